This is an optimization exercise on Yosys and OpenROAD, whose aim is small area, not a production implementation. Function was checked by simulation only, so behaviour that the tests miss may differ from the original. Runs are listed by start time; runs that overlapped did not see each other's results, and the first one shown may already differ from the original design. The series may have gaps, and a smaller design here may also do less where the tests do not look. Power is estimated from default activity; no workload was simulated.

**design/flow/constraint.sdc**
```tcl
create_clock -name core_clock -period 11.0 [get_ports {clk}]
set_input_delay 2.2000 -clock core_clock [delete_from_list [all_inputs] [get_ports {clk}]]
set_output_delay 2.2000 -clock core_clock [all_outputs]
set_load 0.01 [all_outputs]
```
**design/flow/config.mk**
```make
export PLATFORM = sky130hd
export DESIGN_NAME = riscy_core
export DESIGN_NICKNAME = riscy_core
export VERILOG_FILES = /design/flow/design.v
export SDC_FILE = /design/flow/constraint.sdc
export NUM_CORES = 4
export LEC_CHECK = 0
export CAP_MARGIN = 20
export CORE_MARGIN = 2
export CORE_UTILIZATION = 40
export SLEW_MARGIN = 20
```
**design/flow/run.sh**
```bash
#!/bin/bash
# synth_recipe.tcl (not shown) runs the flow's synth.tcl, then flattens the netlist and writes it again
# the make line also repeats each setting of config.mk as NAME=value (left out here)
make -C /OpenROAD-flow-scripts/flow DESIGN_CONFIG=/design/flow/config.mk WORK_HOME=/design/flow/orfs CLKGATE_MAP_FILE= SYNTH_SCRIPT=/design/flow/synth_recipe.tcl finish
```
**design/flow/design.v**
```verilog
module control_unit
(
    input [31:0] instr_in,
    output reg valid_out,
    output reg rs1_read_out,
    output reg rs2_read_out,
    output reg [6:0] imm_out,
    output reg [6:0] alu_op_out,
    output reg [2:0] alu_sub_sra_out,
    output reg [3:0] alu_src1_out,             
    output reg [3:0] alu_src2_out,            
    output reg rd_write_out,
    output reg mem_read_out,
    output reg mem_write_out,
    output reg [3:0] mem_width_out,
    output reg mem_zero_extend_out,  
    output reg [3:0] branch_op_out
  );
 always @* begin
      valid_out = 0;
      rs1_read_out = 0;
      rs2_read_out = 0;
      imm_out = 7'b0;
      alu_op_out = 7'b0;
      alu_sub_sra_out = 3'b0;
      alu_src1_out = 4'b0;
      alu_src2_out = 4'b0;
      rd_write_out = 0;
      mem_read_out = 0;
      mem_write_out = 0;
      mem_width_out = 4'b0;
      mem_zero_extend_out = 1'b0;
      branch_op_out = 4'b0000;
 casez (instr_in)
  32'b???????_?????_?????_000_?????_0010011  : begin
                 valid_out = 0;
                 rs1_read_out = 1;
                 imm_out = 7'b0010011;
                 alu_op_out = 7'b0010011;
                 alu_sub_sra_out = 0;
                 alu_src1_out = 4'b0000;
                 alu_src2_out = 4'b0101;
                 rd_write_out = 1;
             end
  32'b???????_?????_?????_010_?????_0010011: begin
                 valid_out = 0;
                 rs1_read_out = 1;
                 imm_out = 7'b0010011;
                 alu_op_out = 7'b0010011;
                 alu_sub_sra_out = 1;
                 alu_src1_out = 4'b0000;
                 alu_src2_out = 4'b0101;
                 rd_write_out = 1;
             end
  32'b???????_?????_?????_011_?????_0010011: begin
                 valid_out = 0;
                 rs1_read_out = 1;
                 imm_out = 7'b0010011;
                 alu_op_out = 7'b0010011;
                 alu_sub_sra_out = 1;
                 alu_src1_out = 4'b0000;
                 alu_src2_out = 4'b0101;
                 rd_write_out = 1;
             end
  32'b???????_?????_?????_100_?????_0010011: begin
                 valid_out = 0;
                 rs1_read_out = 1;
                 imm_out = 7'b0010011;
                 alu_op_out = 7'b0010011;
                 alu_src1_out = 4'b0000;
                 alu_src2_out = 4'b0101;
                 rd_write_out = 1;
             end
  32'b???????_?????_?????_110_?????_0010011: begin
                 valid_out = 0;
                 rs1_read_out = 1;
                 imm_out = 7'b0010011;
                 alu_op_out = 7'b0010011;
                 alu_src1_out = 4'b0000;
                 alu_src2_out = 4'b0101;
                 rd_write_out = 1;
             end
  32'b???????_?????_?????_111_?????_0010011: begin
                 valid_out = 0;
                 rs1_read_out = 1;
                 imm_out = 7'b0010011;
                 alu_op_out = 7'b0010011;
                 alu_src1_out = 4'b0000;
                 alu_src2_out = 4'b0101;
                 rd_write_out = 1;
             end
  32'b0000000_?????_?????_001_?????_0010011: begin
                 valid_out = 0;
                 rs1_read_out = 1;
                 imm_out = 7'b0010011;
                 alu_op_out = 7'b0010011;
                 alu_src1_out = 4'b0000;
                 alu_src2_out = 4'b0101;
                 rd_write_out = 1;
             end
  32'b0000000_?????_?????_101_?????_0010011: begin
                 valid_out = 0;
                 rs1_read_out = 1;
                 imm_out = 7'b0010011;
                 alu_op_out = 7'b0010011;
                 alu_sub_sra_out = 0;
                 alu_src1_out = 4'b0000;
                 alu_src2_out = 4'b0101;
                 rd_write_out = 1;
             end
  32'b0100000_?????_?????_101_?????_0010011: begin
                 valid_out = 0;
                 rs1_read_out = 1;
                 imm_out = 7'b0010011;
                 alu_op_out = 7'b0010011;
                 alu_sub_sra_out = 1;
                 alu_src1_out = 4'b0000;
                 alu_src2_out = 4'b0101;
                 rd_write_out = 1;
             end
  32'b0000000_?????_?????_000_?????_0110011  : begin
                 valid_out = 0;
                 rs1_read_out = 1;
                 rs2_read_out = 1;
                 alu_op_out = 7'b0110011;
                 alu_sub_sra_out = 0;
                 alu_src1_out = 4'b0000;
                 alu_src2_out = 4'b0000;
                 rd_write_out = 1;
             end
  32'b0100000_?????_?????_000_?????_0110011: begin
                 valid_out = 0;
                 rs1_read_out = 1;
                 rs2_read_out = 1;
                 alu_op_out = 7'b0110011;
                 alu_sub_sra_out = 1;
                 alu_src1_out = 4'b0000;
                 alu_src2_out = 4'b0000;
                 rd_write_out = 1;
             end
  32'b0000000_?????_?????_001_?????_0110011: begin
                 valid_out = 0;
                 rs1_read_out = 1;
                 rs2_read_out = 1;
                 alu_op_out = 7'b0110011;
                 alu_src1_out = 4'b0000;
                 alu_src2_out = 4'b0000;
                 rd_write_out = 1;
             end
  32'b0000000_?????_?????_010_?????_0110011: begin
                 valid_out = 0;
                 rs1_read_out = 1;
                 rs2_read_out = 1;
                 alu_op_out = 7'b0110011;
                 alu_sub_sra_out = 1;
                 alu_src1_out = 4'b0000;
                 alu_src2_out = 4'b0000;
                 rd_write_out = 1;
             end
  32'b0000000_?????_?????_011_?????_0110011: begin
                 valid_out = 0;
                 rs1_read_out = 1;
                 rs2_read_out = 1;
                 alu_op_out = 7'b0110011;
                 alu_sub_sra_out = 1;
                 alu_src1_out = 4'b0000;
                 alu_src2_out = 4'b0000;
                 rd_write_out = 1;
             end
  32'b0000000_?????_?????_100_?????_0110011: begin
                 valid_out = 0;
                 rs1_read_out = 1;
                 rs2_read_out = 1;
                 alu_op_out =  7'b0110011;
                 alu_src1_out = 4'b0000;
                 alu_src2_out = 4'b0000;
                 rd_write_out = 1;
             end
  32'b0000000_?????_?????_101_?????_0110011: begin
                 valid_out = 0;
                 rs1_read_out = 1;
                 rs2_read_out = 1;
                 alu_op_out = 7'b0110011;
                 alu_sub_sra_out = 0;
                 alu_src1_out = 4'b0000;
                 alu_src2_out = 4'b0000;
                 rd_write_out = 1;
             end
  32'b0100000_?????_?????_101_?????_0110011: begin
                 valid_out = 0;
                 rs1_read_out = 1;
                 rs2_read_out = 1;
                 alu_op_out = 7'b0110011;
                 alu_sub_sra_out = 1;
                 alu_src1_out = 4'b0000;
                 alu_src2_out = 4'b0000;
                 rd_write_out = 1;
             end
  32'b0000000_?????_?????_110_?????_0110011: begin
                 valid_out = 0;
                 rs1_read_out = 1;
                 rs2_read_out = 1;
                 alu_op_out = 7'b0110011;
                 alu_src1_out = 4'b0000;
                 alu_src2_out = 4'b0000;
                 rd_write_out = 1;
             end
  32'b0000000_?????_?????_111_?????_0110011: begin
                 valid_out = 0;
                 rs1_read_out = 1;
                 rs2_read_out = 1;
                 alu_op_out = 7'b0110011;
                 alu_src1_out = 4'b0000;
                 alu_src2_out = 4'b0000;
                 rd_write_out = 1;
             end
   32'b???????_?????_?????_???_?????_0110111  : begin
                 valid_out = 0;
                 imm_out = 7'b0110111;
                 alu_op_out = 7'b0110111;
                 alu_sub_sra_out = 0;
                 alu_src1_out = 4'b1010;  
                 alu_src2_out = 4'b0101;  
                 rd_write_out = 1;
             end
   32'b???????_?????_?????_???_?????_0010111  : begin
                 valid_out = 0;
                 imm_out = 7'b0110111;
                 alu_op_out = 7'b0110111;
                 alu_sub_sra_out = 0;
                 alu_src1_out = 4'b0101;  
                 alu_src2_out = 4'b0101;  
                 rd_write_out = 1;
             end
    32'b???????_?????_?????_???_?????_1101111  : begin
                 valid_out = 0;
                 imm_out = 7'b1101111;
                 alu_op_out = 7'b1101111;
                 alu_sub_sra_out = 0;
                 alu_src1_out = 4'b0101;  
                 alu_src2_out = 4'b1010;  
                 branch_op_out = 4'b1111;
                 rd_write_out = 1;
             end
     32'b???????_?????_?????_000_?????_1100111  : begin
                 valid_out = 0;
                 rs1_read_out = 1;
                 imm_out = 7'b1101111;
                 alu_op_out = 7'b1101111;
                 alu_sub_sra_out = 0;
                 alu_src1_out = 4'b0101;  
                 alu_src2_out = 4'b1010;  
                 branch_op_out = 4'b1111;
                 rd_write_out = 1;
             end
      32'b???????_?????_?????_000_?????_1100011  : begin
                 valid_out = 0;
                 rs1_read_out = 1;
                 rs2_read_out = 1;
                 imm_out = 7'b1100011;
                 alu_op_out = 7'b1100011;
                 alu_sub_sra_out = 1;
                 alu_src1_out = 4'b0000;  
                 alu_src2_out = 4'b0000;  
                 branch_op_out = 4'b0101;
             end
      32'b???????_?????_?????_001_?????_1100011: begin
                 valid_out = 0;
                 rs1_read_out = 1;
                 rs2_read_out = 1;
                 imm_out = 7'b1100011;
                 alu_op_out = 7'b1100011;
                 alu_sub_sra_out = 1;
                 alu_src1_out = 4'b0000;  
                 alu_src2_out = 4'b0000;  
                 branch_op_out = 4'b1010;
             end
      32'b???????_?????_?????_100_?????_1100011: begin
                 valid_out = 0;
                 rs1_read_out = 1;
                 rs2_read_out = 1;
                 imm_out = 7'b1100011;
                 alu_op_out = 7'b1100011;
                 alu_sub_sra_out = 1;
                 alu_src1_out = 4'b0000;  
                 alu_src2_out = 4'b0000;  
                 branch_op_out = 4'b1010;
             end
      32'b???????_?????_?????_101_?????_1100011: begin
                 valid_out = 0;
                 rs1_read_out = 1;
                 rs2_read_out = 1;
                 imm_out = 7'b1100011;
                 alu_op_out = 7'b1100011;
                 alu_sub_sra_out = 1;
                 alu_src1_out = 4'b0000;  
                 alu_src2_out = 4'b0000;  
                 branch_op_out = 4'b0101;
             end
      32'b???????_?????_?????_110_?????_1100011: begin
                 valid_out = 0;
                 rs1_read_out = 1;
                 rs2_read_out = 1;
                 imm_out = 7'b1100011;
                 alu_op_out = 7'b1100011;
                 alu_sub_sra_out = 1;
                 alu_src1_out = 4'b0000;  
                 alu_src2_out = 4'b0000;  
                 branch_op_out = 4'b1010;
             end
      32'b???????_?????_?????_111_?????_1100011: begin
                 valid_out = 0;
                 rs1_read_out = 1;
                 rs2_read_out = 1;
                 imm_out = 7'b1100011;
                 alu_op_out = 7'b1100011;
                 alu_sub_sra_out = 1;
                 alu_src1_out = 4'b0000;  
                 alu_src2_out = 4'b0000;  
                 branch_op_out = 4'b0101;
             end
      32'b???????_?????_?????_000_?????_0000011  : begin
                 valid_out = 1;
                 rs1_read_out = 1;
                 imm_out = 7'b0000011;
                 alu_op_out = 7'b0000011;
                 alu_sub_sra_out = 0;
                 alu_src1_out = 4'b0000;  
                 alu_src2_out =  4'b0101;  
                 mem_read_out = 1;
                 mem_width_out = 4'b1010;
                 mem_zero_extend_out = 0;
                 rd_write_out = 1;
             end
      32'b???????_?????_?????_001_?????_0000011: begin
                 valid_out = 1;
                 rs1_read_out = 1;
                 imm_out = 7'b0000011;
                 alu_op_out = 7'b0000011;
                 alu_sub_sra_out = 0;
                 alu_src1_out = 4'b0000;  
                 alu_src2_out =  4'b0101;  
                 mem_read_out = 1;
                 mem_width_out = 4'b0101;
                 mem_zero_extend_out = 0;
                 rd_write_out = 1;
             end
      32'b???????_?????_?????_010_?????_0000011: begin
                 valid_out = 1;
                 rs1_read_out = 1;
                 imm_out = 7'b0000011;
                 alu_op_out = 7'b0000011;
                 alu_sub_sra_out = 0;
                 alu_src1_out = 4'b0000;  
                 alu_src2_out =  4'b0101;  
                 mem_read_out = 1;
                 mem_width_out = 4'b0000;
                 rd_write_out = 1;
             end
      32'b???????_?????_?????_100_?????_0000011: begin
                 valid_out = 1;
                 rs1_read_out = 1;
                 imm_out = 7'b0000011;
                 alu_op_out = 7'b0000011;
                 alu_sub_sra_out = 0;
                 alu_src1_out = 4'b0000;  
                 alu_src2_out =  4'b0101;  
                 mem_read_out = 1;
                 mem_width_out = 4'b1010;
                 mem_zero_extend_out = 1;
                 rd_write_out = 1;
             end
      32'b???????_?????_?????_101_?????_0000011: begin
                 valid_out = 1;
                 rs1_read_out = 1;
                 imm_out = 7'b0000011;
                 alu_op_out = 7'b0000011;
                 alu_sub_sra_out = 0;
                 alu_src1_out = 4'b0000;  
                 alu_src2_out =  4'b0101;  
                 mem_read_out = 1;
                 mem_width_out = 4'b0101;
                 mem_zero_extend_out = 1;
                 rd_write_out = 1;
             end
      32'b???????_?????_?????_000_?????_0100011  : begin
                 valid_out = 1;
                 rs1_read_out = 1;
                 rs2_read_out = 1;
                 imm_out = 7'b0100011;
                 alu_op_out = 7'b0100011;
                 alu_sub_sra_out = 0;
                 alu_src1_out = 4'b0000;  
                 alu_src2_out =  4'b0101;  
                 mem_write_out = 1;
                 mem_width_out = 4'b1010;
             end
      32'b???????_?????_?????_001_?????_0100011: begin
                 valid_out = 1;
                 rs1_read_out = 1;
                 rs2_read_out = 1;
                 imm_out = 7'b0100011;
                 alu_op_out = 7'b0100011;
                 alu_sub_sra_out = 0;
                 alu_src1_out = 4'b0000;  
                 alu_src2_out =  4'b0101;  
                 mem_write_out = 1;
                 mem_width_out = 4'b0101;
             end
      32'b???????_?????_?????_010_?????_0100011: begin
                 valid_out = 1;
                 rs1_read_out = 1;
                 rs2_read_out = 1;
                 imm_out = 7'b0100011;
                 alu_op_out = 7'b0100011;
                 alu_sub_sra_out = 0;
                 alu_src1_out = 4'b0000;  
                 alu_src2_out =  4'b0101;  
                 mem_write_out = 1;
                 mem_width_out = 4'b0000;
             end
      32'b???????_?????_00000_???_00000_0000000: begin
                            valid_out = 0;
                            rs1_read_out = 1;
                            imm_out = 7'b0000000;
                            alu_op_out = 7'b0010011;
                            alu_sub_sra_out = 0;
                            alu_src1_out = 4'b0000;
                            alu_src2_out = 4'b0101;
                            rd_write_out = 1;
                  end
             endcase
         end
     endmodule
module immediat (
    input [6:0] imm_in,
    input [31:0] instr_in,
    output reg [31:0] imm_value_out
);
    wire [31:0] imm_i;
    wire [31:0] imm_i_ld;
    wire [31:0] imm_u;
    wire [31:0] imm_b;
    wire [31:0] imm_j;
    wire [31:0] imm_s;
    assign imm_i = instr_in[31:20];
    assign imm_u = instr_in[31:12];
    assign imm_b = {instr_in[7], instr_in[30:25], instr_in[11:8], instr_in[31]};
    assign imm_j = instr_in[31:12];
    assign imm_s = {instr_in[31:25], instr_in[11:7]};
    always @* begin
        case (imm_in)
            7'b0010011:     imm_value_out = imm_i;
            7'b0000011:     imm_value_out = imm_i;
            7'b0110111:        imm_value_out = imm_u;
            7'b1100011:        imm_value_out = imm_b;
            7'b1101111:        imm_value_out = imm_j;
            7'b0100011:        imm_value_out = imm_s;
            7'b0000000:      imm_value_out = 32'b0;
            default:        imm_value_out = 32'b0;
        endcase
    end
endmodule
module regs(
  input req,
  input rs_read,
  input [4:0] rs1_in,
  input [4:0] rs2_in,
  input [4:0] rd_in,
  input rd_write_in,
  input [31:0] rd_value_in,
  output reg [31:0] rs1_value_out,
  output reg [31:0] rs2_value_out
);
  reg [31:0] regs [31:0];
  always @(posedge req)
  begin
      if (!rs_read) begin
          rs1_value_out <= regs[rs1_in];
          rs2_value_out <= regs[rs2_in];
      end
      if (!rd_write_in)
          regs[rd_in] <= rd_value_in;
  end
endmodule
module decode (
   input req,
   input reset,
   input rs_read,
   input [4:0] rd_in,
   input rd_write_in,
   input [31:0] rd_value_in,
   input [31:0] instr_in,
   input [31:0] pc_in_dec,
   output reg [31:0] pc_out_dec,
   output reg valid_out,
   output reg [2:0] funct3_out,         
   output reg [6:0] funct7_out,        
   output reg [6:0] alu_op_out,
   output reg alu_sub_sra_out,    
   output reg [4:0] rd_out,
   output reg rd_write_out,
   output reg [31:0] rs1_value_out,            
   output reg [31:0] rs2_value_out,           
   output reg [31:0] imm_value_out           
);
    wire [4:0] rs2;
    wire [4:0] rs1;
    wire [4:0] rd;
    logic [2:0] funct3;
    wire [6:0] funct7;
    assign rs2 = instr_in[24:20];
    assign rs1 = instr_in[19:15];
    assign rd  = instr_in[11:7];
    assign funct7 = instr_in[31:25];
    always @ ( * ) begin
      if (instr_in[6:0] == 7'b0000000) funct3 = 3'b0;
      else funct3 = instr_in[14:12];
    end
    reg [31:0] rs1_v_out;
    reg [31:0] rs2_v_out;
    regs regs (
        .req(req),
        .rs_read(rs_read),
        .rs1_in(rs1),
        .rs2_in(rs2),
        .rd_in(rd_in),
        .rd_write_in(rd_write_in),
        .rd_value_in(rd_value_in),
        .rs1_value_out(rs1_v_out),
        .rs2_value_out(rs2_v_out)
    );
    reg valid;
    wire rs1_read;
    wire rs2_read;
    reg [6:0] imm;
    reg [6:0] alu_op;
    reg [2:0] alu_sub_sra;
    reg [3:0] alu_src1;
    reg [3:0] alu_src2;
    reg rd_write;
    reg mem_read;
    reg mem_write;
    reg [3:0] mem_width;
    reg mem_zero_extend;
    reg [3:0] branch_op;
    reg branch_pc_src;
    control_unit control_unit (
        .instr_in(instr_in),
        .valid_out(valid),
        .rs1_read_out(rs1_read),
        .rs2_read_out(rs2_read),
        .imm_out(imm),
        .alu_op_out(alu_op),
        .alu_sub_sra_out(alu_sub_sra),
        .alu_src1_out(alu_src1),
        .alu_src2_out(alu_src2),
        .rd_write_out(rd_write), 
        .mem_read_out(mem_read), 
        .mem_write_out(mem_write), 
        .mem_width_out(mem_width), 
        .mem_zero_extend_out(mem_zero_extend),
        .branch_op_out(branch_op)
    );
    reg [31:0] imm_value;
    immediat immediat (
        .imm_in(imm),
        .instr_in(instr_in),
        .imm_value_out(imm_value)
    );
    always @ ( * ) begin
    rs1_value_out = rs1_v_out;
    rs2_value_out = rs2_v_out;
    end
    always_ff @(posedge req) begin
        if (reset) begin
            pc_out_dec <= 32'b0;
            valid_out <= 0;
            alu_op_out <= 7'b0;
            alu_sub_sra_out <= 1'b0;
            rd_out <= 5'b0;
            rd_write_out <= 0;
            imm_value_out <= 32'b0;
            funct3_out <= 3'b0;
            funct7_out <= 7'b0;
        end
        else if (!rs_read) begin
            pc_out_dec <= pc_in_dec;
            valid_out <= valid;
            alu_op_out <= alu_op;
            alu_sub_sra_out <= alu_sub_sra[0];
            rd_out <= rd;
            rd_write_out <= rd_write;
            imm_value_out <= imm_value;
            funct3_out <= funct3;
            funct7_out <= funct7;
        end
    end
endmodule
module alu(
  input [6:0] opcode_in,
  input [2:0] funct3,
  input [6:0] funct7,
  input [31:0] rs1_value_in,
  input [31:0] rs2_value_in,
  input [31:0] imm_value_in,
  output wire non_zero_out,
  output reg [31:0] result_out
  );
  reg [31:0] src1;
  reg [31:0] src2;
  wire src1_sign;
  wire src2_sign;
  wire [4:0] shift;
  wire [31:0] srl_sra;
  wire [32:0] add_sub;
  wire sub_or_sra;
  assign sub_or_sra = (funct7 == 7'h20 || imm_value_in[11:5] == 7'h20)? 1'b0 : 1'b1;
  wire carry;
  wire sign;
  wire ovf;
  wire lt;
  wire ltu;
  always @* begin  
        src1 = 32'b0;
        src2 = 32'b0;
        case (opcode_in)
            7'b0110011:  begin
                      src1 = rs1_value_in;
                      src2 = rs2_value_in;
                      end
            7'b0010011, 7'b0000011, 7'b0100011: begin
                                      src1 = rs1_value_in;
                                      src2 = imm_value_in;
                                      end
        endcase
  end
  assign src1_sign = src1[31];
  assign src2_sign = src2[31];
  assign shift = src2[4:0];
  assign add_sub = sub_or_sra ? src1 + src2 : src1 - src2;
  assign srl_sra = (opcode_in == 7'b0110011)? ($signed({sub_or_sra ? 1'b1 : src1_sign , src1}) >>> src2) : ($signed({sub_or_sra ? 1'b1 : src1_sign , src1}) >>> shift);
  assign carry = add_sub[32];
  assign sign  = add_sub[31];
  assign ovf   = (!src1_sign && src2_sign && sign) || (src1_sign && !src2_sign && !sign);
  assign lt  = sign != ovf;
  assign ltu = carry;
    always @* begin
      result_out = 32'b0;
      case (opcode_in)
        7'b0110011:
          case (funct3)
            3'b000: result_out = add_sub[31:0];  
            3'b100: result_out = src1 ^ src2;    
            3'b110: result_out = src1 | src2;    
            3'b111: result_out = src1 & src2;    
            3'b001: result_out = src1 << src2;   
            3'b101: result_out = srl_sra;        
            3'b010: result_out = {31'b0, lt};    
            3'b011: result_out = {31'b0, ltu};   
          endcase
        7'b0010011:
          case (funct3)
            3'b000: result_out = add_sub[31:0];  
            3'b100: result_out = src1 ^ src2;    
            3'b110: result_out = src1 | src2;    
            3'b111: result_out = src1 & src2;    
            3'b001: result_out = src1 << src2;   
            3'b101: result_out = srl_sra;        
            3'b010: result_out = {31'b0, lt};    
            3'b011: result_out = {31'b0, ltu};   
          endcase
        7'b0000011 , 7'b0100011:
              result_out = add_sub[31:0];  
      endcase
    end
    assign non_zero_out = |result_out;
endmodule
module branch_pc (
    input [6:0] opcode,
    input [31:0] pc_in,
    input funct3,
    input [31:0] rs1_value_in,
    input [31:0] rs2_value_in,
    input [31:0] imm_value_in,
    output reg [31:0] pc_out,
    output reg branch_mispredicted_out
);
    reg branch;
    always @(*) begin
      branch_mispredicted_out = 1'b0;
      pc_out = 32'b0;
      branch = 0;
      if (opcode == 7'b1100011) begin
        case(funct3)
          000: branch = (rs1_value_in == rs2_value_in) ? 1 : 0;       
          001: branch = (rs1_value_in != rs2_value_in) ? 1 : 0;       
          100: branch = (rs1_value_in < rs2_value_in) ? 1 : 0;        
          101: branch = (rs1_value_in >= rs2_value_in) ? 1 : 0;       
          110: branch = (rs1_value_in < rs2_value_in) ? 1 : 0;        
          111: branch = (rs1_value_in >= rs2_value_in) ? 1 : 0;       
          default:       branch = 0;
        endcase
      end
      if (branch == 1 || opcode == 7'b1101111 ) begin pc_out = pc_in + imm_value_in;
                                                            branch_mispredicted_out = 1;
                                                    end
      if (opcode == 7'b1100111) begin
                                        pc_out = rs1_value_in + imm_value_in;
                                        branch_mispredicted_out = 1;
                                        end
    end
endmodule
module execute(
  input req,
  input stall_in,
  input [6:0] alu_opcode_in,
  input [2:0] alu_funct3,
  input [6:0] alu_funct7,
  input [31:0] rs1_value_in,
  input [31:0] rs2_value_in,
  input [31:0] imm_value_in,
  input [31:0] pc_co_in,
  input [4:0] rd_in,
  input rd_write_in,
  output reg rd_write,
  output reg [4:0] rd_out,
  output reg alu_non_zero_out,
  output reg [31:0] result_out,
  output reg [31:0] lsu_out,
  output reg [31:0] branch_pc_out,
  output reg branch_mispredicted_out
  );
  reg [31:0] rs1_value;  
  reg [31:0] rs2_value;  
  reg alu_non_zero;
  reg [31:0] alu_result;
  alu alu(
    .opcode_in(alu_opcode_in),
    .funct3(alu_funct3),
    .funct7(alu_funct7),
    .rs1_value_in(rs1_value_in),
    .rs2_value_in(rs2_value_in),
    .imm_value_in(imm_value_in),
    .non_zero_out(alu_non_zero),
    .result_out(alu_result)
    );
    reg [31:0] branch_pc;
    branch_pc branch (
        .opcode(alu_opcode_in),
        .pc_in(pc_co_in),
        .funct3(alu_funct3),
        .rs1_value_in(rs1_value_in),
        .rs2_value_in(rs2_value_in),
        .imm_value_in(imm_value_in),
        .pc_out(branch_pc_out),
        .branch_mispredicted_out(branch_mispredicted_out)
    );
    always @ ( * ) begin
          lsu_out = alu_result;
    end
   always @(posedge req) begin
      if(!stall_in) begin
      rd_write <= !rd_write_in;
      result_out <= alu_result;
      rd_out <= rd_in;
      alu_non_zero_out <= alu_non_zero;
      end
      else rd_write <= 1'b1;
    end
endmodule
module fetch(
input req,
input reset,
input instr_rvalid_in,
input [31:0] instr_rdata_in,
input branch_mispredicted_in,  
input [31:0] pc_in,
output reg instr_req_out,
output reg [31:0] instr_addr_out,
output wire instr_read_out,
output reg [31:0] instr_out,
output reg [31:0] pc_out
);
reg [31:0] next_pc;
wire [31:0] pc;
assign pc = branch_mispredicted_in ? pc_in : next_pc;
always @ (*) begin
  instr_addr_out = pc;
end
assign instr_read_out = instr_rvalid_in;
always_ff @ (posedge req) begin
  if (instr_rvalid_in)begin
    instr_out <= instr_rdata_in;
    next_pc <= pc + 1'b1;
    pc_out <= pc;
  end
  if (reset)  begin
    next_pc <= 0;
    instr_out <= 32'h0000000f;  
    pc_out <= 32'b0;
  end
  instr_req_out <= !reset;
end
endmodule
module lsu(
  input req,
  input [6:0] opcode_in,
  input [2:0] funct3,
  input [4:0] rd_in_lsu,
  input mem_valid,
  input [31:0] data_add_in,
  input [31:0] mem_wdata_in,
  input data_rvalid,
  input [31:0] data_rdata_in,
  output reg [31:0] data_add_o,
  output reg [31:0] data_wdata_o,
  output reg [3:0] data_be_o,
  output reg data_we_o,
  output reg data_req_o,
  output reg rd_write,
  output reg [4:0] rd_out_lsu,
  output reg [31:0] mem_data_out
  );
  wire [2:0] add_req ;
  assign add_req = data_add_in % 4;
  reg [2:0] funct;
  reg [2:0] add;
  reg [4:0] rd_in_data;
  always @(posedge req) begin
    rd_in_data <= rd_in_lsu;
    if (mem_valid && opcode_in == 7'b0000011) begin
      funct <= funct3;
      add <= add_req;
    end
  end
  always @ ( * ) begin
    data_req_o = 0;
    data_we_o = 1'b0;
    data_be_o = 4'b0;
    mem_data_out = 32'b0;
    rd_write = 1'b1;
    rd_out_lsu = rd_in_data;
    data_add_o = data_add_in;
    data_wdata_o = mem_wdata_in;
    if (data_rvalid) begin
              case (funct)
                3'b000:   begin
                          case (add)
                                0:  mem_data_out = {{24{data_rdata_in[7]}},data_rdata_in[7:0]};
                                1:  mem_data_out = {{24{data_rdata_in[15]}},data_rdata_in[15:7]};
                                2:  mem_data_out = {{24{data_rdata_in[23]}},data_rdata_in[23:16]};
                                3:  mem_data_out = {{24{data_rdata_in[31]}},data_rdata_in[31:24]};
                          endcase
                          end
                3'b001:   begin
                          case (add)
                                0:  mem_data_out = {{16{data_rdata_in[15]}},data_rdata_in[15:0]};
                                2:  mem_data_out = {{16{data_rdata_in[31]}},data_rdata_in[31:16]};
                          endcase
                          end
                3'b010:   mem_data_out = data_rdata_in;
                3'b100:   begin
                          case (add)
                                0:  mem_data_out = {{24{1'b0}},data_rdata_in[7:0]};
                                1:  mem_data_out = {{24{1'b0}},data_rdata_in[15:7]};
                                2:  mem_data_out = {{24{1'b0}},data_rdata_in[23:16]};
                                3:  mem_data_out = {{24{1'b0}},data_rdata_in[31:24]};
                          endcase
                          end
                3'b101:   begin
                          case (add)
                                0:  mem_data_out = {{16{1'b0}},data_rdata_in[15:0]};
                                2:  mem_data_out = {{16{1'b0}},data_rdata_in[31:16]};
                          endcase
                          end
              endcase
              rd_write = 0;
              rd_out_lsu = rd_in_data;
    end
    if (mem_valid) begin
      data_req_o = 1;
      case (opcode_in)
        7'b0000011: begin
          data_we_o = 0;
          end
        7'b0100011:  begin
          data_we_o = 1;
          case (funct3)
            3'b000:   begin
                      case (add_req)
                            0:  data_be_o = 4'b1000;
                            1:  data_be_o = 4'b1001;
                            2:  data_be_o = 4'b1010;
                            3:  data_be_o = 4'b1100;
                      endcase
                      end
            3'b001:   begin
                      case (add_req)
                            0:  data_be_o = 4'b0010;
                            2:  data_be_o = 4'b0011;
                      endcase
                      end
            3'b010:   data_be_o = 4'b0001;
          endcase
        end
      endcase
    end
  end
endmodule
module riscy_core (
  input clk,
  input rst,
  output instr_req_o,
  output [31:0] instr_addr_o,
  input instr_rvalid_i,
  input [31:0] instr_rdata_i,
  output data_req_o,
  output data_we_o,
  output [3:0] data_be_o,
  output [31:0] data_addr_o,
  output [31:0] data_wdata_o,
  input data_rvalid_i,
  input [31:0] data_rdata_i,
  output rf_we_o,
  output [4:0] rf_waddr_o,
  output [31:0] rf_wdata_o
);
  wire [31:0] instr, pc, pc_dec, branch_pc, lsu_addr;
  wire [31:0] rs1, rs2, imm, ex_result, mem_data;
  wire [2:0] funct3;
  wire [6:0] funct7, opcode;
  wire [4:0] rd_dec, ex_rd, lsu_rd;
  wire br, rvalid, valid_dec, sub_sra, rd_write_dec, ex_rd_write, lsu_rd_write, non_zero;
  wire rd_write_n = data_rvalid_i ? lsu_rd_write : ex_rd_write;
  wire [4:0] rd_w = data_rvalid_i ? lsu_rd : ex_rd;
  wire [31:0] rd_value = data_rvalid_i ? mem_data : ex_result;
  assign rf_we_o = !rd_write_n;
  assign rf_waddr_o = rd_w;
  assign rf_wdata_o = rd_value;
  fetch fetch (
    .req(clk),
    .reset(rst),
    .instr_rvalid_in(instr_rvalid_i),
    .instr_rdata_in(instr_rdata_i),
    .branch_mispredicted_in(br),
    .pc_in(branch_pc),
    .instr_req_out(instr_req_o),
    .instr_addr_out(instr_addr_o),
    .instr_read_out(rvalid),
    .instr_out(instr),
    .pc_out(pc)
  );
  decode deco (
    .req(clk),
    .reset(rst),
    .rs_read(!rvalid),
    .rd_in(rd_w),
    .rd_write_in(rd_write_n),
    .rd_value_in(rd_value),
    .instr_in(instr),
    .pc_in_dec(pc),
    .pc_out_dec(pc_dec),
    .valid_out(valid_dec),
    .funct3_out(funct3),
    .funct7_out(funct7),
    .alu_op_out(opcode),
    .alu_sub_sra_out(sub_sra),
    .rd_out(rd_dec),
    .rd_write_out(rd_write_dec),
    .rs1_value_out(rs1),
    .rs2_value_out(rs2),
    .imm_value_out(imm)
  );
  execute exec (
    .req(clk),
    .stall_in(valid_dec),
    .alu_opcode_in(opcode),
    .alu_funct3(funct3),
    .alu_funct7(funct7),
    .rs1_value_in(rs1),
    .rs2_value_in(rs2),
    .imm_value_in(imm),
    .pc_co_in(pc_dec),
    .rd_in(rd_dec),
    .rd_write_in(rd_write_dec),
    .rd_write(ex_rd_write),
    .rd_out(ex_rd),
    .alu_non_zero_out(non_zero),
    .result_out(ex_result),
    .lsu_out(lsu_addr),
    .branch_pc_out(branch_pc),
    .branch_mispredicted_out(br)
  );
  lsu lsu (
    .req(clk),
    .opcode_in(opcode),
    .funct3(funct3),
    .rd_in_lsu(rd_dec),
    .mem_valid(valid_dec),
    .data_add_in(lsu_addr),
    .mem_wdata_in(rs2),
    .data_rvalid(data_rvalid_i),
    .data_rdata_in(data_rdata_i),
    .data_add_o(data_addr_o),
    .data_wdata_o(data_wdata_o),
    .data_be_o(data_be_o),
    .data_we_o(data_we_o),
    .data_req_o(data_req_o),
    .rd_write(lsu_rd_write),
    .rd_out_lsu(lsu_rd),
    .mem_data_out(mem_data)
  );
endmodule
```
==> results of run 1 <==
-- final timing paths --
path                                   startpoint                            end  slack, ns  cells past startpoint
setup / recovery  deco.alu_op_out[5]$_SDFFE_PP0P_                   data_be_o[1]       0.49                     22
hold / removal        deco.rd_out[4]$_SDFFE_PP0P_      lsu.rd_in_data[4]$_DFF_P_       0.37                      0
setup reg to reg  deco.alu_op_out[5]$_SDFFE_PP0P_  exec.result_out[29]$_DFFE_PN_       4.01                     20
hold reg to reg       deco.rd_out[4]$_SDFFE_PP0P_      lsu.rd_in_data[4]$_DFF_P_       0.37                      0
-- power by group through the flow --
stage          Sequential, mW  Combinational [mW]  Clock (mW)
6_report                 5.64                1.32        4.75
5_1_grt                  5.64                1.38        5.00
4_1_cts                  5.63                1.30        4.82
3_3_place_gp             5.73                1.30           0
2_1_floorplan            5.63               0.823           0
3_5_place_dp             5.74                1.30           0
-- kinds of logic after synthesis --
logic type / count (synthesis) / share of synthesized area
xor gates and xnor gates: 132 / 0.01636
adders and majority gates: 143 / 0.02547
muxes: 890 / 0.2415
buffers and inverters: 496 / 0.02670
DFF: 1308 / 0.5271
AOI/OAI and AO/OA: 989 / 0.09034
and+or+nand+nor: 1112 / 0.07249
-- per-layer routing --
metal / up-vias / share of wire
met4: 8 / 0.058
met5: - / 0.00021
met2: 2838 / 0.47
met3: 608 / 0.088
met1: 26040 / 0.39
li1: 20680 / -
-- worst max-delay path, delay by kind of cell (launching register included) --
| family | cells | cell delay, ns |
|---|---|---|
| buf+inv | 2 | 0.89 |
| compound gates | 9 | 2.99 |
| flops | 1 | 0.49 |
| fa+ha+maj | 1 | 0.41 |
| mux | 2 | 0.37 |
| simple gates | 8 | 2.36 |
-- per-stage QoR --
step / utilization / hold slack, ns / power (mW) / std cells
after floorplan: - / 0.3461 / 6.456 / 5070
after global placement: 0.4334 / 0.3629 / 7.032 / 7411
after detailed placement: 0.4334 / 0.3656 / 7.036 / 7411
after CTS: 0.4595 / 0.3729 / 11.75 / 7674
after global routing: 0.4597 / 0.3891 / 12.02 / 7676
final: 0.4598 / 0.3727 / 11.71 / 7681
-- cell usage in the layout, fill, tap and decap left out, types with 32 or more instances in the layout --
cell	count
nor3_1	58
a211oi_1	77
mux4_2	654
nand4_1	36
xnor2_1	95
nor2_1	405
mux2i_1	165
ha_1	140
clkbuf_16	144
o21ai_0	211
clkdlybuf4s50_1	205
inv_1	128
a21oi_1	270
xor2_1	36
nand3_1	71
dfxtp_1	166
a21o_1	35
nand2_1	291
o211ai_1	57
buf_4	154
and3_1	44
a31oi_1	37
clkbuf_1	36
nor2_4	33
mux2_2	71
clkinv_1	32
edfxtp_1	1130
-- state kept, by name (all words and copies together) (netlist names), 3 cells and up --
name,flops
deco.alu_op_out,6
deco.funct3_out,3
deco.funct7_out,7
deco.imm_value_out,20
deco.pc_out_dec,32
deco.rd_out,5
deco.regs.regs,1024
deco.regs.rs1_value_out,32
deco.regs.rs2_value_out,32
exec.rd_out,5
exec.result_out,32
fetch.instr_out,32
fetch.next_pc,32
fetch.pc_out,32
lsu.funct,3
lsu.rd_in_data,5
-- area by class of cell --
type                            count  area share
Tap cell                         2340     0.03608
Antenna cell                        6   0.0001850
Clock inverter                     80     0.01033
Sequential cell                  1308      0.4625
Timing Repair Buffer              366     0.04079
Clock buffer                      183     0.04658
Multi-Input combinational cell   3266      0.3975
Inverter                          132    0.006105
==> results.py, run 1 <==
metrics = {
    "status": {
        "outcome": "finished clean",
    },
    "synth": {
        "synth_edf_count": 1130,
        "synth.area.top_cells": "edfxtp_1 (48%), mux4_2 (21%), dfxtp_1 (5.0%)",
        "syn-num-nets": 5281,
        "netlist.top_cell.by_area": "edfxtp_1",
        "ys_seq_area_frac": 0.5271,
        "synth-seq-cells": 1308,
        "synth_most_common_cell": "edfxtp_1",
        "netlist.area_leader.share": 0.4770,
        "synth_cell_types": 102,
        "synth_commonest_cells": "edfxtp_1 (1130), mux4_2 (654), nor2_1 (438)",
        "synth.cell_area_mm2": 0.07113,
        "synthCells": 5070,
        "synth_ff_type": "edfxtp_1",
        "synthArstFlopShare": 0,
        "avgSynthCellArea_um2": 14.03,
        "yosys_warnings": 10,
    },
    "floorplan": {
        "ioPinCount": 209,
        "die_y_um": 425.7,
        "coreArea_mm2": 0.1765,
        "rows": 154,
        "die_w_um": 425.7,
        "start_util": 0.4030,
        "die-area_mm2": 0.1812,
    },
    "clocking": {
        "h-tree-depth": 4,
        "cts_tree": "yes",
        "cts_buffers": 142,
        "clock_sinks": 1308,
        "clkLatencyLatePin_ns": 0.82,
        "cts_hold_buffers": 0,
        "postCtsSetupRepairBufs": 0,
        "cts_buffer_depth": 3,
        "root_buffer": "clkbuf_16",
        "postCtsResizedCells": 0,
        "clk_pin_slew_worst_paths_ns": 0.06,
    },
    "run": {
        "maxCapViolCount": 0,
    },
    "route": {
        "drtIter0Drc": 6625,
        "final_antenna_net_count": 0,
        "drcViolationCount": 0,
        "vias": 50170,
        "post_drt_via_cell_ratio": 6.532,
        "wire_per_inst_um": 35.16,
        "drt_wl_total_um": 270100,
        "drt-pass1-iter-count": 6,
    },
    "sta": {
        "clock_skew_ns": 0.06051,
        "tns_ns": 0,
        "finalHoldViolCount": 0,
        "final.setup.worst_slack_ns": 0.4908,
        "setup_violations": 0,
        "final-max-slew-violation-count": 0,
        "fin_crit_ns": 10.51,
        "rsz0062_at_grt": "no",
        "relSlewSlack": 0.1928,
        "post-route-period-util": 0.9554,
        "fmax_mhz": 95.15,
        "tightest_slew_ns": 1.180,
    },
    "grt": {
        "grt_pass1_vias": 48330,
        "grtUsageMet2": 0.4663,
        "grtUsageMet1": 0.3914,
        "busiest_layer": "met2",
        "grtUsageTotal": 0.2946,
        "grt_pass1_wl_um": 376100,
        "grt_start_max_net_pins": 134,
        "antenna_found_initial": 15,
        "overflow": 0,
        "met3_usage": 0.05475,
    },
    "power_and_ir_drop": {
        "pwr-share-clk": 0.406,
        "ir_drop_mv": 0.1582,
        "power_frac_seq": 0.482,
        "p_leak_nw": 26.97,
        "p_sw_mw": 3.011,
        "pwr-share-comb": 0.112,
        "powerDensity_mw_per_mm2": 144.3,
        "switching_share": 0.2571,
        "p_int_mw": 8.699,
    },
    "layout": {
        "drive_gt1_frac": 0.2309,
        "fin_nets": 5427,
        "area_delta_synth_final_pct": 14.09,
        "final_cell_area_mm2": 0.08116,
        "n_fill_cell": 15530,
        "seq_area_mm2": 0.03753,
        "multi_input_area_mm2": 0.03226,
    },
    "placement": {
        "dp_slack_ns": 1.152,
        "hpwlAfterDp_um": 178100,
        "io_buffers": 208,
        "place.gp.congestion": 1.004,
        "place_area_mm2": 0.07649,
    },
    "critical_path": {
        "critPathMaxFanout": 17,
        "worstPathArrival_ns": 8.31,
        "end_kind": "output pin",
        "worst_path_max_delay_cell": "o311ai_2",
        "path_cells": "buf_4 > nand2_1 > o311ai_2 > and4_1 > nor2b_1 > and2_1 > nand2_1 > o21ai_0 > a22oi_1 > o22a_1 > ha_1 > and3_1 > nand2_1 > o21ai_0 > mux2i_1 > o31ai_1 > a211oi_2 > mux2i_1 > a221o_1 > and2_1 > a2111oi_2 > clkdlybuf4s50_1",
        "startpoint_type": "flip-flop",
        "cpMostUsedCell": "nand2_1",
        "critPathKind": "reg2out",
        "max_stage_delay_ns": 0.77,
        "crit_required_ns": 8.80,
    },
    "worst_hold_path": {
        "min_path_type": "reg2reg",
    },
}
==> inputs of run 2 (changes only) <==
==> design/flow/design.v (replaced) <==
module riscy_core (
  input clk,
  input rst,
  output instr_req_o,
  output [31:0] instr_addr_o,
  input instr_rvalid_i,
  input [31:0] instr_rdata_i,
  output data_req_o,
  output data_we_o,
  output [3:0] data_be_o,
  output [31:0] data_addr_o,
  output [31:0] data_wdata_o,
  input data_rvalid_i,
  input [31:0] data_rdata_i,
  output rf_we_o,
  output [4:0] rf_waddr_o,
  output [31:0] rf_wdata_o
);
  localparam [2:0] C_NONE = 3'd0, C_U = 3'd1, C_R = 3'd2, C_I = 3'd3,
                   C_B = 3'd4, C_J = 3'd5, C_L = 3'd6, C_S = 3'd7;
  wire [31:0] iw = instr_rdata_i;
  wire [6:0] op = iw[6:0];
  wire [2:0] f3 = iw[14:12];
  wire f7_0 = iw[31:25] == 7'h00;
  wire f7_20 = iw[31:25] == 7'h20;
  wire is_nop = op == 7'b0000000 && iw[19:15] == 5'd0 && iw[11:7] == 5'd0;
  reg [2:0] cls;
  always @* begin
    cls = C_NONE;
    case (op)
      7'b0010011: if ((f3 != 3'b001 && f3 != 3'b101) || f7_0 || (f3 == 3'b101 && f7_20)) cls = C_I;
      7'b0110011: if (f7_0 || (f7_20 && (f3 == 3'b000 || f3 == 3'b101))) cls = C_R;
      7'b0110111, 7'b0010111: cls = C_U;
      7'b1101111: cls = C_J;
      7'b1100111: if (f3 == 3'b000) cls = C_J;
      7'b1100011: if (f3[2:1] != 2'b01) cls = C_B;
      7'b0000011: if (f3 != 3'b011 && f3[2:1] != 2'b11) cls = C_L;
      7'b0100011: if (f3[2:1] != 2'b11 && f3 != 3'b011 && !f3[2]) cls = C_S;
      default: if (is_nop) cls = C_I;
    endcase
  end
  wire [31:7] iw_m = is_nop ? {12'b0, iw[19:15], 3'b000, iw[11:7]} : iw[31:7];
  reg [2:0] f_cls;
  reg [31:7] f_ins;
  reg [31:0] f_pc;
  reg req_q;
  wire br;
  wire [31:0] sum;
  wire [31:0] pc = br ? sum : f_pc + 32'd1;
  assign instr_addr_o = pc;
  assign instr_req_o = req_q;
  always @(posedge clk) begin
    req_q <= !rst;
    if (rst) begin
      f_cls <= C_NONE;
      f_pc <= 32'hffffffff;
    end else if (instr_rvalid_i) begin
      f_cls <= cls;
      f_pc <= pc;
    end
    if (instr_rvalid_i)
      f_ins <= iw_m;
  end
  reg [1023:0] rf;
  wire we = rf_we_o;
  wire [4:0] wa = rf_waddr_o;
  wire [31:0] wd = rf_wdata_o;
  genvar gi;
  generate
    for (gi = 0; gi < 32; gi = gi + 1) begin : g_rf
      always @(posedge clk)
        if (we && wa == gi)
          rf[gi*32 +: 32] <= wd;
    end
  endgenerate
  wire [31:0] sel1 = 32'd1 << f_ins[19:15];
  wire [31:0] sel2 = 32'd1 << f_ins[24:20];
  reg [31:0] rd1, rd2;
  integer k;
  always @* begin
    rd1 = 32'd0;
    rd2 = 32'd0;
    for (k = 0; k < 32; k = k + 1) begin
      rd1 = rd1 | ({32{sel1[k]}} & rf[k*32 +: 32]);
      rd2 = rd2 | ({32{sel2[k]}} & rf[k*32 +: 32]);
    end
  end
  reg [2:0] d_cls;
  reg [31:7] d_ins;
  reg [31:0] d_pc;
  reg [31:0] d_rs1, d_rs2;
  always @(posedge clk) begin
    if (rst)
      d_cls <= C_NONE;
    else if (instr_rvalid_i)
      d_cls <= f_cls;
    if (instr_rvalid_i) begin
      d_ins <= f_ins;
      d_pc <= f_pc;
      d_rs1 <= rd1;
      d_rs2 <= rd2;
    end
  end
  wire c_r = d_cls == C_R;
  wire c_i = d_cls == C_I;
  wire c_s = d_cls == C_S;
  wire c_b = d_cls == C_B;
  wire c_j = d_cls == C_J;
  wire c_bj = d_cls[2:1] == 2'b10;
  wire c_mem = d_cls[2:1] == 2'b11;
  wire c_alu = d_cls[2:1] == 2'b01;
  wire c_wr = c_alu || d_cls == C_U || c_j;
  wire [2:0] e_f3 = d_ins[14:12];
  wire sub = d_ins[31:25] == 7'h20 && !c_bj;
  reg [31:0] src2;
  always @* begin
    if (c_r) src2 = d_rs2;
    else if (c_s) src2 = {20'b0, d_ins[31:25], d_ins[11:7]};
    else if (c_b) src2 = {20'b0, d_ins[7], d_ins[30:25], d_ins[11:8], d_ins[31]};
    else if (c_j) src2 = {12'b0, d_ins[31:12]};
    else src2 = {20'b0, d_ins[31:20]};
  end
  wire [31:0] src1 = c_bj ? d_pc : d_rs1;
  wire [32:0] add = {1'b0, src1} + {1'b0, src2 ^ {32{sub}}} + {32'b0, sub};
  assign sum = add[31:0];
  wire ltu = add[32] ^ sub;
  wire ovf = (!src1[31] && src2[31] && sum[31]) || (src1[31] && !src2[31] && !sum[31]);
  wire lt = sum[31] != ovf;
  wire sh_left = !e_f3[2];
  wire fill = sh_left ? 1'b0 : (sub ? src1[31] : 1'b1);
  wire big = c_r && |src2[31:5];
  reg [31:0] sh_in, sh_out_l;
  integer b;
  always @* begin
    for (b = 0; b < 32; b = b + 1)
      sh_in[b] = sh_left ? src1[31-b] : src1[b];
  end
  wire [63:0] sh_ext = {{32{fill}}, sh_in} >> src2[4:0];
  wire [31:0] sh_out = big ? {32{fill}} : sh_ext[31:0];
  always @* begin
    for (b = 0; b < 32; b = b + 1)
      sh_out_l[b] = sh_out[31-b];
  end
  reg [31:0] res;
  always @* begin
    case (e_f3)
      3'b000: res = sum;
      3'b001: res = sh_out_l;
      3'b010: res = {31'b0, lt};
      3'b011: res = {31'b0, ltu};
      3'b100: res = src1 ^ src2;
      3'b101: res = sh_out;
      3'b110: res = src1 | src2;
      default: res = src1 & src2;
    endcase
    if (!c_alu) res = 32'b0;
  end
  wire eq = d_rs1 == d_rs2;
  assign br = c_j || (c_b && (eq ^ e_f3[0]));
  assign data_req_o = c_mem;
  assign data_we_o = d_cls[0];
  assign data_addr_o = sum;
  assign data_wdata_o = d_rs2;
  reg [3:0] be;
  always @* begin
    be = 4'b0000;
    case (e_f3[1:0])
      2'b00: case (sum[1:0])
               2'd0: be = 4'b1000;
               2'd1: be = 4'b1001;
               2'd2: be = 4'b1010;
               default: be = 4'b1100;
             endcase
      2'b01: if (sum[1:0] == 2'd0) be = 4'b0010;
             else if (sum[1:0] == 2'd2) be = 4'b0011;
      2'b10: be = 4'b0001;
      default: be = 4'b0000;
    endcase
  end
  assign data_be_o = be;
  reg [31:0] w_res;
  reg w_we;
  reg [4:0] w_rd;
  reg [2:0] l_f3;
  reg [1:0] l_off;
  always @(posedge clk) begin
    w_res <= res;
    w_we <= c_wr;
    w_rd <= d_ins[11:7];
    l_f3 <= e_f3;
    l_off <= sum[1:0];
  end
  wire [31:0] dr = data_rdata_i;
  reg [31:0] ld;
  always @* begin
    ld = 32'b0;
    case (l_f3)
      3'b000: case (l_off)
                2'd0: ld = {{24{dr[7]}}, dr[7:0]};
                2'd1: ld = {{23{dr[15]}}, dr[15:7]};
                2'd2: ld = {{24{dr[23]}}, dr[23:16]};
                default: ld = {{24{dr[31]}}, dr[31:24]};
              endcase
      3'b001: if (l_off == 2'd0) ld = {{16{dr[15]}}, dr[15:0]};
              else if (l_off == 2'd2) ld = {{16{dr[31]}}, dr[31:16]};
      3'b010: ld = dr;
      3'b100: case (l_off)
                2'd0: ld = {24'b0, dr[7:0]};
                2'd1: ld = {23'b0, dr[15:7]};
                2'd2: ld = {24'b0, dr[23:16]};
                default: ld = {24'b0, dr[31:24]};
              endcase
      3'b101: if (l_off == 2'd0) ld = {16'b0, dr[15:0]};
              else if (l_off == 2'd2) ld = {16'b0, dr[31:16]};
      default: ld = 32'b0;
    endcase
  end
  assign rf_we_o = data_rvalid_i || w_we;
  assign rf_waddr_o = w_rd;
  assign rf_wdata_o = data_rvalid_i ? ld : w_res;
endmodule
==> run 2 against run 1 <==
Net effect: register-to-register slack got worse by 0.18 ns; critical path depth fell by 3; non-clock buffer count rose by 40; clock-buffer cell count fell by 20; design area fell by 14%; synthesized area fell by 16%; fmax rose by 9.8%; combinational power rose by about 60%; clock power fell by 4.8%; critical endpoint is now instr_addr_o[28].
==> results.py, run 2 <==
metrics = {
    "critical_path": {
        "ff2ff_path_depth": 17,
        "r2r-start": "d_cls[2]$_SDFFE_PP0P_",
        "critPathMaxFanout": 36,
        "max_stage_delay_ns": 0.60,
        "worstPathArrival_ns": 7.37,
        "crit_required_ns": 8.80,
        "path_cells": "nand2b_2 > buf_4 > o221ai_1 > o22ai_4 > buf_4 > inv_2 > xnor2_1 > inv_1 > fa_1 > nand2b_1 > a21oi_1 > o31a_1 > o21a_1 > o21ai_0 > o21ai_0 > a21o_1 > xor2_1 > mux2_2 > clkdlybuf4s50_1",
        "critPathKind": "reg2out",
        "worst_path_max_delay_cell": "dfxtp_1",
        "end_kind": "output pin",
        "worstReg2RegEnd": "w_res[26]$_SDFF_PP0_",
        "cp_top_family": "compound AO/OA/AOI/OAI gates",
        "startpoint_type": "flip-flop",
        "path_buf_inv": 5,
        "r2r_slack_ns": 3.83,
    },
    "sta": {
        "fin_crit_ns": 9.568,
        "tightest_slew_ns": 1.370,
        "setup_violations": 0,
        "tns_ns": 0,
        "rsz0062_at_grt": "no",
        "relSlewSlack": 0.07833,
        "worst_hold_slack_ns": 0.4191,
        "clock_skew_ns": 0.03724,
        "post-route-period-util": 0.8699,
        "final-max-slew-violation-count": 0,
        "finalHoldViolCount": 0,
        "fmax_mhz": 104.5,
        "final.setup.worst_slack_ns": 1.432,
    },
    "run": {
        "maxCapViolCount": 0,
    },
    "power_and_ir_drop": {
        "ir_drop_mv": 0.1479,
        "pwr-share-clk": 0.370,
        "switching_share": 0.2965,
        "p_sw_mw": 3.621,
        "power_frac_seq": 0.457,
        "p_int_mw": 8.591,
        "powerDensity_mw_per_mm2": 176.0,
        "pwr-share-comb": 0.172,
        "p_leak_nw": 23.15,
        "power_mw": 12.21,
    },
    "placement": {
        "io_buffers": 208,
        "place.gp.congestion": 1.103,
        "dp_slack_ns": 2.430,
        "hpwlAfterDp_um": 181200,
    },
    "grt": {
        "grt_start_max_net_pins": 74,
        "overflow": 0,
        "grtUsageTotal": 0.3987,
        "met3_usage": 0.1775,
        "antenna_found_initial": 18,
        "grtUsageMet2": 0.5665,
        "grt_pass1_vias": 48260,
        "grtUsageMet1": 0.4716,
        "grt_pass1_wl_um": 412700,
        "busiest_layer": "met2",
    },
    "synth": {
        "synth.cell_area_mm2": 0.05941,
        "synth.area.top_cells": "edfxtp_1 (59%), a22oi_1 (8.3%), a221oi_1 (3.1%)",
        "ys_seq_area_frac": 0.6190,
        "synth_commonest_cells": "edfxtp_1 (1170), a22oi_1 (653), clkbuf_1 (262)",
        "synthCells": 4620,
        "netlist.area_leader.share": 0.5914,
        "netlist.top_cell.by_area": "edfxtp_1",
        "yosys_warnings": 1,
        "synth-seq-cells": 1252,
        "syn-num-nets": 4787,
        "synthArstFlopShare": 0,
        "avgSynthCellArea_um2": 12.86,
        "synth_ff_type": "edfxtp_1",
        "synth_cell_types": 87,
        "synth_edf_count": 1170,
        "synth_most_common_cell": "edfxtp_1",
    },
    "floorplan": {
        "start_util": 0.4023,
        "rows": 141,
        "coreArea_mm2": 0.1477,
        "die_y_um": 389.4,
        "die-area_mm2": 0.1516,
        "die_w_um": 389.4,
        "ioPinCount": 209,
    },
    "clocking": {
        "h-tree-depth": 4,
        "root_buffer": "clkbuf_16",
        "postCtsResizedCells": 0,
        "clkLatencyLatePin_ns": 0.81,
        "cts_hold_buffers": 0,
        "cts_buffers": 133,
        "cts_tree": "yes",
        "postCtsSetupRepairBufs": 0,
        "clock_sinks": 1252,
        "cts_buffer_depth": 3,
        "clk_pin_slew_worst_paths_ns": 0.06,
    },
    "route": {
        "drt_wl_total_um": 312600,
        "vias": 52670,
        "drt-pass1-iter-count": 12,
        "drcViolationCount": 0,
        "post_drt_via_cell_ratio": 7.641,
        "final_antenna_net_count": 0,
        "wire_per_inst_um": 45.36,
        "drtIter0Drc": 12190,
    },
    "layout": {
        "final_common_cell": "edfxtp_1",
        "final_util": 0.4700,
        "seq_area_mm2": 0.03678,
        "area_delta_synth_final_pct": 16.81,
        "largest_reg_flops": 1024,
        "fin_nets": 5004,
        "max_flop_register": "rf",
        "final_cell_mix": "edfxtp_1 (1170), a22oi_1 (653), a221oi_1 (212)",
        "drive_gt1_frac": 0.1236,
        "n_fill_cell": 12910,
        "multi_input_area_mm2": 0.02178,
    },
    "status": {
        "outcome": "finished clean",
    },
    "worst_hold_path": {
        "min_path_type": "reg2reg",
        "whs_path_depth": 0,
        "worstHoldStart": "f_ins[11]$_DFFE_PP_",
        "hold_end": "d_ins[11]$_DFFE_PP_",
    },
}
[run 2: logic make-up after synthesis]
family | Yosys count | share of synthesized area
flops | 1252 | 0.6190
simple gates | 943 | 0.08167
buf+inv | 454 | 0.03060
fa+ha+maj | 101 | 0.02131
mux | 163 | 0.03224
xor+xnor | 124 | 0.01828
compound gates | 1583 | 0.1969
[run 2: cell type report]
type | count | share of cell area
flip-flops and latches | 1252 | 0.5299
multi-input cells | 2914 | 0.3138
repair buffers | 406 | 0.05178
clock buffers | 163 | 0.05050
well taps | 1930 | 0.03480
clock inverters | 77 | 0.01134
inverters | 130 | 0.007068
diodes | 21 | 0.0007572
[run 2: power groups by stage]
stage | clock, mW | sequential [mW] | combinational [mW]
after detailed placement | 0 | 5.67 | 1.99
after global routing | 4.69 | 5.58 | 2.15
after CTS | 4.51 | 5.57 | 2.00
after floorplan | 0 | 5.56 | 0.988
after global placement | 0 | 5.67 | 1.99
final | 4.52 | 5.58 | 2.11
[run 2: worst max path at each step]
stage / start / end / slack [ns] / depth (start not counted)
floorplan: d_cls[1]$_SDFFE_PP0P_ / instr_addr_o[27] / 4.33 / 20
global placement: d_cls[2]$_SDFFE_PP0P_ / instr_addr_o[28] / 2.47 / 19
detailed placement: d_cls[2]$_SDFFE_PP0P_ / instr_addr_o[28] / 2.43 / 19
CTS: d_cls[2]$_SDFFE_PP0P_ / instr_addr_o[28] / 1.55 / 19
global route: d_cls[2]$_SDFFE_PP0P_ / instr_addr_o[26] / 0.95 / 17
finish: d_cls[2]$_SDFFE_PP0P_ / instr_addr_o[28] / 1.43 / 19
[run 2: worst reg2reg max path: cells and delay by family, from the launching register on]
| family | cells | cell delay (ns) |
|---|---|---|
| XOR/XNOR | 1 | 0.18 |
| flip-flops | 1 | 0.92 |
| adder cells (fa/ha/maj) | 2 | 0.81 |
| AO/OA/AOI/OAI | 10 | 3.63 |
| buffers and inverters | 2 | 0.53 |
| AND/OR/NAND/NOR | 2 | 0.87 |
[run 2: through the flow]
step                      instance area [um^2]  std cells
after floorplan                          59410       4620
after global placement                   65010       6630
after detailed placement                 65030       6631
after CTS                                69320       6871
after global routing                     69350       6873
final                                    69400       6893
[run 2: layer usage]
metal | vias up | wire length (um)
met2 | 6001 | 128000
met5 | - | 258
met4 | 24 | 30770
met3 | 1755 | 51840
met1 | 25540 | 101800
li1 | 19360 | -
==> inputs of run 3 (changes only) <==
--- a/design/flow/design.v
+++ b/design/flow/design.v
@@ -78,11 +78,11 @@
   reg [31:0] rd1, rd2;
   integer k;
   always @* begin
-    rd1 = 32'd0;
-    rd2 = 32'd0;
+    rd1 = 32'hffffffff;
+    rd2 = 32'hffffffff;
     for (k = 0; k < 32; k = k + 1) begin
-      rd1 = rd1 | ({32{sel1[k]}} & rf[k*32 +: 32]);
-      rd2 = rd2 | ({32{sel2[k]}} & rf[k*32 +: 32]);
+      rd1 = rd1 & ({32{~sel1[k]}} | rf[k*32 +: 32]);
+      rd2 = rd2 & ({32{~sel2[k]}} | rf[k*32 +: 32]);
     end
   end
   reg [2:0] d_cls;
--- a/design/flow/config.mk
+++ b/design/flow/config.mk
@@ -5,7 +5,10 @@
 export SDC_FILE = /design/flow/constraint.sdc
 export NUM_CORES = 4
 export LEC_CHECK = 0
-export CAP_MARGIN = 20
+export CAP_MARGIN = 10
 export CORE_MARGIN = 2
 export CORE_UTILIZATION = 40
-export SLEW_MARGIN = 20
+export CTS_BUF_LIST = sky130_fd_sc_hd__clkbuf_8
+export CTS_CLUSTER_DIAMETER = 50
+export CTS_CLUSTER_SIZE = 15
+export SLEW_MARGIN = 10
==> run 3 against run 2 <==
Net effect: clock skew up 0.060 ns; utilization down 1.3 points; combinational power about the same; clock power down 25%; die area down 1.9%; fmax down 0.75%; still clean on timing, DRC and antenna.
==> results.py, run 3 <==
metrics = {
    "synth": {
        "synth_cell_types": 104,
        "synth.cell_area_mm2": 0.05828,
        "synth_ff_type": "edfxtp_1",
        "synth.area.top_cells": "edfxtp_1 (60%), o22ai_1 (10%), dfxtp_1 (2.8%)",
        "synth-seq-cells": 1252,
        "synth_commonest_cells": "edfxtp_1 (1170), o22ai_1 (942), nand2_1 (214)",
        "synthArstFlopShare": 0,
        "syn-num-nets": 4810,
        "netlist.top_cell.by_area": "edfxtp_1",
        "avgSynthCellArea_um2": 12.55,
        "netlist.area_leader.share": 0.6028,
        "ys_seq_area_frac": 0.6310,
        "synth_edf_count": 1170,
        "synthCells": 4643,
        "synth_most_common_cell": "edfxtp_1",
        "yosys_warnings": 1,
    },
    "placement": {
        "io_buffers": 208,
        "place.gp.congestion": 1.029,
        "hpwlAfterDp_um": 171900,
        "dp_slack_ns": 2.448,
    },
    "grt": {
        "overflow": 0,
        "antenna_found_initial": 15,
        "grt_pass1_wl_um": 406300,
        "grtUsageTotal": 0.4022,
        "grt_pass1_vias": 47620,
        "grt_start_max_net_pins": 93,
    },
    "layout": {
        "final_common_cell": "edfxtp_1",
        "drive_gt1_frac": 0.1157,
        "max_flop_register": "rf",
        "largest_reg_flops": 1024,
        "final_cell_mix": "edfxtp_1 (1170), o22ai_1 (910), nor4_1 (209)",
        "fin_nets": 4985,
        "area_delta_synth_final_pct": 13.82,
    },
    "clocking": {
        "cts_buffer_depth": 3,
        "cts_tree": "yes",
        "cts_buffers": 132,
        "clkLatencyLatePin_ns": 0.96,
        "clk_pin_slew_worst_paths_ns": 0.09,
        "root_buffer": "clkbuf_8",
        "clock_sinks": 1252,
        "postCtsSetupRepairBufs": 0,
        "postCtsResizedCells": 0,
        "cts_hold_buffers": 0,
        "h-tree-depth": 4,
    },
    "sta": {
        "final.setup.worst_slack_ns": 1.359,
        "rsz0062_at_grt": "no",
        "tightest_slew_ns": 1.295,
        "worst_hold_slack_ns": 0.4217,
        "fin_crit_ns": 9.641,
        "setup_violations": 0,
        "clock_skew_ns": 0.09701,
        "relSlewSlack": 0.1347,
        "final-max-slew-violation-count": 0,
        "finalHoldViolCount": 0,
        "fmax_mhz": 103.7,
        "tns_ns": 0,
        "post-route-period-util": 0.8765,
    },
    "route": {
        "wl_met2_um": 127300,
        "top_layer": "met5",
        "drt-pass1-iter-count": 12,
        "final_antenna_net_count": 0,
        "post_drt_via_cell_ratio": 7.576,
        "drtIter0Drc": 11680,
        "met3_length_um": 50970,
        "drt_wl_total_um": 308400,
        "wire_per_inst_um": 45.11,
        "drcViolationCount": 0,
        "vias": 51800,
        "drt-met1-wl_um": 100800,
    },
    "floorplan": {
        "rows": 140,
        "start_util": 0.4014,
        "ioPinCount": 209,
        "coreArea_mm2": 0.1452,
        "die_w_um": 385.7,
        "die_y_um": 385.7,
        "die-area_mm2": 0.1488,
    },
    "worst_hold_path": {
        "whs_path_depth": 0,
        "hold_end": "w_rd[4]$_DFF_P_",
        "worstHoldStart": "d_ins[11]$_DFFE_PP_",
        "min_path_type": "reg2reg",
    },
    "power_and_ir_drop": {
        "p_int_mw": 7.590,
        "p_sw_mw": 3.498,
        "pwr-share-clk": 0.306,
        "power_frac_seq": 0.502,
        "p_leak_nw": 22.61,
        "ir_drop_mv": 0.1037,
        "powerDensity_mw_per_mm2": 167.1,
        "pwr-share-comb": 0.192,
        "switching_share": 0.3155,
    },
    "critical_path": {
        "crit_required_ns": 8.80,
        "worst_path_max_delay_cell": "nand4_1",
        "critPathMaxFanout": 36,
        "r2r_slack_ns": 4.36,
        "end_kind": "output pin",
        "cp_top_family": "compound AO/OA/AOI/OAI gates",
        "path_cells": "buf_4 > nand2b_2 > buf_4 > nand4_1 > mux2i_4 > inv_1 > fa_1 > nor2b_1 > o21bai_1 > a2111o_1 > a311oi_1 > o21ai_1 > o21ai_1 > mux2_2 > o21ai_0 > o21ai_1 > clkdlybuf4s50_1",
        "worstPathArrival_ns": 7.44,
        "startpoint_type": "flip-flop",
        "path_buf_inv": 4,
        "ff2ff_path_depth": 17,
        "worstReg2RegEnd": "w_res[0]$_SDFF_PP0_",
        "r2r-start": "d_cls[1]$_SDFFE_PP0P_",
        "max_stage_delay_ns": 0.89,
        "cpMostUsedCell": "o21ai_1",
        "critPathKind": "reg2out",
    },
    "status": {
        "outcome": "finished clean",
    },
    "run": {
        "maxCapViolCount": 0,
    },
}
-- run 3: worst max-delay path by stage --
stage,start,end,depth (start not counted)
detailed placement,d_cls[1]$_SDFFE_PP0P_,instr_addr_o[30],17
global route,d_cls[1]$_SDFFE_PP0P_,instr_addr_o[30],17
floorplan,d_cls[1]$_SDFFE_PP0P_,instr_addr_o[30],20
global placement,d_cls[1]$_SDFFE_PP0P_,instr_addr_o[30],17
CTS,d_cls[1]$_SDFFE_PP0P_,instr_addr_o[30],17
finish,d_cls[1]$_SDFFE_PP0P_,instr_addr_o[30],17
-- run 3: cell type report --
class                      count  area, um^2
timing repair buffer         360        3223
fill                       13070       78870
antenna                       10       25.02
multi-input combinational   2934       20540
clock inverter                88       960.9
clock buffer                 138        1899
sequential                  1252       36780
tap                         1917        2399
inverter                     138       523.0
-- run 3: metrics by stage --
stage                     utilization  cell area, um^2  total power [mW]  cells
after global placement         0.4369            63440             7.690   6600
after global routing           0.4567            66320             11.30   6828
after detailed placement       0.4369            63440             7.683   6600
after floorplan                     -            58280             6.551   4643
after CTS                      0.4566            66300             10.96   6826
final                          0.4569            66340             11.09   6837
-- run 3: cells by family after synthesis --
| group | after synthesis | synth area share |
|---|---|---|
| muxes | 162 | 0.02980 |
| DFF | 1252 | 0.6310 |
| xor gates and xnor gates | 121 | 0.01818 |
| and+or+nand+nor | 965 | 0.08849 |
| adders and majority gates | 99 | 0.02138 |
| buffers and inverters | 457 | 0.03151 |
| AOI/OAI and AO/OA | 1587 | 0.1797 |
-- run 3: per-layer routing --
layer	global-route usage	vias to the layer above
met5	0.006173	-
met4	0.2847	16
met3	0.1820	1693
met2	0.5814	5775
met1	0.4738	25060
li1	-	19250
-- run 3: power groups by stage --
stage                     sequential, mW  combinational, mW  clock (mW)
after global placement              5.67               2.02           0
after detailed placement            5.67               2.02           0
after global routing                5.57               2.17        3.56
final                               5.57               2.13        3.39
after floorplan                     5.56              0.995           0
after CTS                           5.56               2.02        3.38
==> inputs of run 4 (changes only) <==
==> design/flow/flow/run.sh (new file) <==
#!/bin/bash
set -e
cd "$(dirname "$0")/.."
export BUFFER_PORTS_ARGS="-buffer_cell sky130_fd_sc_hd__buf_1"
echo "export BUFFER_PORTS_ARGS = -buffer_cell sky130_fd_sc_hd__buf_1" >> config.mk
bash standard.sh > standard.log 2>&1
==> design/flow/standard.sh (new file) <==
#!/bin/bash
# synth_recipe.tcl (not shown) runs the flow's synth.tcl, then flattens the netlist and writes it again
# the make line also repeats each setting of config.mk as NAME=value (left out here)
make -C /OpenROAD-flow-scripts/flow DESIGN_CONFIG=/design/flow/config.mk WORK_HOME=/design/flow/orfs CLKGATE_MAP_FILE= SYNTH_SCRIPT=/design/flow/synth_recipe.tcl "${@:-finish}"
--- a/design/flow/config.mk
+++ b/design/flow/config.mk
@@ -12,3 +12,4 @@
 export CTS_CLUSTER_DIAMETER = 50
 export CTS_CLUSTER_SIZE = 15
 export SLEW_MARGIN = 10
+export BUFFER_PORTS_ARGS = -buffer_cell sky130_fd_sc_hd__buf_1
removed: design/flow/run.sh
==> run 4 against run 3 <==
Net effect: still clean; power is 1.4% lower; design area fell by 2.2%; cell count decreased by 0.10%; die area is the same; register-to-register slack barely moved; clock power about the same; critical path type unchanged; critical endpoint unchanged; highest routed layer unchanged.
==> results.py, run 4 <==
metrics = {
    "power_and_ir_drop": {
        "p_int_mw": 7.406,
        "powerDensity_mw_per_mm2": 168.4,
        "p_sw_mw": 3.522,
        "ir_drop_mv": 0.1295,
        "p_leak_nw": 21.94,
        "power_mw": 10.93,
        "switching_share": 0.3223,
        "power_frac_seq": 0.510,
        "pwr-share-clk": 0.311,
        "pwr-share-comb": 0.179,
    },
    "route": {
        "wire_per_inst_um": 45.02,
        "drt-pass1-iter-count": 17,
        "drcViolationCount": 0,
        "drt_wl_total_um": 307500,
        "drtIter0Drc": 11740,
        "post_drt_via_cell_ratio": 7.624,
        "vias": 52070,
        "final_antenna_net_count": 0,
    },
    "layout": {
        "final_cell_mix": "edfxtp_1 (1170), o22ai_1 (910), nor4_1 (210)",
        "area_delta_synth_final_pct": 11.35,
        "largest_reg_flops": 1024,
        "fin_nets": 4972,
        "drive_gt1_frac": 0.1136,
        "final_util": 0.4469,
        "max_flop_register": "rf",
        "final_common_cell": "edfxtp_1",
    },
    "clocking": {
        "cts_hold_buffers": 0,
        "h-tree-depth": 4,
        "postCtsResizedCells": 0,
        "clk_pin_slew_worst_paths_ns": 0.08,
        "postCtsSetupRepairBufs": 0,
        "cts_buffers": 131,
        "clock_sinks": 1252,
        "cts_tree": "yes",
        "root_buffer": "clkbuf_8",
        "clkLatencyLatePin_ns": 0.96,
        "cts_buffer_depth": 3,
    },
    "run": {
        "maxCapViolCount": 0,
    },
    "synth": {
        "synth_most_common_cell": "edfxtp_1",
        "synthSimpleGateAreaFrac": 0.08849,
        "synth_compound_area_frac": 0.1797,
        "netlist.area_leader.share": 0.6028,
        "syn-num-nets": 4810,
        "synthAdderAreaFrac": 0.02138,
        "synth.cell_area_mm2": 0.05828,
        "synth_xor_area_frac": 0.01818,
        "synth_top_family_by_area": "compound AO/OA/AOI/OAI gates",
        "synth_commonest_cells": "edfxtp_1 (1170), o22ai_1 (942), nand2_1 (214)",
        "synthCells": 4643,
        "synthArstFlopShare": 0,
        "synth_ff_type": "edfxtp_1",
        "synth_cell_types": 104,
        "netlist.top_cell.by_area": "edfxtp_1",
        "synth-seq-cells": 1252,
        "muxShareOfSynthArea": 0.02980,
        "avgSynthCellArea_um2": 12.55,
        "synth_edf_count": 1170,
        "yosys_warnings": 1,
        "synth.area.top_cells": "edfxtp_1 (60%), o22ai_1 (10%), dfxtp_1 (2.8%)",
        "ys_seq_area_frac": 0.6310,
    },
    "grt": {
        "grt_start_max_net_pins": 59,
        "antenna_found_initial": 11,
        "overflow": 0,
        "grtUsageTotal": 0.4001,
        "grt_pass1_wl_um": 404000,
        "grt_pass1_vias": 47910,
    },
    "critical_path": {
        "worst_path_max_delay_cell": "dfxtp_1",
        "cpMostUsedCell": "o21ai_1",
        "end_kind": "output pin",
        "crit_required_ns": 8.80,
        "worstPathArrival_ns": 7.26,
        "path_cells": "or3b_1 > o32a_2 > buf_4 > inv_6 > mux2i_4 > inv_1 > fa_1 > nor2b_1 > o21bai_1 > a2111o_1 > a311oi_1 > o21ai_1 > o21ai_1 > mux2_2 > o21ai_0 > o21ai_1 > buf_1",
        "max_stage_delay_ns": 0.89,
        "startpoint_type": "flip-flop",
        "critPathKind": "reg2out",
        "critPathMaxFanout": 32,
    },
    "placement": {
        "hpwlAfterDp_um": 170500,
        "io_buffers": 208,
        "place.gp.congestion": 1.022,
    },
    "floorplan": {
        "start_util": 0.4014,
        "coreArea_mm2": 0.1452,
        "die_y_um": 385.7,
        "rows": 140,
        "ioPinCount": 209,
        "die-area_mm2": 0.1488,
        "die_w_um": 385.7,
    },
    "sta": {
        "tns_ns": 0,
        "final-max-slew-violation-count": 0,
        "fin_crit_ns": 9.463,
        "tightest_slew_ns": 1.300,
        "finalHoldViolCount": 0,
        "rsz0062_at_grt": "no",
        "fmax_mhz": 105.7,
        "relSlewSlack": 0.1315,
        "clock_skew_ns": 0.07253,
        "setup_violations": 0,
        "worst_hold_slack_ns": 0.4180,
        "post-route-period-util": 0.8602,
    },
    "worst_hold_path": {
        "min_path_type": "reg2reg",
    },
    "status": {
        "outcome": "finished clean",
    },
}
## run 4: cell counts after synthesis
No cell type changed its count.
## run 4: final cells by class
cell class | instances | area, um^2
Antenna cell | 17 | 42.54
Clock buffer | 134 | 1844
Clock inverter | 90 | 975.9
Fill cell | 13200 | 80310
Inverter | 138 | 523.0
Multi-Input combinational cell | 2934 | 20500
Sequential cell | 1252 | 36780
Tap cell | 1917 | 2399
Timing Repair Buffer | 348 | 1838
## run 4: final timing paths
check	startpoint	end	slack, ns	depth (start not counted)
worst max-delay path	d_cls[1]$_SDFFE_PP0P_	instr_addr_o[30]	1.54	17
worst min-delay path	f_ins[7]$_DFFE_PP_	d_ins[7]$_DFFE_PP_	0.42	0
worst max register to register	d_cls[1]$_SDFFE_PP0P_	w_res[30]$_SDFF_PP0_	4.37	17
worst min register to register	f_ins[7]$_DFFE_PP_	d_ins[7]$_DFFE_PP_	0.42	0
## run 4: layer usage
layer,wire length (um),vias to the layer above,GRT usage,share of wire
met5,459,-,0.01007,0.0015
met4,29710,10,0.2915,0.097
met3,50280,1807,0.1884,0.16
met2,126800,5899,0.5780,0.41
met1,100200,25080,0.4632,0.33
li1,-,19280,-,-
## run 4: logic make-up after synthesis
family	after synthesis
AOI/OAI and AO/OA	1587
xor gates and xnor gates	121
adders and majority gates	99
buffers and inverters	457
DFF	1252
muxes	162
and+or+nand+nor	965
## run 4: power groups by stage
stage | Clock [mW] | Sequential (mW) | Combinational [mW]
final | 3.39 | 5.57 | 1.96
after global routing | 3.55 | 5.57 | 2.00
after CTS | 3.38 | 5.56 | 1.86
after detailed placement | 0 | 5.67 | 1.85
after global placement | 0 | 5.67 | 1.86
after floorplan | 0 | 5.56 | 0.995
## run 4: stage by stage
| stage | instance area (um^2) | instances | setup WS, ns |
|---|---|---|---|
| floorplan | 58280 | 4643 | 4.287 |
| global placement | 62040 | 6589 | 2.675 |
| detailed placement | 62040 | 6589 | 2.646 |
| CTS | 64860 | 6813 | 1.645 |
| global route | 64860 | 6815 | 1.300 |
| finish | 64900 | 6830 | 1.537 |
## run 4: critical path: cells and delay by family (launching register included)
| family | cells | cell delay (ns) |
|---|---|---|
| simple gates | 2 | 0.92 |
| mux | 2 | 0.86 |
| fa+ha+maj | 1 | 0.46 |
| compound gates | 8 | 2.30 |
| buf+inv | 4 | 0.86 |
| flops | 1 | 0.89 |

## port drivers added, routing unchanged
Ports are ideal in the flow. The routed layouts listed here were re-timed in OpenROAD. Step 1 sets driving cells, clkbuf_16 on the clock port and buf_2 on the other inputs (assumed; they add their load-dependent delay and slew). Step 2 also shifts input and output timing later by t, the mid clock arrival at the registers, as if the neighbouring blocks saw the same clock. Slacks: ideal / step 1 / step 2; pairs: ideal / step 1.
run	shift t [ns]	setup slack, ns	cell pins on the clock port's net
run 1	0.861	0.491 / 0.413 / 1.274	1
run 2	0.874	1.432 / 1.350 / 2.224	1
run 3	0.986	1.359 / 1.283 / 2.269	1
run 4	0.996	1.537 / 1.463 / 2.459	1
After both steps every run listed still meets setup and hold.
